This design comes from an exercise in tuning for small area on the open sky130 flow, not from production work.
Function was checked by simulation only, so behaviour that the tests miss may differ from the original.
The runs stand in the order in which they began. Some may have run side by side, so a run need not build on the results above it, and the first need not be the original design.
The series may have gaps, and a smaller design here may also do less where the tests do not look.
Power is estimated from default activity; no workload was simulated.

`run.sh`:
```
#!/bin/bash
# synth_recipe.tcl (not shown) runs the flow's synth.tcl, then flattens the netlist and writes it again
# the make line also repeats each setting of config.mk as NAME=value (left out here)
make -C /OpenROAD-flow-scripts/flow DESIGN_CONFIG=/design/flow/config.mk WORK_HOME=/design/flow/orfs CLKGATE_MAP_FILE= SYNTH_SCRIPT=/design/flow/synth_recipe.tcl finish
```
`config.mk`:
```
export PLATFORM = sky130hd
export DESIGN_NAME = c7552_top
export DESIGN_NICKNAME = c7552_top
export VERILOG_FILES = /design/flow/design.v
export SDC_FILE = /design/flow/constraint.sdc
export NUM_CORES = 4
export LEC_CHECK = 0
export CAP_MARGIN = 20
export CORE_MARGIN = 2
export CORE_UTILIZATION = 40
export SLEW_MARGIN = 20
```
`constraint.sdc`:
```
create_clock -name core_clock -period 5.0 [get_ports {clk}]
set_input_delay 1.0000 -clock core_clock [delete_from_list [all_inputs] [get_ports {clk}]]
set_output_delay 1.0000 -clock core_clock [all_outputs]
set_load 0.01 [all_outputs]
```
`design.v`:
```
module c7552_top (clk,
    in213, in214, in215, in216, in209, in153, in154, in155, in156, in157, in158, in159, in160, in151, in219, in220, in221, in222, in223, in224, in225, in226, in217, in231, in232, in233, in234, in235, in236, in237, in238, in135, in144, in138, in147, in66, in50, in32, in35, in47, in121, in94, in97, in118, in100, in124, in127, in130, in103, in23, in26, in29, in41, in1486, in1480, in106, in1469, in1462, in2256, in2253, in2247, in2239, in2236, in2230, in2224, in2218, in2211, in4437, in4432, in4427, in4420, in4415, in4410, in4405, in4400, in4394, in3749, in3743, in3737, in3729, in3723, in3717, in3711, in3705, in88, in112, in87, in111, in113, in110, in109, in86, in63, in64, in85, in84, in83, in65, in62, in61, in60, in79, in80, in81, in59, in78, in77, in56, in55, in54, in53, in73, in75, in76, in74, in166, in167, in168, in169, in173, in174, in175, in176, in177, in178, in179, in180, in171, in189, in190, in191, in192, in193, in194, in195, in196, in187, in200, in201, in202, in203, in204, in205, in206, in207, in18, in12, in9, in4526, in89, in38, in4528, in211, in212, in161, in227, in239, in229, in141, in115, in44, in1459, in1496, in1492, in2208, in4393, in3701, in3698, in114, in2204, in1455, in82, in58, in70, in69, in170, in164, in165, in181, in197, in208, in198, in199, in188, in172, in162, in186, in185, in182, in183, in230, in218, in152, in210, in240, in228, in184, in150, in1, in163, in15, in1197, in134, in133, in5, in57, in339,
    out469, out471, out327, out330, out333, out336, out324, out298, out301, out304, out307, out310, out313, out316, out319, out295, out347, out350, out353, out356, out359, out362, out365, out368, out344, out376, out379, out382, out385, out388, out391, out394, out397, out373, out419, out422, out270, out246, out273, out276, out258, out264, out249, out252, out338, out321, out370, out399, out416, out414, out412, out418, out410, out408, out406, out404, out440, out438, out442, out444, out446, out448, out436, out480, out482, out484, out486, out488, out490, out492, out494, out478, out524, out526, out528, out530, out532, out534, out536, out538, out522, out544, out546, out548, out550, out552, out554, out556, out558, out542, out450, out496, out540, out560, out402, out289, out292, out279, out278, out2, out3, out432, out453, out286, out341, out281, out284, out339);
  input clk;
  input in213, in214, in215, in216, in209, in153, in154, in155, in156, in157, in158, in159, in160, in151, in219, in220, in221, in222, in223, in224, in225, in226, in217, in231, in232, in233, in234, in235, in236, in237, in238, in135, in144, in138, in147, in66, in50, in32, in35, in47, in121, in94, in97, in118, in100, in124, in127, in130, in103, in23, in26, in29, in41, in1486, in1480, in106, in1469, in1462, in2256, in2253, in2247, in2239, in2236, in2230, in2224, in2218, in2211, in4437, in4432, in4427, in4420, in4415, in4410, in4405, in4400, in4394, in3749, in3743, in3737, in3729, in3723, in3717, in3711, in3705, in88, in112, in87, in111, in113, in110, in109, in86, in63, in64, in85, in84, in83, in65, in62, in61, in60, in79, in80, in81, in59, in78, in77, in56, in55, in54, in53, in73, in75, in76, in74, in166, in167, in168, in169, in173, in174, in175, in176, in177, in178, in179, in180, in171, in189, in190, in191, in192, in193, in194, in195, in196, in187, in200, in201, in202, in203, in204, in205, in206, in207, in18, in12, in9, in4526, in89, in38, in4528, in211, in212, in161, in227, in239, in229, in141, in115, in44, in1459, in1496, in1492, in2208, in4393, in3701, in3698, in114, in2204, in1455, in82, in58, in70, in69, in170, in164, in165, in181, in197, in208, in198, in199, in188, in172, in162, in186, in185, in182, in183, in230, in218, in152, in210, in240, in228, in184, in150, in1, in163, in15, in1197, in134, in133, in5, in57, in339;
  output reg out469, out471, out327, out330, out333, out336, out324, out298, out301, out304, out307, out310, out313, out316, out319, out295, out347, out350, out353, out356, out359, out362, out365, out368, out344, out376, out379, out382, out385, out388, out391, out394, out397, out373, out419, out422, out270, out246, out273, out276, out258, out264, out249, out252, out338, out321, out370, out399, out416, out414, out412, out418, out410, out408, out406, out404, out440, out438, out442, out444, out446, out448, out436, out480, out482, out484, out486, out488, out490, out492, out494, out478, out524, out526, out528, out530, out532, out534, out536, out538, out522, out544, out546, out548, out550, out552, out554, out556, out558, out542, out450, out496, out540, out560, out402, out289, out292, out279, out278, out2, out3, out432, out453, out286, out341, out281, out284, out339;
  wire c_out469;
  wire c_out471;
  wire c_out327;
  wire c_out330;
  wire c_out333;
  wire c_out336;
  wire c_out324;
  wire c_out298;
  wire c_out301;
  wire c_out304;
  wire c_out307;
  wire c_out310;
  wire c_out313;
  wire c_out316;
  wire c_out319;
  wire c_out295;
  wire c_out347;
  wire c_out350;
  wire c_out353;
  wire c_out356;
  wire c_out359;
  wire c_out362;
  wire c_out365;
  wire c_out368;
  wire c_out344;
  wire c_out376;
  wire c_out379;
  wire c_out382;
  wire c_out385;
  wire c_out388;
  wire c_out391;
  wire c_out394;
  wire c_out397;
  wire c_out373;
  wire c_out419;
  wire c_out422;
  wire c_out270;
  wire c_out246;
  wire c_out273;
  wire c_out276;
  wire c_out258;
  wire c_out264;
  wire c_out249;
  wire c_out252;
  wire c_out338;
  wire c_out321;
  wire c_out370;
  wire c_out399;
  wire c_out416;
  wire c_out414;
  wire c_out412;
  wire c_out418;
  wire c_out410;
  wire c_out408;
  wire c_out406;
  wire c_out404;
  wire c_out440;
  wire c_out438;
  wire c_out442;
  wire c_out444;
  wire c_out446;
  wire c_out448;
  wire c_out436;
  wire c_out480;
  wire c_out482;
  wire c_out484;
  wire c_out486;
  wire c_out488;
  wire c_out490;
  wire c_out492;
  wire c_out494;
  wire c_out478;
  wire c_out524;
  wire c_out526;
  wire c_out528;
  wire c_out530;
  wire c_out532;
  wire c_out534;
  wire c_out536;
  wire c_out538;
  wire c_out522;
  wire c_out544;
  wire c_out546;
  wire c_out548;
  wire c_out550;
  wire c_out552;
  wire c_out554;
  wire c_out556;
  wire c_out558;
  wire c_out542;
  wire c_out450;
  wire c_out496;
  wire c_out540;
  wire c_out560;
  wire c_out402;
  wire c_out289;
  wire c_out292;
  wire c_out279;
  wire c_out278;
  wire c_out2;
  wire c_out3;
  wire c_out432;
  wire c_out453;
  wire c_out286;
  wire c_out341;
  wire c_out281;
  wire c_out284;
  wire c_out339;
  Circuit7552 core (
    .in213(in213),
    .in214(in214),
    .in215(in215),
    .in216(in216),
    .in209(in209),
    .in153(in153),
    .in154(in154),
    .in155(in155),
    .in156(in156),
    .in157(in157),
    .in158(in158),
    .in159(in159),
    .in160(in160),
    .in151(in151),
    .in219(in219),
    .in220(in220),
    .in221(in221),
    .in222(in222),
    .in223(in223),
    .in224(in224),
    .in225(in225),
    .in226(in226),
    .in217(in217),
    .in231(in231),
    .in232(in232),
    .in233(in233),
    .in234(in234),
    .in235(in235),
    .in236(in236),
    .in237(in237),
    .in238(in238),
    .in135(in135),
    .in144(in144),
    .in138(in138),
    .in147(in147),
    .in66(in66),
    .in50(in50),
    .in32(in32),
    .in35(in35),
    .in47(in47),
    .in121(in121),
    .in94(in94),
    .in97(in97),
    .in118(in118),
    .in100(in100),
    .in124(in124),
    .in127(in127),
    .in130(in130),
    .in103(in103),
    .in23(in23),
    .in26(in26),
    .in29(in29),
    .in41(in41),
    .in1486(in1486),
    .in1480(in1480),
    .in106(in106),
    .in1469(in1469),
    .in1462(in1462),
    .in2256(in2256),
    .in2253(in2253),
    .in2247(in2247),
    .in2239(in2239),
    .in2236(in2236),
    .in2230(in2230),
    .in2224(in2224),
    .in2218(in2218),
    .in2211(in2211),
    .in4437(in4437),
    .in4432(in4432),
    .in4427(in4427),
    .in4420(in4420),
    .in4415(in4415),
    .in4410(in4410),
    .in4405(in4405),
    .in4400(in4400),
    .in4394(in4394),
    .in3749(in3749),
    .in3743(in3743),
    .in3737(in3737),
    .in3729(in3729),
    .in3723(in3723),
    .in3717(in3717),
    .in3711(in3711),
    .in3705(in3705),
    .in88(in88),
    .in112(in112),
    .in87(in87),
    .in111(in111),
    .in113(in113),
    .in110(in110),
    .in109(in109),
    .in86(in86),
    .in63(in63),
    .in64(in64),
    .in85(in85),
    .in84(in84),
    .in83(in83),
    .in65(in65),
    .in62(in62),
    .in61(in61),
    .in60(in60),
    .in79(in79),
    .in80(in80),
    .in81(in81),
    .in59(in59),
    .in78(in78),
    .in77(in77),
    .in56(in56),
    .in55(in55),
    .in54(in54),
    .in53(in53),
    .in73(in73),
    .in75(in75),
    .in76(in76),
    .in74(in74),
    .in166(in166),
    .in167(in167),
    .in168(in168),
    .in169(in169),
    .in173(in173),
    .in174(in174),
    .in175(in175),
    .in176(in176),
    .in177(in177),
    .in178(in178),
    .in179(in179),
    .in180(in180),
    .in171(in171),
    .in189(in189),
    .in190(in190),
    .in191(in191),
    .in192(in192),
    .in193(in193),
    .in194(in194),
    .in195(in195),
    .in196(in196),
    .in187(in187),
    .in200(in200),
    .in201(in201),
    .in202(in202),
    .in203(in203),
    .in204(in204),
    .in205(in205),
    .in206(in206),
    .in207(in207),
    .in18(in18),
    .in12(in12),
    .in9(in9),
    .in4526(in4526),
    .in89(in89),
    .in38(in38),
    .in4528(in4528),
    .in211(in211),
    .in212(in212),
    .in161(in161),
    .in227(in227),
    .in239(in239),
    .in229(in229),
    .in141(in141),
    .in115(in115),
    .in44(in44),
    .in1459(in1459),
    .in1496(in1496),
    .in1492(in1492),
    .in2208(in2208),
    .in4393(in4393),
    .in3701(in3701),
    .in3698(in3698),
    .in114(in114),
    .in2204(in2204),
    .in1455(in1455),
    .in82(in82),
    .in58(in58),
    .in70(in70),
    .in69(in69),
    .in170(in170),
    .in164(in164),
    .in165(in165),
    .in181(in181),
    .in197(in197),
    .in208(in208),
    .in198(in198),
    .in199(in199),
    .in188(in188),
    .in172(in172),
    .in162(in162),
    .in186(in186),
    .in185(in185),
    .in182(in182),
    .in183(in183),
    .in230(in230),
    .in218(in218),
    .in152(in152),
    .in210(in210),
    .in240(in240),
    .in228(in228),
    .in184(in184),
    .in150(in150),
    .in1(in1),
    .in163(in163),
    .in15(in15),
    .in1197(in1197),
    .in134(in134),
    .in133(in133),
    .in5(in5),
    .in57(in57),
    .in339(in339),
    .out469(c_out469),
    .out471(c_out471),
    .out327(c_out327),
    .out330(c_out330),
    .out333(c_out333),
    .out336(c_out336),
    .out324(c_out324),
    .out298(c_out298),
    .out301(c_out301),
    .out304(c_out304),
    .out307(c_out307),
    .out310(c_out310),
    .out313(c_out313),
    .out316(c_out316),
    .out319(c_out319),
    .out295(c_out295),
    .out347(c_out347),
    .out350(c_out350),
    .out353(c_out353),
    .out356(c_out356),
    .out359(c_out359),
    .out362(c_out362),
    .out365(c_out365),
    .out368(c_out368),
    .out344(c_out344),
    .out376(c_out376),
    .out379(c_out379),
    .out382(c_out382),
    .out385(c_out385),
    .out388(c_out388),
    .out391(c_out391),
    .out394(c_out394),
    .out397(c_out397),
    .out373(c_out373),
    .out419(c_out419),
    .out422(c_out422),
    .out270(c_out270),
    .out246(c_out246),
    .out273(c_out273),
    .out276(c_out276),
    .out258(c_out258),
    .out264(c_out264),
    .out249(c_out249),
    .out252(c_out252),
    .out338(c_out338),
    .out321(c_out321),
    .out370(c_out370),
    .out399(c_out399),
    .out416(c_out416),
    .out414(c_out414),
    .out412(c_out412),
    .out418(c_out418),
    .out410(c_out410),
    .out408(c_out408),
    .out406(c_out406),
    .out404(c_out404),
    .out440(c_out440),
    .out438(c_out438),
    .out442(c_out442),
    .out444(c_out444),
    .out446(c_out446),
    .out448(c_out448),
    .out436(c_out436),
    .out480(c_out480),
    .out482(c_out482),
    .out484(c_out484),
    .out486(c_out486),
    .out488(c_out488),
    .out490(c_out490),
    .out492(c_out492),
    .out494(c_out494),
    .out478(c_out478),
    .out524(c_out524),
    .out526(c_out526),
    .out528(c_out528),
    .out530(c_out530),
    .out532(c_out532),
    .out534(c_out534),
    .out536(c_out536),
    .out538(c_out538),
    .out522(c_out522),
    .out544(c_out544),
    .out546(c_out546),
    .out548(c_out548),
    .out550(c_out550),
    .out552(c_out552),
    .out554(c_out554),
    .out556(c_out556),
    .out558(c_out558),
    .out542(c_out542),
    .out450(c_out450),
    .out496(c_out496),
    .out540(c_out540),
    .out560(c_out560),
    .out402(c_out402),
    .out289(c_out289),
    .out292(c_out292),
    .out279(c_out279),
    .out278(c_out278),
    .out2(c_out2),
    .out3(c_out3),
    .out432(c_out432),
    .out453(c_out453),
    .out286(c_out286),
    .out341(c_out341),
    .out281(c_out281),
    .out284(c_out284),
    .out339(c_out339)
  );
  always @(posedge clk) begin
    out469 <= c_out469;
    out471 <= c_out471;
    out327 <= c_out327;
    out330 <= c_out330;
    out333 <= c_out333;
    out336 <= c_out336;
    out324 <= c_out324;
    out298 <= c_out298;
    out301 <= c_out301;
    out304 <= c_out304;
    out307 <= c_out307;
    out310 <= c_out310;
    out313 <= c_out313;
    out316 <= c_out316;
    out319 <= c_out319;
    out295 <= c_out295;
    out347 <= c_out347;
    out350 <= c_out350;
    out353 <= c_out353;
    out356 <= c_out356;
    out359 <= c_out359;
    out362 <= c_out362;
    out365 <= c_out365;
    out368 <= c_out368;
    out344 <= c_out344;
    out376 <= c_out376;
    out379 <= c_out379;
    out382 <= c_out382;
    out385 <= c_out385;
    out388 <= c_out388;
    out391 <= c_out391;
    out394 <= c_out394;
    out397 <= c_out397;
    out373 <= c_out373;
    out419 <= c_out419;
    out422 <= c_out422;
    out270 <= c_out270;
    out246 <= c_out246;
    out273 <= c_out273;
    out276 <= c_out276;
    out258 <= c_out258;
    out264 <= c_out264;
    out249 <= c_out249;
    out252 <= c_out252;
    out338 <= c_out338;
    out321 <= c_out321;
    out370 <= c_out370;
    out399 <= c_out399;
    out416 <= c_out416;
    out414 <= c_out414;
    out412 <= c_out412;
    out418 <= c_out418;
    out410 <= c_out410;
    out408 <= c_out408;
    out406 <= c_out406;
    out404 <= c_out404;
    out440 <= c_out440;
    out438 <= c_out438;
    out442 <= c_out442;
    out444 <= c_out444;
    out446 <= c_out446;
    out448 <= c_out448;
    out436 <= c_out436;
    out480 <= c_out480;
    out482 <= c_out482;
    out484 <= c_out484;
    out486 <= c_out486;
    out488 <= c_out488;
    out490 <= c_out490;
    out492 <= c_out492;
    out494 <= c_out494;
    out478 <= c_out478;
    out524 <= c_out524;
    out526 <= c_out526;
    out528 <= c_out528;
    out530 <= c_out530;
    out532 <= c_out532;
    out534 <= c_out534;
    out536 <= c_out536;
    out538 <= c_out538;
    out522 <= c_out522;
    out544 <= c_out544;
    out546 <= c_out546;
    out548 <= c_out548;
    out550 <= c_out550;
    out552 <= c_out552;
    out554 <= c_out554;
    out556 <= c_out556;
    out558 <= c_out558;
    out542 <= c_out542;
    out450 <= c_out450;
    out496 <= c_out496;
    out540 <= c_out540;
    out560 <= c_out560;
    out402 <= c_out402;
    out289 <= c_out289;
    out292 <= c_out292;
    out279 <= c_out279;
    out278 <= c_out278;
    out2 <= c_out2;
    out3 <= c_out3;
    out432 <= c_out432;
    out453 <= c_out453;
    out286 <= c_out286;
    out341 <= c_out341;
    out281 <= c_out281;
    out284 <= c_out284;
    out339 <= c_out339;
  end
endmodule

module inv ( A, Y );
   input  A;
   output Y;
   assign Y = ~A;
endmodule
module buffer ( A, Y );
   input  A;
   output Y;
   assign Y = A;
endmodule
module and2 ( A, B, Y );
   input  A, B;
   output Y;
   assign Y = A & B;
endmodule
module and3 ( A, B, C, Y );
   input  A, B, C;
   output Y;
   assign Y = A & B & C;
endmodule
module and4 ( A, B, C, D, Y );
   input  A, B, C, D;
   output Y;
   assign Y = A & B & C & D;
endmodule
module and5 ( A, B, C, D, E, Y );
   input  A, B, C, D, E;
   output Y;
   assign Y = A & B & C & D & E;
endmodule
module and6 ( A, B, C, D, E, F, Y );
   input  A, B, C, D, E, F;
   output Y;
   assign Y = A & B & C & D & E & F;
endmodule
module nand2 ( A, B, Y );
   input  A, B;
   output Y;
   assign Y = ~(A & B);
endmodule
module nor2 ( A, B, Y );
   input  A, B;
   output Y;
   assign Y = ~(A | B);
endmodule
module or2 ( A, B, Y );
   input  A, B;
   output Y;
   assign Y = A | B;
endmodule
module or3 ( A, B, C, Y );
   input  A, B, C;
   output Y;
   assign Y = A | B | C;
endmodule
module or4 ( A, B, C, D, Y );
   input  A, B, C, D;
   output Y;
   assign Y = A | B | C | D;
endmodule
module or5 ( A, B, C, D, E, Y );
   input  A, B, C, D, E;
   output Y;
   assign Y = A | B | C | D | E;
endmodule
module or6 ( A, B, C, D, E, F, Y );
   input  A, B, C, D, E, F;
   output Y;
   assign Y = A | B | C | D | E | F;
endmodule
module Circuit7552(
        in213, in214, in215, in216, in209, in153, in154, 
        in155, in156, in157, in158, in159, in160, in151, in219, 
        in220, in221, in222, in223, in224, in225, in226, in217, 
        in231, in232, in233, in234, in235, in236, in237, in238, 
        in135, in144, in138, in147, in66, in50, in32, in35, 
        in47, in121, in94, in97, in118, in100, in124, in127, 
        in130, in103, in23, in26, in29, in41, in1486, in1480, 
        in106, in1469, in1462, in2256, in2253, in2247, in2239, in2236, 
        in2230, in2224, in2218, in2211, in4437, in4432, in4427, in4420, 
        in4415, in4410, in4405, in4400, in4394, in3749, in3743, in3737, 
        in3729, in3723, in3717, in3711, in3705, in88, in112, in87, 
        in111, in113, in110, in109, in86, in63, in64, in85, 
        in84, in83, in65, in62, in61, in60, in79, in80, 
        in81, in59, in78, in77, in56, in55, in54, in53, 
        in73, in75, in76, in74, in166, in167, in168, in169, 
        in173, in174, in175, in176, in177, in178, in179, in180, 
        in171, in189, in190, in191, in192, in193, in194, in195, 
        in196, in187, in200, in201, in202, in203, in204, in205, 
        in206, in207, in18, in12, in9, in4526, in89, in38, 
        in4528, in211, in212, in161, in227, in239, in229, in141, 
        in115, in44, in1459, in1496, in1492, in2208, in4393, in3701, 
        in3698, in114, in2204, in1455, in82, in58, in70, in69, 
        in170, in164, in165, in181, in197, in208, in198, in199, 
        in188, in172, in162, in186, in185, in182, in183, in230, 
        in218, in152, in210, in240, in228, in184, in150, in1, 
        in163, in15, in1197, in134, in133, in5, in57, in339,
        out469, out471, out327, out330, out333, out336, out324, 
        out298, out301, out304, out307, out310, out313, out316, out319, 
        out295, out347, out350, out353, out356, out359, out362, out365, 
        out368, out344, out376, out379, out382, out385, out388, out391, 
        out394, out397, out373, out419, out422, out270, out246, out273, 
        out276, out258, out264, out249, out252, out338, out321, out370, 
        out399, out416, out414, out412, out418, out410, out408, out406, 
        out404, out440, out438, out442, out444, out446, out448, out436, 
        out480, out482, out484, out486, out488, out490, out492, out494, 
        out478, out524, out526, out528, out530, out532, out534, out536, 
        out538, out522, out544, out546, out548, out550, out552, out554, 
        out556, out558, out542, out450, out496, out540, out560, out402, 
        out289, out292, out279, out278, out2, out3, out432, out453, 
        out286, out341, out281, out284, out339);
   input
        in213, in214, in215, in216, in209, in153, in154, 
        in155, in156, in157, in158, in159, in160, in151, in219, 
        in220, in221, in222, in223, in224, in225, in226, in217, 
        in231, in232, in233, in234, in235, in236, in237, in238, 
        in135, in144, in138, in147, in66, in50, in32, in35, 
        in47, in121, in94, in97, in118, in100, in124, in127, 
        in130, in103, in23, in26, in29, in41, in1486, in1480, 
        in106, in1469, in1462, in2256, in2253, in2247, in2239, in2236, 
        in2230, in2224, in2218, in2211, in4437, in4432, in4427, in4420, 
        in4415, in4410, in4405, in4400, in4394, in3749, in3743, in3737, 
        in3729, in3723, in3717, in3711, in3705, in88, in112, in87, 
        in111, in113, in110, in109, in86, in63, in64, in85, 
        in84, in83, in65, in62, in61, in60, in79, in80, 
        in81, in59, in78, in77, in56, in55, in54, in53, 
        in73, in75, in76, in74, in166, in167, in168, in169, 
        in173, in174, in175, in176, in177, in178, in179, in180, 
        in171, in189, in190, in191, in192, in193, in194, in195, 
        in196, in187, in200, in201, in202, in203, in204, in205, 
        in206, in207, in18, in12, in9, in4526, in89, in38, 
        in4528, in211, in212, in161, in227, in239, in229, in141, 
        in115, in44, in1459, in1496, in1492, in2208, in4393, in3701, 
        in3698, in114, in2204, in1455, in82, in58, in70, in69, 
        in170, in164, in165, in181, in197, in208, in198, in199, 
        in188, in172, in162, in186, in185, in182, in183, in230, 
        in218, in152, in210, in240, in228, in184, in150, in1, 
        in163, in15, in1197, in134, in133, in5, in57, in339;
   output
        out469, out471, out327, out330, out333, out336, out324, 
        out298, out301, out304, out307, out310, out313, out316, out319, 
        out295, out347, out350, out353, out356, out359, out362, out365, 
        out368, out344, out376, out379, out382, out385, out388, out391, 
        out394, out397, out373, out419, out422, out270, out246, out273, 
        out276, out258, out264, out249, out252, out338, out321, out370, 
        out399, out416, out414, out412, out418, out410, out408, out406, 
        out404, out440, out438, out442, out444, out446, out448, out436, 
        out480, out482, out484, out486, out488, out490, out492, out494, 
        out478, out524, out526, out528, out530, out532, out534, out536, 
        out538, out522, out544, out546, out548, out550, out552, out554, 
        out556, out558, out542, out450, out496, out540, out560, out402, 
        out289, out292, out279, out278, out2, out3, out432, out453, 
        out286, out341, out281, out284, out339;
   wire VDD, GND;
   assign
     VDD = 1'b1,
     GND = 1'b0;
   wire [31:0] XA0bus, XA1bus;
   wire [31:0] YA1bus;
   wire [33:0] XBbus, YB0bus;
   wire	       CinX, CinY;
   wire	       NotMuxSel, ContBusMask0, ContBusMask1;
   wire	       XYAext, XYBext;
   wire [33:0] SumXbus;
   wire [3:0]  NotSumParbus;
   wire	       CoutX1, CoutX2;
   wire	       CoutY1, CoutY2, CoutY_17;
   wire [6:0]  PCXA0bus, PCXA1bus, PCYA0bus, PCYA1bus, PCYB0bus;
   wire [3:0]  ParCheck;
   wire [33:0] XBbufbus;
   wire [3:0]  PCYA0bufbus;
   wire [15:0] StrobeInbus;
   wire [3:0]  Not_StrobeOutbus;
   wire [7:0]  MiscInbus;
   wire [5:0]  MiscOutbus;
   assign
      XA0bus[31:0] = { in213, in214, in215, in216, in209, in153, in154,
		       in155, in156, in157, in158, in159, in160, in151,
		       in219, in220, in221, in222, in223, in224, in225,
		       in226, in217, in231, in232, in233, in234, in235,
		       in236, in237, in238, GND };
   assign
      XA1bus[31:0] = { VDD, VDD, VDD, VDD, VDD, VDD, VDD, VDD, VDD, VDD,
		       in135, in144, in138, in147, in66, in50,
		       in32, in35, in47, in121, in94, in97, in118, in100,
		       in124, in127, in130, in103, in23, in26, in29, in41};
   assign
      XBbus[33:0] = { in1496, in1492,
		      in1486, in1480, in106,  in1469, in1462, in2256, in2253,
		      in2247, in2239, in2236, in2230, in2224, in2218, in2211,
		      in4437, in4432, in4427, in4420, in4415, in4410, in4405,
		      in4400, in4394, in3749, in3743, in3737, in3729, in3723,
		      in3717, in3711, in3705, in3701 };
   assign
      YA1bus[31:0] = { in88, in112, in87, in111, in113, in110, in109, in86,
		       in63, in64, in85, in84, in83, in65, in62, in61, in60,
		       in79, in80, in81, in59, in78, in77, in56, in55, in54,
		       in53, in73, in75, in76, in74, in70};
   assign
      YB0bus[33:0] = { in2204, in1455,
		       in166, in167, in168, in169, VDD,  in173, in174, in175,
		       in176, in177, in178, in179, in180, in171, in189, in190,
		       in191, in192, in193, in194, in195, in196, in187, in200,
		       in201, in202, in203, in204, in205, in206, in207, GND};
   assign NotMuxSel = in18;
   assign
      ContBusMask0 = in12, ContBusMask1 = in9;
   assign
      CinX = in4526, CinY = in89;
   assign
      XYAext = in38, XYBext = in4528;
   assign
      PCXA0bus[6:0] = { VDD, in211, in212, in161, in227, in239, in229 },
      PCXA1bus[6:0] = { VDD, VDD, VDD, in141, in115, in44, in41 },
      PCYA0bus[6:0] = { in1459, in1496, in1492, in2208, in4393, in3701, in3698 },
      PCYA1bus[6:0] = { in114, in2204, in1455, in82, in58, in70, in69 },
      PCYB0bus[6:0] = { in170, in164, in165, in181, in197, in208, in198 };
   assign
      StrobeInbus[15:0] = { in199, in188, in172, in162, in186, in185,
			    in182, in183, in230, in218, in152, in210,
			    in240, in228, in184, in150 };
   assign
      MiscInbus[7:0] = { in57 , in5, in133, in134, in1197, in15, in163, in1 };
   assign
      { out469, out471, out327, out330, out333, out336,
	out324, out298, out301, out304, out307, out310,
	out313, out316, out319, out295, out347, out350,
	out353, out356, out359, out362, out365, out368,
	out344, out376, out379, out382, out385, out388,
	out391, out394, out397, out373} = SumXbus[33:0];
   assign out419 = SumXbus[32];     
   assign out422 = SumXbus[33];     
   assign out270 = CoutX1;
   assign out246 = CoutX1;          
   assign out273 = CoutX2;
   assign out276 = CoutX2;
   assign out258 = CoutY1;
   assign out264 = CoutY1;           
   assign out249 = CoutY2;
   assign out252 = CoutY_17;
   assign
      { out338, out321, out370, out399 } = NotSumParbus[3:0];
   assign
      { out416, out414, out412, out418 } = ParCheck[3:0];
   assign
      { out410, out408, out406, out404 } = Not_StrobeOutbus[3:0];
   assign
      { out438, out440, out442, out444, out446, out448,
	out436, out480, out482, out484, out486, out488,
	out490, out492, out494, out478, out524, out526,
	out528, out530, out532, out534, out536, out538,
	out522, out544, out546, out548, out550, out552,
	out554, out556, out558, out542 } = XBbufbus[33:0];
   assign
      { out450, out496, out540, out560 } = PCYA0bufbus[3:0];
   assign
      { out402, out289, out292, out279, out278, out2 } = MiscOutbus[5:0];
   assign
      out3 = MiscOutbus[0],
      out432 = MiscOutbus[0],
      out453 = MiscOutbus[0],
      out286 = MiscOutbus[2],
      out341 = MiscOutbus[2],
      out281 = MiscOutbus[3],
      out284 = MiscOutbus[4];
   assign out339 = in339;     
   TopLevel7552 Ckt7552( XA0bus, XA1bus, XBbus, YA1bus, YB0bus,
			 NotMuxSel, ContBusMask0, ContBusMask1,
			 XYAext, XYBext, CinX, CinY, StrobeInbus,
			 PCXA0bus, PCXA1bus, PCYA0bus, PCYA1bus, PCYB0bus,
			 SumXbus, NotSumParbus, CoutX1, CoutX2,
			 CoutY1, CoutY2, CoutY_17, ParCheck, Not_StrobeOutbus,
			 XBbufbus, PCYA0bufbus, MiscInbus, MiscOutbus );
endmodule  
module TopLevel7552( XA0bus, XA1bus, XBbus, YA1bus, YB0bus,
		     NotMuxSel, ContBusMask0, ContBusMask1,
		     XYAext, XYBext, CinX, CinY, StrobeInbus,
		     PCXA0bus, PCXA1bus, PCYA0bus, PCYA1bus, PCYB0bus,
		     SumXbus, NotSumParbus, CoutX1, CoutX2,
		     CoutY1, CoutY2, CoutY_17, ParCheck, Not_StrobeOutbus,
		     XBbufbus, PCYA0bufbus, MiscInbus, MiscOutbus );
   input [31:0]	 XA0bus, XA1bus, YA1bus;
   input [33:0]	 XBbus, YB0bus;
   input	 NotMuxSel, ContBusMask0, ContBusMask1;
   input	 XYAext, XYBext;
   input	 CinX, CinY;
   input [6:0]	 PCXA0bus, PCXA1bus, PCYA0bus, PCYA1bus, PCYB0bus;
   input [15:0]	 StrobeInbus;
   input [7:0]	 MiscInbus;
   output [33:0] SumXbus;
   output [3:0]	 NotSumParbus;
   output	 CoutX1, CoutX2, CoutY1, CoutY2, CoutY_17;
   output [3:0]	 ParCheck;
   output [3:0]	 Not_StrobeOutbus;
   output [33:0] XBbufbus;
   output [3:0]	 PCYA0bufbus;
   output [5:0]	 MiscOutbus;
   wire		 MuxSel;
   wire [33:0]	 XAbus, YAbus, YBbus, Not_XBbus;
   wire [31:0]	 YA0bus, YB1bus;
   wire [33:0]	 PropXbus, CarryXbus;
   wire [33:0]	 LocalCarryXCin0, LocalCarryXCin1;
   wire [3:0]	 PCYA0select;
   assign YB1bus[31:0] = XA1bus[31:0];
   nand2 M0( .A(ContBusMask0), .B(ContBusMask1), .Y(ContBusMask) );
   inv   M00( .A(NotMuxSel), .Y(MuxSel) );
   MuxBusXA M1( XA0bus, XA1bus, MuxSel, ContBusMask, XYAext, XAbus);
   InvertXB M2( XBbus, MuxSel, XYBext, Not_XBbus);
   assign
      YA0bus[0]    = 1'b1,
      YA0bus[31:1] = Not_XBbus[31:1];
   MuxBusYA M3( YA0bus, YA1bus, MuxSel, XYAext, YAbus);
   MuxBusYB M4( YB0bus, YB1bus, MuxSel, ContBusMask, XYBext, YBbus);
   AdderX34bit M5( XAbus, Not_XBbus, CinX, PropXbus,
		   LocalCarryXCin0, LocalCarryXCin1, CarryXbus, CoutX1, CoutX2);
   GenerateSumX M6( PropXbus, CinX, LocalCarryXCin0, LocalCarryXCin1, CarryXbus,
		    SumXbus );
   GenerateSumParity M7( PropXbus, CinX, LocalCarryXCin0, LocalCarryXCin1, CarryXbus,
			 NotSumParbus);
   AdderY34bit M8( YAbus, YBbus, CinY, CoutY1, CoutY2, CoutY_17 );
   ParityModule M9( XAbus, YAbus, YBbus, MuxSel, ContBusMask, StrobeInbus,
		    PCXA0bus, PCXA1bus, PCYA0bus, PCYA1bus, PCYB0bus,
		    ParCheck, Not_StrobeOutbus );   
   Buffer34 M10( XBbus, XBbufbus );
   assign PCYA0select = { PCYA0bus[6],PCYA0bus[3],PCYA0bus[2],PCYA0bus[0] };
   Buffer4  M11( PCYA0select, PCYA0bufbus );
   MiscLogic M12( MiscInbus, MiscOutbus	);
endmodule  
module MuxBusXA( XA0bus, XA1bus, MuxSel, ContBusMask, XYAext, XAbus);
   input [31:0]	 XA0bus, XA1bus;
   input	 MuxSel, ContBusMask, XYAext;
   output [33:0] XAbus;
   Mux_and_Mask32 UM1_0( XA0bus, XA1bus, MuxSel, ContBusMask, XAbus[31:0]);
   assign
      XAbus[32] = XYAext,
   XAbus[33] = XYAext;
endmodule  
module Mux_and_Mask32( In1bus, In2bus, MuxSel, ContBusMask, Outbus);
   input [31:0]	 In1bus, In2bus;
   input	 MuxSel, ContBusMask;
   output [31:0] Outbus;
   wire [31:0]	 MuxOutbus;
   Mux32 MM0( In1bus, In2bus, MuxSel, MuxOutbus);
   assign Outbus[21:0] = MuxOutbus[21:0];
   and2 MM1( .A(MuxOutbus[22]), .B(ContBusMask), .Y(Outbus[22]) ),
        MM2( .A(MuxOutbus[23]), .B(ContBusMask), .Y(Outbus[23]) ),
        MM3( .A(MuxOutbus[24]), .B(ContBusMask), .Y(Outbus[24]) ),
        MM4( .A(MuxOutbus[25]), .B(ContBusMask), .Y(Outbus[25]) ),
        MM5( .A(MuxOutbus[26]), .B(ContBusMask), .Y(Outbus[26]) ),
        MM6( .A(MuxOutbus[27]), .B(ContBusMask), .Y(Outbus[27]) ),
        MM7( .A(MuxOutbus[28]), .B(ContBusMask), .Y(Outbus[28]) ),
        MM8( .A(MuxOutbus[29]), .B(ContBusMask), .Y(Outbus[29]) ),
        MM9( .A(MuxOutbus[30]), .B(ContBusMask), .Y(Outbus[30]) ),
        MM10( .A(MuxOutbus[31]), .B(ContBusMask), .Y(Outbus[31]) );
endmodule  
module Mux32( In1bus, In2bus, MuxSel, Outbus);
   input [31:0]	 In1bus, In2bus;
   input	 MuxSel;
   output [31:0] Outbus;
   Mux8 Mux32_0( In1bus[7:0],   In2bus[7:0],   MuxSel, Outbus[7:0]   ),
        Mux32_1( In1bus[15:8],  In2bus[15:8],  MuxSel, Outbus[15:8]  ),
        Mux32_2( In1bus[23:16], In2bus[23:16], MuxSel, Outbus[23:16] ),
        Mux32_3( In1bus[31:24], In2bus[31:24], MuxSel, Outbus[31:24] );
endmodule  
module Mux8( In1bus, In2bus, MuxSel, Outbus);
   input [7:0]	In1bus, In2bus;
   input	MuxSel;
   output [7:0]	Outbus;
   Mux2_1 Mux8_0 ( In1bus[0], In2bus[0], MuxSel, Outbus[0]),
          Mux8_1 ( In1bus[1], In2bus[1], MuxSel, Outbus[1]),
          Mux8_2 ( In1bus[2], In2bus[2], MuxSel, Outbus[2]),
          Mux8_3 ( In1bus[3], In2bus[3], MuxSel, Outbus[3]),
          Mux8_4 ( In1bus[4], In2bus[4], MuxSel, Outbus[4]),
          Mux8_5 ( In1bus[5], In2bus[5], MuxSel, Outbus[5]),
          Mux8_6 ( In1bus[6], In2bus[6], MuxSel, Outbus[6]),
          Mux8_7 ( In1bus[7], In2bus[7], MuxSel, Outbus[7]);
endmodule  
module InvertXB( XBbus, MuxSel, XYBext, Not_XBbus);
   input [33:0]	 XBbus;
   input	 MuxSel, XYBext;
   output [33:0] Not_XBbus;
   wire [33:0]	 AuxXBbus;
   Mux2_1 UM2_0( 1'b0, XBbus[0], MuxSel, AuxXBbus[0] );
   assign AuxXBbus[31:1] = XBbus[31:1];
   and2 UM2_1( .A(XBbus[32]), .B(XYBext), .Y(AuxXBbus[32]) );
   and2 UM2_2( .A(XBbus[33]), .B(XYBext), .Y(AuxXBbus[33]) );
   Invert34 UM2_3( AuxXBbus, Not_XBbus);
endmodule  
module Invert34( Inbus, Outbus );
   input [33:0]	 Inbus;
   output [33:0] Outbus;
   Invert8 Inv34_0( Inbus[7:0],   Outbus[7:0] ),
           Inv34_1( Inbus[15:8],  Outbus[15:8] ),
           Inv34_2( Inbus[23:16], Outbus[23:16] ),
           Inv34_3( Inbus[31:24], Outbus[31:24] );
   inv     Inv34_4( .A(Inbus[32]), .Y(Outbus[32]) ),
           Inv34_5( .A(Inbus[33]), .Y(Outbus[33]) );
endmodule  
module Invert8( Inbus, Outbus );
   input [7:0]	Inbus;
   output [7:0]	Outbus;
   inv Inv8_0( .A(Inbus[0]), .Y(Outbus[0]) ),
   Inv8_1( .A(Inbus[1]), .Y(Outbus[1]) ),
   Inv8_2( .A(Inbus[2]), .Y(Outbus[2]) ),
   Inv8_3( .A(Inbus[3]), .Y(Outbus[3]) ),
   Inv8_4( .A(Inbus[4]), .Y(Outbus[4]) ),
   Inv8_5( .A(Inbus[5]), .Y(Outbus[5]) ),
   Inv8_6( .A(Inbus[6]), .Y(Outbus[6]) ),
   Inv8_7( .A(Inbus[7]), .Y(Outbus[7]) );
endmodule  
module MuxBusYA( YA0bus, YA1bus, MuxSel, XYAext, YAbus);
   input [31:0]	 YA0bus, YA1bus;
   input	 MuxSel, XYAext;
   output [33:0] YAbus;
   Mux32 UM3_0( YA0bus, YA1bus, MuxSel, YAbus[31:0]);
   assign
      YAbus[32] = XYAext,
      YAbus[33] = XYAext;
endmodule  
module MuxBusYB( YB0bus, YB1bus, MuxSel, ContBusMask, XYBext, YBbus);
   input [33:0]	 YB0bus;
   input [31:0]	 YB1bus;
   input	 MuxSel, ContBusMask, XYBext;
   output [33:0] YBbus;
   Mux_and_Mask32 UM4_0( YB0bus[31:0], YB1bus, MuxSel, ContBusMask, YBbus[31:0]);
   inv     UM4_1( .A(XYBext), .Y(NotXYBext) );
   or2     UM4_2( .A(NotXYBext), .B(YB0bus[32]), .Y(YBbus[32]) ),
           UM4_3( .A(NotXYBext), .B(YB0bus[33]), .Y(YBbus[33]) );
endmodule  
module AdderX34bit( XAbus, XBbus, CinX, PropXbus, LocalCarryXCin0, LocalCarryXCin1,
		    CarryOutXbus, CoutX1, CoutX2);
   input [33:0]	 XAbus, XBbus;
   input	 CinX;
   output [33:0] PropXbus;
   output [33:0] LocalCarryXCin0, LocalCarryXCin1;
   output [33:0] CarryOutXbus;
   output	 CoutX1, CoutX2;
   wire [33:0]	 GenXbus;
   GenProp34 UM5_0( XAbus, XBbus, GenXbus, PropXbus);
   CLA_CSA34 UM5_1( GenXbus, PropXbus, CinX,
		    LocalCarryXCin0, LocalCarryXCin1, CarryOutXbus, CoutX1, CoutX2);
endmodule  
module GenProp34( InAbus, InBbus, Gbus, Pbus);
   input [33:0]	 InAbus, InBbus;
   output [33:0] Gbus, Pbus;
   GenProp8 GP34_0( InAbus[7:0],   InBbus[7:0],   Gbus[7:0],   Pbus[7:0]),
   GP34_1( InAbus[15:8],  InBbus[15:8],  Gbus[15:8],  Pbus[15:8]),
   GP34_2( InAbus[23:16], InBbus[23:16], Gbus[23:16], Pbus[23:16]),
   GP34_3( InAbus[31:24], InBbus[31:24], Gbus[31:24], Pbus[31:24]);
   and2    GP34_4( .A(InAbus[32]), .B(InBbus[32]), .Y(Gbus[32]) ),
   GP34_5( .A(InAbus[33]), .B(InBbus[33]), .Y(Gbus[33]) );
   XOR2a  GP34_6( .A(InAbus[32]), .B(InBbus[32]), .Y(Pbus[32]) ),
   GP34_7( .A(InAbus[33]), .B(InBbus[33]), .Y(Pbus[33]) );
endmodule  
module GenProp8( InAbus, InBbus, Gbus, Pbus);
   input [7:0]	InAbus, InBbus;
   output [7:0]	Gbus, Pbus;
   and2 GenProp8_0( .A(InAbus[0]), .B(InBbus[0]), .Y(Gbus[0]) ),
   GenProp8_1( .A(InAbus[1]), .B(InBbus[1]), .Y(Gbus[1]) ),
   GenProp8_2( .A(InAbus[2]), .B(InBbus[2]), .Y(Gbus[2]) ),
   GenProp8_3( .A(InAbus[3]), .B(InBbus[3]), .Y(Gbus[3]) ),
   GenProp8_4( .A(InAbus[4]), .B(InBbus[4]), .Y(Gbus[4]) ),
   GenProp8_5( .A(InAbus[5]), .B(InBbus[5]), .Y(Gbus[5]) ),
   GenProp8_6( .A(InAbus[6]), .B(InBbus[6]), .Y(Gbus[6]) ),
   GenProp8_7( .A(InAbus[7]), .B(InBbus[7]), .Y(Gbus[7]) );
   XOR2a GenProp8_8( .A(InAbus[0]), .B(InBbus[0]), .Y(Pbus[0]) ),
   GenProp8_9( .A(InAbus[1]), .B(InBbus[1]), .Y(Pbus[1]) ),
   GenProp8_10( .A(InAbus[2]), .B(InBbus[2]), .Y(Pbus[2]) ),
   GenProp8_11( .A(InAbus[3]), .B(InBbus[3]), .Y(Pbus[3]) ),
   GenProp8_12( .A(InAbus[4]), .B(InBbus[4]), .Y(Pbus[4]) ),
   GenProp8_13( .A(InAbus[5]), .B(InBbus[5]), .Y(Pbus[5]) ),
   GenProp8_14( .A(InAbus[6]), .B(InBbus[6]), .Y(Pbus[6]) ),
   GenProp8_15( .A(InAbus[7]), .B(InBbus[7]), .Y(Pbus[7]) );
endmodule  
module CLA_CSA34( Genbus, Propbus, Cin,
		  LocalCarryCin0, LocalCarryCin1, CarryOutbus, Cout1, Cout2);
   input [33:0]	 Genbus, Propbus;
   input	 Cin;
   output [33:0] LocalCarryCin0, LocalCarryCin1;
   output [33:0] CarryOutbus;
   output	 Cout1, Cout2;
   GenLocalCarry34 CC_0( Genbus, Propbus, LocalCarryCin0, LocalCarryCin1 );
   GenerateGlobalCarry34 CC_1( Genbus, Propbus, Cin, LocalCarryCin0, LocalCarryCin1,
			       CarryOutbus );
   assign Cout1 = CarryOutbus[33];
   Mux2_1 CC_2( LocalCarryCin0[33], LocalCarryCin1[33], CarryOutbus[31],
		Cout2 );
endmodule  
module GenLocalCarry34( Gbus, Pbus, LocalC0, LocalC1 );
   input [33:0]	 Gbus, Pbus;
   output [33:0] LocalC0, LocalC1;
   GenLocalCarry9 GLC34_0( Gbus[8:0], Pbus[8:0],
			   LocalC0[8:0], LocalC1[8:0] ),
   GLC34_1( Gbus[17:9], Pbus[17:9],
	    LocalC0[17:9], LocalC1[17:9] ),
   GLC34_2( Gbus[26:18], Pbus[26:18],
	    LocalC0[26:18], LocalC1[26:18] );
   GenLocalCarry5 GLC34_3( Gbus[31:27], Pbus[31:27],
			   LocalC0[31:27], LocalC1[31:27] );
   GenLocalCarry2 GLC34_4( Gbus[33:32], Pbus[33:32],
			   LocalC0[33:32], LocalC1[33:32] );
endmodule  
module GenLocalCarry9( Gbus, Pbus, LocalC0, LocalC1 );
   input [8:0]	Gbus, Pbus;
   output [8:0]	LocalC0, LocalC1;
   GenLocalCarry5 GLC9_0( Gbus[4:0], Pbus[4:0],
			  LocalC0[4:0], LocalC1[4:0] );
   GenLocalCarry4 GLC9_4( Gbus[8:5], Pbus[8:5],
			  LocalC0[8:5], LocalC1[8:5] );
endmodule  
module GenLocalCarry5( Gbus, Pbus, LocalC0, LocalC1 );
   input [4:0]	Gbus, Pbus;
   output [4:0]	LocalC0, LocalC1;
   GenLocalCarry4 GLC5_0( Gbus[3:0], Pbus[3:0],
			  LocalC0[3:0], LocalC1[3:0] );
   AND_OR5a GLC5_1( Gbus[4], Pbus[4], Gbus[3], Pbus[3], Gbus[2],
		    Pbus[2], Gbus[1], Pbus[1], Gbus[0],
		    LocalC0[4] );
   AND_OR6b GLC5_2( Gbus[4], Pbus[4], Gbus[3], Pbus[3], Gbus[2],
		    Pbus[2], Gbus[1], Pbus[1], Gbus[0], Pbus[0],
		    LocalC1[4] );
endmodule  
module GenLocalCarry4( Gbus, Pbus, LocalC0, LocalC1 );
   input [3:0]	Gbus, Pbus;
   output [3:0]	LocalC0, LocalC1;
   assign LocalC0[0] = Gbus[0];
   or2 GLC4_0( .A(Gbus[0]), .B(Pbus[0]), .Y(LocalC1[0]) );
   AND_OR2  GLC4_1( Gbus[1], Pbus[1], Gbus[0], LocalC0[1] );
   AND_OR3b GLC4_2( Gbus[1], Pbus[1], Gbus[0], Pbus[0], LocalC1[1] );
   AND_OR3a GLC4_3( Gbus[2], Pbus[2], Gbus[1], Pbus[1], Gbus[0],
		    LocalC0[2] );
   AND_OR4b GLC4_4( Gbus[2], Pbus[2], Gbus[1], Pbus[1], Gbus[0],
		    Pbus[0], LocalC1[2] );
   AND_OR4a GLC4_5( Gbus[3], Pbus[3], Gbus[2], Pbus[2], Gbus[1],
		    Pbus[1], Gbus[0], LocalC0[3] );
   AND_OR5b GLC4_6( Gbus[3], Pbus[3], Gbus[2], Pbus[2], Gbus[1],
		    Pbus[1], Gbus[0], Pbus[0], LocalC1[3] );
endmodule  
module GenLocalCarry2( Gbus, Pbus, LocalC0, LocalC1 );
   input [1:0]	Gbus, Pbus;
   output [1:0]	LocalC0, LocalC1;
   assign LocalC0[0] = Gbus[0];
   or2 GLC2_0( .A(Gbus[0]), .B(Pbus[0]), .Y(LocalC1[0]) );
   AND_OR2  GLC2_1( Gbus[1], Pbus[1], Gbus[0], LocalC0[1] );
   AND_OR3b GLC2_2( Gbus[1], Pbus[1], Gbus[0], Pbus[0], LocalC1[1] );
endmodule  
module GenerateGlobalCarry34( Gbus, Pbus, Cin, LocalC0, LocalC1,
			      CarryOutbus );
   input [33:0]	 Gbus, Pbus;
   input	 Cin;
   input [33:0]	 LocalC0, LocalC1;
   output [33:0] CarryOutbus;
   CalcPivotCarry CGC34_0( Pbus, Cin, LocalC0, LocalC1, CarryOutbus );
   CalcBlockCLA5 CGC34_1( Pbus[3:0], Gbus[3:0], Cin,
			  CarryOutbus[3:0] );
   CalcBlockCLA5 CGC34_2( Pbus[12:9], Gbus[12:9], CarryOutbus[8],
			  CarryOutbus[12:9] );
   CalcBlockCLA5 CGC34_3( Pbus[21:18], Gbus[21:18], CarryOutbus[17],
			  CarryOutbus[21:18] );
   CalcBlockCLA5 CGC34_4( Pbus[30:27], Gbus[30:27], CarryOutbus[26],
			  CarryOutbus[30:27] );
endmodule  
module CalcPivotCarry( Pbus, Cin, LocalC0, LocalC1, CarryOutbus );
   input [33:0]	 Pbus;
   input	 Cin;
   input [33:0]	 LocalC0, LocalC1;
   output [33:0] CarryOutbus;
   and5 CBC0( .A(Pbus[0]), .B(Pbus[1]), .C(Pbus[2]), .D(Pbus[3]),
	     .E(Pbus[4]), .Y(Prop4_0) );
   and4 CBC1( .A(Pbus[5]), .B(Pbus[6]), .C(Pbus[7]), .D(Pbus[8]),
	     .Y(Prop8_5) );
   and5 CBC2( .A(Pbus[9]), .B(Pbus[10]), .C(Pbus[11]), .D(Pbus[12]),
	     .E(Pbus[13]), .Y(Prop13_9) );
   and4 CBC3( .A(Pbus[14]), .B(Pbus[15]), .C(Pbus[16]), .D(Pbus[17]),
	     .Y(Prop17_14) );
   and5 CBC4( .A(Pbus[18]), .B(Pbus[19]), .C(Pbus[20]), .D(Pbus[21]),
	     .E(Pbus[22]), .Y(Prop22_18) );
   and4 CBC5( .A(Pbus[23]), .B(Pbus[24]), .C(Pbus[25]), .D(Pbus[26]),
	     .Y(Prop26_23) );
   and5 CBC6( .A(Pbus[27]), .B(Pbus[28]), .C(Pbus[29]), .D(Pbus[30]),
	     .E(Pbus[31]), .Y(Prop31_27) );
   and2 CBC7( .A(Pbus[32]), .B(Pbus[33]), .Y(Prop33_32) );
   and2 CBC8( .A(Prop4_0), .B(Prop8_5), .Y(Prop8_0) );
   and2 CBC9( .A(Prop13_9), .B(Prop17_14), .Y(Prop17_9) );
   and2 CBC10( .A(Prop22_18), .B(Prop26_23), .Y(Prop26_18) );
   and2 CBC11( .A(Prop31_27), .B(Prop33_32), .Y(Prop33_27) );
   AND_OR2 CBC12( LocalC0[4], Cin, Prop4_0, CarryOutbus[4]);
   Mux2_1 CGC13( LocalC0[8],  LocalC1[8], CarryOutbus[4],
		 CarryOutbus[8] );
   AND_OR2 GGC14( LocalC0[13], CarryOutbus[8], Prop13_9,
		  CarryOutbus[13] );
   AND_OR2 CGC15( LocalC0[17], LocalC0[13], Prop17_14,
		  LocalCarry17_9 );
   AND_OR2 CGC16( LocalC0[8], LocalC0[4], Prop8_5, LocalCarry8_0 );
   AND_OR3a CGC17( LocalCarry17_9, Prop17_9, LocalCarry8_0,
		   Prop8_0, Cin, CarryOutbus[17] );
   AND_OR2 CGC18( LocalC0[22], CarryOutbus[17], Prop22_18,
		  CarryOutbus[22]);
   AND_OR2 CGC19( LocalC0[26], LocalC0[22], Prop26_23,
		  LocalCarry26_18 );
   AND_OR4a CGC20( LocalCarry26_18, Prop26_18, LocalCarry17_9,
		   Prop17_9, LocalCarry8_0, Prop8_0, Cin, CarryOutbus[26] );
   AND_OR2 CGC21( LocalC0[31], CarryOutbus[26], Prop31_27,
		  CarryOutbus[31]);
   AND_OR2 CGC22( LocalC0[33], LocalC0[31], Prop33_32,
		  LocalCarry33_27 );
   AND_OR5a CGC23( LocalCarry33_27, Prop33_27, LocalCarry26_18, Prop26_18,
		   LocalCarry17_9,	Prop17_9, LocalCarry8_0, Prop8_0, Cin,
		   CarryOutbus[33] );
endmodule  
module CalcBlockCLA5( Pbus, Gbus, Cin, Carrybus );
   input [3:0]	Pbus, Gbus;
   input	Cin;
   output [3:0]	Carrybus;
   AND_OR2  CB5_0( Gbus[0], Pbus[0], Cin, Carrybus[0] );
   AND_OR3a CB5_1( Gbus[1], Pbus[1], Gbus[0], Pbus[0], Cin, Carrybus[1] );
   AND_OR4a CB5_2( Gbus[2], Pbus[2], Gbus[1], Pbus[1],
		   Gbus[0], Pbus[0], Cin, Carrybus[2] );
   AND_OR5a CB5_3( Gbus[3], Pbus[3], Gbus[2], Pbus[2], Gbus[1], Pbus[1],
		   Gbus[0], Pbus[0], Cin, Carrybus[3] );
endmodule
module GenerateSumX( PropXbus, CinX, LocalCarryCin0, LocalCarryCin1, CarryXbus,
		     SumXbus );
   input [33:0]	 PropXbus;
   input	 CinX;
   input [33:0]	 LocalCarryCin0, LocalCarryCin1, CarryXbus;
   output [33:0] SumXbus;
   wire [5:0]	 Cry5_0;
   assign Cry5_0[0] = CinX,
   Cry5_0[5:1] = CarryXbus[4:0]; 
   CalcSumXor6 UM6_0( PropXbus[5:0], Cry5_0, SumXbus[5:0] );
   CalcSumMux3 UM6_1( PropXbus[8:6], CarryXbus[4], LocalCarryCin0[7:5],
		      LocalCarryCin1[7:5], SumXbus[8:6] );
   CalcSumXor6 UM6_2( PropXbus[14:9], CarryXbus[13:8], SumXbus[14:9] );
   CalcSumMux3 UM6_3( PropXbus[17:15], CarryXbus[13], LocalCarryCin0[16:14],
		      LocalCarryCin1[16:14], SumXbus[17:15] );
   CalcSumXor6 UM6_4( PropXbus[23:18], CarryXbus[22:17], SumXbus[23:18] );
   CalcSumMux3 UM6_5( PropXbus[26:24], CarryXbus[22], LocalCarryCin0[25:23],
		      LocalCarryCin1[25:23], SumXbus[26:24] );
   CalcSumXor6 UM6_6( PropXbus[32:27], CarryXbus[31:26], SumXbus[32:27] );
   XOR2a  UM6_7( .A(PropXbus[33]), .B(LocalCarryCin0[32]), .Y(Sum33_0) ),
   UM6_8( .A(PropXbus[33]), .B(LocalCarryCin1[32]), .Y(Sum33_1) );
   Mux2_1 UM6_9( Sum33_0, Sum33_1, CarryXbus[31], SumXbus[33] );
endmodule  
module CalcSumXor6( Pbus, Carrybus, Sumbus );
   input [5:0]	Pbus;
   input [5:0]	Carrybus;
   output [5:0]	Sumbus;
   XOR2a CSX6_0( .A(Pbus[0]), .B(Carrybus[0]), .Y(Sumbus[0]) ),
   CSX6_1( .A(Pbus[1]), .B(Carrybus[1]), .Y(Sumbus[1]) ),
   CSX6_2( .A(Pbus[2]), .B(Carrybus[2]), .Y(Sumbus[2]) ),
   CSX6_3( .A(Pbus[3]), .B(Carrybus[3]), .Y(Sumbus[3]) ),
   CSX6_4( .A(Pbus[4]), .B(Carrybus[4]), .Y(Sumbus[4]) ),
   CSX6_5( .A(Pbus[5]), .B(Carrybus[5]), .Y(Sumbus[5]) );
endmodule  
module CalcSumMux3( Pbus, Cin, LocalCarryCin0, LocalCarryCin1, Sumbus );
   input [2:0]	Pbus;
   input	Cin;
   input [2:0]	LocalCarryCin0, LocalCarryCin1;
   output [2:0]	Sumbus;
   wire [2:0]	Sum0, Sum1;
   XOR2a CSM4_0( .A(Pbus[0]), .B(LocalCarryCin0[0]), .Y(Sum0[0]) ),
   CSM4_1( .A(Pbus[1]), .B(LocalCarryCin0[1]), .Y(Sum0[1]) ),
   CSM4_2( .A(Pbus[2]), .B(LocalCarryCin0[2]), .Y(Sum0[2]) ),
   CSM4_3( .A(Pbus[0]), .B(LocalCarryCin1[0]), .Y(Sum1[0]) ),
   CSM4_4( .A(Pbus[1]), .B(LocalCarryCin1[1]), .Y(Sum1[1]) ),
   CSM4_5( .A(Pbus[2]), .B(LocalCarryCin1[2]), .Y(Sum1[2]) );
   Mux2_1 CSM4_6( Sum0[0], Sum1[0], Cin, Sumbus[0] ),
   CSM4_7( Sum0[1], Sum1[1], Cin, Sumbus[1] ),
   CSM4_8( Sum0[2], Sum1[2], Cin, Sumbus[2] );
endmodule  
module GenerateSumParity( Pbus, CinX, LocalC0, LocalC1, CarryXbus,
			  NotSumParbus);
   input [33:0]	Pbus;
   input	CinX;
   input [33:0]	LocalC0, LocalC1, CarryXbus;
   output [3:0]	NotSumParbus;
   wire		ParCin0b33_32, ParCin1b33_32armut; 
   SerialPar9nc GSP0( {Pbus[4:0], LocalC0[3:0]}, ParCin0b4_0);
   SerialPar9c  GSP1( {Pbus[4:0], LocalC1[3:0]}, ParCin1b4_0);   
   SerialPar7nc GSP2( {Pbus[8:5], LocalC0[7:5]}, ParCin0b8_5);
   SerialPar7c  GSP3( {Pbus[8:5], LocalC1[7:5]}, ParCin1b8_5);
   SerialPar9nc GSP4( {Pbus[13:9], LocalC0[12:9]}, ParCin0b13_9);
   SerialPar9c  GSP5( {Pbus[13:9], LocalC1[12:9]}, ParCin1b13_9);
   SerialPar7nc GSP6( {Pbus[17:14], LocalC0[16:14]}, ParCin0b17_14);
   SerialPar7c  GSP7( {Pbus[17:14], LocalC1[16:14]}, ParCin1b17_14);
   SerialPar9nc GSP8( {Pbus[22:18], LocalC0[21:18]}, ParCin0b22_18);
   SerialPar9c  GSP9( {Pbus[22:18], LocalC1[21:18]}, ParCin1b22_18);
   SerialPar7nc GSP10( {Pbus[26:23], LocalC0[25:23]}, ParCin0b26_23);
   SerialPar7c  GSP11( {Pbus[26:23], LocalC1[25:23]}, ParCin1b26_23);
   SerialPar9nc GSP12( {Pbus[31:27], LocalC0[30:27]}, ParCin0b31_27);
   SerialPar9c  GSP13( {Pbus[31:27], LocalC1[30:27]}, ParCin1b31_27);
   SerialPar3nc GSP14( {Pbus[33:32], LocalC0[32]}, ParCin0b33_32);
   SerialPar3c  GSP15( {Pbus[33:32], LocalC1[32]}, ParCin1b33_32armut);
   SelectPar9 GSP16( ParCin0b4_0, ParCin1b4_0, ParCin0b8_5, ParCin1b8_5,
		     CinX, LocalC0[4], LocalC1[4],
		     NotSumParbus[0] );
   SelectPar9 GSP17( ParCin0b13_9, ParCin1b13_9, ParCin0b17_14, ParCin1b17_14,
		     CarryXbus[8], LocalC0[13], LocalC1[13],
		     NotSumParbus[1] );
   SelectPar9 GSP18( ParCin0b22_18, ParCin1b22_18, ParCin0b26_23, ParCin1b26_23,
		     CarryXbus[17], LocalC0[22], LocalC1[22],
		     NotSumParbus[2] );
   SelectPar9 GSP19( ParCin0b31_27, ParCin1b31_27, ParCin0b33_32, ParCin1b33_32armut,
		     CarryXbus[26], LocalC0[31], LocalC1[31],
		     NotSumParbus[3] );
endmodule  
module SerialPar9nc( Inbus, Out);
   input [8:0] Inbus;
   output      Out;
   SerialPar7nc SP9nc0( Inbus[6:0], line0 );
   XOR2a        SP9nc1( .A(Inbus[7]), .B(line0), .Y(line1) ),
   SP9nc2( .A(Inbus[8]), .B(line1), .Y(Out) );
endmodule  
module SerialPar9c( Inbus, Out);
   input [8:0] Inbus;
   output      Out;
   SerialPar7c SP9nc0( Inbus[6:0], line0 );
   XOR2a       SP9nc1( .A(Inbus[7]), .B(line0), .Y(line1) ),
   SP9nc2( .A(Inbus[8]), .B(line1), .Y(Out) );
endmodule  
module SerialPar7nc( Inbus, Out);
   input [6:0] Inbus;
   output      Out;
   XOR2a SP7nc0( .A(Inbus[0]), .B(Inbus[1]), .Y(line0) ),
   SP7nc1( .A(Inbus[2]), .B(line0), .Y(line1) ),
   SP7nc2( .A(Inbus[3]), .B(line1), .Y(line2) ),
   SP7nc3( .A(Inbus[4]), .B(line2), .Y(line3) ),
   SP7nc4( .A(Inbus[5]), .B(line3), .Y(line4) ),
   SP7nc5( .A(Inbus[6]), .B(line4), .Y(Out) );
endmodule  
module SerialPar7c( Inbus, Out);
   input [6:0] Inbus;
   output      Out;
   wire [6:0]  NewInbus;
   inv  SP7c0( .A(Inbus[6]), .Y(NewInbus[6]) );
   assign NewInbus[5:0] = Inbus[5:0];
   SerialPar7nc SP7c2( NewInbus, Out );
endmodule  
module SerialPar3nc( Inbus, Out );
   input [2:0] Inbus;
   output      Out;
   XOR2a  SP3nc0( .A(Inbus[0]), .B(Inbus[1]), .Y(line0) ),
   SP3nc1( .A(Inbus[2]), .B(line0), .Y(Out) );
endmodule  
module SerialPar3c( Inbus, Out );
   input [2:0] Inbus;
   output      Out;
   inv     SP3c0( .A(Inbus[2]), .Y(NotIn2) );
   XOR2a  SP3c1( .A(Inbus[0]), .B(Inbus[1]), .Y(line1) ),
   SP3c2( .A(NotIn2), .B(line1), .Y(Out) );
endmodule  
module SelectPar9( ParCin0Lo, ParCin1Lo, ParCin0Hi, ParCin1Hi,
		   Cin, LocalC0, LocalC1,
		   NotSumPar );
   input  ParCin0Lo, ParCin1Lo, ParCin0Hi, ParCin1Hi;
   input  Cin, LocalC0, LocalC1;
   output NotSumPar;
   Mux2_1 SPar0( ParCin0Lo, ParCin1Lo, Cin, line0),
   SPar1( ParCin0Hi, ParCin1Hi, LocalC0, line1),
   SPar2( ParCin0Hi, ParCin1Hi, LocalC1, line2),
   SPar3( line1, line2, Cin, line3);
   XOR2a  SPar4( .A(line0), .B(line3), .Y(line4) );
   inv     SPar5( .A(line4), .Y(NotSumPar) );
endmodule  
module AdderY34bit( YAbus, YBbus, CinY, CoutY1, CoutY2, CoutY_17 );
   input [33:0]	YAbus, YBbus;
   input	CinY;
   output	CoutY1, CoutY2, CoutY_17;
   wire [33:0]	GenYbus, PropYbus;
   wire [33:0]	CarryOutYbus;
   wire [33:0]	dummy0, dummy1;
   GenProp34 UM8_0( YAbus, YBbus, GenYbus, PropYbus);
   CLA_CSA34 UM8_1( .Genbus(GenYbus), .Propbus(PropYbus), .Cin(CinY),
		    .LocalCarryCin0(dummy0), .LocalCarryCin1(dummy1),
		    .CarryOutbus(CarryOutYbus), .Cout1(CoutY1), .Cout2(CoutY2) );
   assign CoutY_17 = CarryOutYbus[17];
endmodule  
module ParityModule( XAbus, YAbus, YBbus, MuxSel, ContBusMask, StrobeInbus,
		     PCXA0bus, PCXA1bus, PCYA0bus, PCYA1bus, PCYB0bus,
		     ParCheck, Not_StrobeOutbus );
   input [33:0]	XAbus, YAbus, YBbus;
   input	MuxSel, ContBusMask;
   input [15:0]	StrobeInbus;
   input [6:0]	PCXA0bus, PCXA1bus, PCYA0bus, PCYA1bus, PCYB0bus;
   output [3:0]	ParCheck;
   output [3:0]	Not_StrobeOutbus;
   wire [6:0]	PCXAbus, PCYAbus, PCYBbus, PCYB1bus;
   wire		StrobeK0_1, StrobeK2_3;
   assign PCYB1bus[6:0] = PCXA1bus[6:0];
   ParityStrobe UM9_0( StrobeInbus, StrobeK0_1, StrobeK2_3, Not_StrobeOutbus );
   ParChkBuses UM9_1( PCXA0bus, PCXA1bus, PCYA0bus, PCYA1bus, PCYB0bus, PCYB1bus,
		      MuxSel, ContBusMask,
		      PCXAbus, PCYAbus, PCYBbus );
   ParityChecker UM9_2( XAbus, YAbus, YBbus, PCXAbus, PCYAbus, PCYBbus,
			StrobeK0_1, StrobeK2_3, ParCheck );
endmodule
module ParityStrobe( StrInbus, StrobeK0_1, StrobeK2_3,
		     Not_StrOutbus );
   input [15:0]	StrInbus;
   output	StrobeK0_1, StrobeK2_3;
   output [3:0]	Not_StrOutbus;
   wire		K0, K1, K2, K3;
   and4  GS0( .A(StrInbus[0]), .B(StrInbus[1]), .C(StrInbus[2]),
	     .D(StrInbus[3]), .Y(K0) ),
   GS1( .A(StrInbus[4]), .B(StrInbus[5]), .C(StrInbus[6]),
	.D(StrInbus[7]), .Y(K1) ),
   GS2( .A(StrInbus[8]), .B(StrInbus[9]), .C(StrInbus[10]),
	.D(StrInbus[11]), .Y(K2) ),
   GS3( .A(StrInbus[12]), .B(StrInbus[13]), .C(StrInbus[14]),
	.D(StrInbus[15]), .Y(K3) );
   and2 GS4( .A(K0), .B(K1), .Y(StrobeK0_1) ),
   GS5( .A(K2), .B(K3), .Y(StrobeK2_3) );
   inv  GS6( .A(K0), .Y(Not_StrOutbus[0]) ),
   GS7( .A(K1), .Y(Not_StrOutbus[1]) ),
   GS8( .A(K2), .Y(Not_StrOutbus[2]) ),
   GS9( .A(K3), .Y(Not_StrOutbus[3]) );
endmodule  
module ParChkBuses( PCXA0bus, PCXA1bus, PCYA0bus, PCYA1bus, PCYB0bus, PCYB1bus,
		    MuxSel, ContBusMask,
		    PCXAbus, PCYAbus, PCYBbus );
   input [6:0]	PCXA0bus, PCXA1bus, PCYA0bus, PCYA1bus, PCYB0bus, PCYB1bus;
   input	MuxSel, ContBusMask;
   output [6:0]	PCXAbus, PCYAbus, PCYBbus;
   wire [6:0]	Not_PCYA0bus;
   wire [6:0]	PCXAtempbus, PCYBtempbus;
   Invert7 PCB0( PCYA0bus, Not_PCYA0bus );
   Mux7    PCB1( PCXA0bus, PCXA1bus, MuxSel, PCXAtempbus ),
   PCB2( Not_PCYA0bus, PCYA1bus, MuxSel, PCYAbus ),
   PCB3( PCYB0bus, PCYB1bus, MuxSel, PCYBtempbus );
   Mask3_Not1 PCB4( PCXAtempbus, ContBusMask, PCXAbus ),
   PCB5( PCYBtempbus, ContBusMask, PCYBbus );
endmodule  
module Mux7( In1bus, In2bus, MuxSel, Outbus);
   input [6:0]	In1bus, In2bus;
   input	MuxSel;
   output [6:0]	Outbus;
   Mux2_1 Mux7_0 ( In1bus[0], In2bus[0], MuxSel, Outbus[0]),
   Mux7_1 ( In1bus[1], In2bus[1], MuxSel, Outbus[1]),
   Mux7_2 ( In1bus[2], In2bus[2], MuxSel, Outbus[2]),
   Mux7_3 ( In1bus[3], In2bus[3], MuxSel, Outbus[3]),
   Mux7_4 ( In1bus[4], In2bus[4], MuxSel, Outbus[4]),
   Mux7_5 ( In1bus[5], In2bus[5], MuxSel, Outbus[5]),
   Mux7_6 ( In1bus[6], In2bus[6], MuxSel, Outbus[6]);
endmodule  
module Invert7( Inbus, Outbus );
   input [6:0]	Inbus;
   output [6:0]	Outbus;
   inv Inv7_0( .A(Inbus[0]), .Y(Outbus[0]) ),
   Inv7_1( .A(Inbus[1]), .Y(Outbus[1]) ),
   Inv7_2( .A(Inbus[2]), .Y(Outbus[2]) ),
   Inv7_3( .A(Inbus[3]), .Y(Outbus[3]) ),
   Inv7_4( .A(Inbus[4]), .Y(Outbus[4]) ),
   Inv7_5( .A(Inbus[5]), .Y(Outbus[5]) ),
   Inv7_6( .A(Inbus[6]), .Y(Outbus[6]) );
endmodule  
module Mask3_Not1( Inbus, ContBusMask, Outbus );
   input [6:0]	Inbus;
   input	ContBusMask;
   output [6:0]	Outbus;
   assign Outbus[3:0] = Inbus[3:0];
   and2 MN0( .A(Inbus[4]), .B(ContBusMask), .Y(Outbus[4]) ),
        MN1( .A(Inbus[5]), .B(ContBusMask), .Y(Outbus[5]) );
   and2 MN2( .A(Inbus[6]), .B(ContBusMask), .Y(line2) );
   inv  MN3( .A(line2), .Y(Outbus[6]) );
endmodule  
module ParityChecker( XAbus, YAbus, YBbus, PCXAbus, PCYAbus, PCYBbus,
		      StrobeK0_1, StrobeK2_3, ParCheck);
   input [33:0]	XAbus, YAbus, YBbus;
   input [6:0]	PCXAbus, PCYAbus, PCYBbus;
   input	StrobeK0_1, StrobeK2_3;
   output [3:0]	ParCheck;
   ParityTree10bit ParC0( { XAbus[8:1],PCXAbus[1:0] },   XaP0),
   ParC1( { XAbus[17:9],PCXAbus[2] },    XaP1),
   ParC2( { XAbus[26:18],PCXAbus[3] },   XaP2);
   ParityTree8bit  ParC3( { XAbus[31:27],PCXAbus[6:4] }, XaP3);
   ParityTree10bit ParC4( { YAbus[8:1],PCYAbus[1:0] },   YaP0),
   ParC5( { YAbus[17:9],PCYAbus[2] },    YaP1),
   ParC6( { YAbus[26:18],PCYAbus[3] },   YaP2);
   ParityTree8bit  ParC7( { YAbus[31:27],PCYAbus[6:4] }, YaP3);
   ParityTree10bit ParC8( { YBbus[8:1],PCYBbus[1:0] },   YbP0),
   ParC9( { YBbus[17:9],PCYBbus[2] },    YbP1),
   ParC10({ YBbus[26:18],PCYBbus[3] },   YbP2);
   ParityTree8bit  ParC11({ YBbus[31:27],PCYBbus[6:4] }, YbP3);
   and4 ParC12( .A(XaP0), .B(XaP1), .C(XaP2), .D(XaP3), .Y(XaP) ),
   ParC13( .A(YaP0), .B(YaP1), .C(YaP2), .D(YaP3), .Y(YaP) ),
   ParC14( .A(YbP0), .B(YbP1), .C(YbP2), .D(YbP3), .Y(YbP) );
   and3 ParC15( .A(XaP), .B(YaP), .C(YbP), .Y(XYabP) ),
   ParC16( .A(StrobeK0_1), .B(StrobeK2_3), .C(XYabP), .Y(NotPar0) );
   inv  ParC17( .A(NotPar0), .Y(ParCheck[0]) ),
   ParC18( .A(XaP), .Y(ParCheck[1]) ),
   ParC19( .A(YaP), .Y(ParCheck[2]) ),
   ParC20( .A(YbP), .Y(ParCheck[3]) );
endmodule  
module ParityTree10bit( Inbus, ParOut );
   input [9:0] Inbus;
   output      ParOut;
   XOR2a PT0( .A(Inbus[6]), .B(Inbus[7]), .Y(line0) ),
         PT1( .A(Inbus[8]), .B(Inbus[9]), .Y(line1) ),
         PT2( .A(Inbus[2]), .B(Inbus[3]), .Y(line2) ),
         PT3( .A(Inbus[0]), .B(Inbus[1]), .Y(line3) ),
         PT4( .A(Inbus[4]), .B(Inbus[5]), .Y(line4) );
   XOR2a PT5( .A(line0), .B(line1), .Y(line5) );
   XOR3a PT6( .A(line2), .B(line3), .C(line4), .Y(line6) );
   XOR2a PT7( .A(line5), .B(line6), .Y(ParOut) );
endmodule  
module ParityTree8bit( Inbus, ParOut );
   input [7:0] Inbus;
   output      ParOut;
   XOR2a PT0( .A(Inbus[0]), .B(Inbus[1]), .Y(line0) ),
         PT1( .A(Inbus[2]), .B(Inbus[3]), .Y(line1) ),
         PT2( .A(Inbus[4]), .B(Inbus[5]), .Y(line2) ),
         PT3( .A(Inbus[6]), .B(Inbus[7]), .Y(line3) );
   XOR3a PT4( .A(line1), .B(line2), .C(line3), .Y(line4) );
   XOR2a PT5( .A(line0), .B(line4), .Y(ParOut) );
endmodule  
module Buffer34( Inbus, Outbus );
   input [33:0]	 Inbus;
   output [33:0] Outbus;
   Buffer8 Buf34_0( Inbus[7:0],   Outbus[7:0] ),
           Buf34_1( Inbus[15:8],  Outbus[15:8] ),
           Buf34_2( Inbus[23:16], Outbus[23:16] ),
           Buf34_3( Inbus[31:24], Outbus[31:24] );
   buffer   Buf34_4( .A(Inbus[32]), .Y(Outbus[32]) ),
   Buf34_5( .A(Inbus[33]), .Y(Outbus[33]) );
endmodule  
module Buffer8( Inbus, Outbus );
   input [7:0]	Inbus;
   output [7:0]	Outbus;
   Buffer4  Buf8_0( Inbus[3:0], Outbus[3:0] ),
            Buf8_1( Inbus[7:4], Outbus[7:4] );
endmodule  
module Buffer4( Inbus, Outbus );
   input [3:0]	Inbus;
   output [3:0]	Outbus;
   buffer Buf4_0( .A(Inbus[0]), .Y(Outbus[0]) ),
          Buf4_1( .A(Inbus[1]), .Y(Outbus[1]) ),
          Buf4_2( .A(Inbus[2]), .Y(Outbus[2]) ),
          Buf4_3( .A(Inbus[3]), .Y(Outbus[3]) );
endmodule  
module MiscLogic( MiscInbus, MiscOutbus	);
   input [7:0]	MiscInbus;
   output [5:0]	MiscOutbus;
   buffer UM12_0( .A(MiscInbus[0]), .Y(MiscOutbus[0]) );
   and2   UM12_1( .A(MiscInbus[0]), .B(MiscInbus[1]), .Y(MiscOutbus[1]) );
   inv    UM12_2( .A(MiscInbus[2]), .Y(MiscOutbus[2]) );
   and2   UM12_3( .A(MiscInbus[4]), .B(MiscInbus[5]), .Y(line3) );
   inv    UM12_4( .A(MiscInbus[6]), .Y(line4) );
   nand2   UM12_5( .A(line3), .B(line4), .Y(MiscOutbus[3]) );
   nand2   UM12_6( .A(MiscInbus[3]), .B(line4), .Y(MiscOutbus[4]) );
   inv    UM12_7( .A(MiscInbus[7]), .Y(line7) );
   nand2   UM12_8( .A(line7), .B(line4), .Y(MiscOutbus[5]) );
endmodule  
module Mux2_1( In1, In2, ContIn, Out );
   input  In1, In2, ContIn;
   output Out;
   inv  Mux0( .A(ContIn), .Y(Not_ContIn) );
   and2 Mux1( .A(In1), .B(Not_ContIn), .Y(line1) ),
   Mux2( .A(In2), .B(ContIn), .Y(line2) );
   or2 Mux3( .A(line1), .B(line2), .Y(Out) );
endmodule  
module AND_OR2( O, P, Q, YY);
   input  O, P, Q;
   output YY;
   and2 Ao2_0( .A(P), .B(Q), .Y(line0) );
   or2 Ao2_1( .A(O), .B(line0), .Y(YY) );
endmodule  
module AND_OR3a( O, P, Q, R, S, YY);
   input  O, P, Q, R, S;
   output YY;
   and2 Ao3a_0( .A(P), .B(Q), .Y(line0) );
   and3 Ao3a_1( .A(P), .B(R), .C(S), .Y(line1) );
   or3 Ao3a_2( .A(O), .B(line0), .C(line1), .Y(YY) );
endmodule  
module AND_OR3b( O, P, Q, R, YY);
   input  O, P, Q, R;
   output YY;
   and2 Ao3a_0( .A(P), .B(Q), .Y(line0) );
   and2 Ao3a_1( .A(P), .B(R), .Y(line1) );
   or3 Ao3a_2( .A(O), .B(line0), .C(line1), .Y(YY) );
endmodule  
module AND_OR4a( O, P, Q, R, S, T, U, YY);
   input  O, P, Q, R, S, T, U;
   output YY;
   and2 Ao4a_0( .A(P), .B(Q), .Y(line0) );
   and3 Ao4a_1( .A(P), .B(R), .C(S), .Y(line1) );
   and4 Ao4a_2( .A(P), .B(R), .C(T), .D(U), .Y(line2) );
   or4 Ao4a_3( .A(O), .B(line0), .C(line1), .D(line2), .Y(YY) );
endmodule  
module AND_OR4b( O, P, Q, R, S, T, YY);
   input  O, P, Q, R, S, T;
   output YY;
   and2 Ao4a_0( .A(P), .B(Q), .Y(line0) );
   and3 Ao4a_1( .A(P), .B(R), .C(S), .Y(line1) );
   and3 Ao4a_2( .A(P), .B(R), .C(T), .Y(line2) );
   or4 Ao4a_3( .A(O), .B(line0), .C(line1), .D(line2), .Y(YY) );
endmodule  
module AND_OR5a( O, P, Q, R, S, T, U, V, W, YY);
   input  O, P, Q, R, S, T, U, V, W;
   output YY;
   and2 Ao5a_0( .A(P), .B(Q), .Y(line0) );
   and3 Ao5a_1( .A(P), .B(R), .C(S), .Y(line1) );
   and4 Ao5a_2( .A(P), .B(R), .C(T), .D(U), .Y(line2) );
   and5 Ao5a_3( .A(P), .B(R), .C(T), .D(V), .E(W), .Y(line3) );
   or5 Ao5a_4( .A(O), .B(line0), .C(line1), .D(line2), .E(line3), .Y(YY) );
endmodule  
module AND_OR5b( O, P, Q, R, S, T, U, V, YY);
   input  O, P, Q, R, S, T, U, V;
   output YY;
   and2 Ao5a_0( .A(P), .B(Q), .Y(line0) );
   and3 Ao5a_1( .A(P), .B(R), .C(S), .Y(line1) );
   and4 Ao5a_2( .A(P), .B(R), .C(T), .D(U), .Y(line2) );
   and4 Ao5a_3( .A(P), .B(R), .C(T), .D(V), .Y(line3) );
   or5 Ao5a_4( .A(O), .B(line0), .C(line1), .D(line2), .E(line3), .Y(YY) );
endmodule  
module AND_OR6a( O, P, Q, R, S, T, U, V, W, X, Y, YY);
   input  O, P, Q, R, S, T, U, V, W, X, Y;
   output YY;
   and2 Ao6a_0( .A(P), .B(Q), .Y(line0) );
   and3 Ao6a_1( .A(P), .B(R), .C(S), .Y(line1) );
   and4 Ao6a_2( .A(P), .B(R), .C(T), .D(U), .Y(line2) );
   and5 Ao6a_3( .A(P), .B(R), .C(T), .D(V), .E(W), .Y(line3) );
   and6 Ao6a_4( .A(P), .B(R), .C(T), .D(V), .E(X), .F(Y), .Y(line4) );
   or6 Ao6a_5( .A(O), .B(line0), .C(line1), .D(line2), .E(line3),
	       .F(line4), .Y(YY) );
endmodule  
module AND_OR6b( O, P, Q, R, S, T, U, V, W, X, YY);
   input  O, P, Q, R, S, T, U, V, W, X;
   output YY;
   and2 Ao6a_0( .A(P), .B(Q), .Y(line0) );
   and3 Ao6a_1( .A(P), .B(R), .C(S), .Y(line1) );
   and4 Ao6a_2( .A(P), .B(R), .C(T), .D(U), .Y(line2) );
   and5 Ao6a_3( .A(P), .B(R), .C(T), .D(V), .E(W), .Y(line3) );
   and5 Ao6a_4( .A(P), .B(R), .C(T), .D(V), .E(X), .Y(line4) );
   or6 Ao6a_5( .A(O), .B(line0), .C(line1), .D(line2), .E(line3),
	       .F(line4), .Y(YY) );
endmodule  
module XOR2a ( A, B, Y );
   input  A, B;
   output Y;
   inv  Xo0( .A(A), .Y(NotA) ),
   Xo1( .A(B), .Y(NotB) );
   nand2 Xo2( .A(NotA), .B(B), .Y(line2) ),
   Xo3( .A(NotB), .B(A), .Y(line3) ),
   Xo4( .A(line2), .B(line3), .Y(Y) );
endmodule  
module XOR3a( A, B, C, Y);
   input  A, B, C;
   output Y;
   inv  Xo3_0( .A(A), .Y(NotA) ),
   Xo3_1( .A(B), .Y(NotB) ),
   Xo3_2( .A(C), .Y(NotC) );
   and3 Xo3_3( .A(NotA), .B(NotB), .C(C), .Y(line3) ),
   Xo3_4( .A(NotA), .B(B), .C(NotC), .Y(line4) ),
   Xo3_5( .A(A), .B(NotB), .C(NotC), .Y(line5) ),
   Xo3_6( .A(A), .B(B), .C(C), .Y(line6) );
   nor2 Xo3_7( .A(line3), .B(line4), .Y(line7) ),
   Xo3_8( .A(line5), .B(line6), .Y(line8) );
   nand2 Xo3_9( .A(line7), .B(line8), .Y(Y) );
endmodule  
```
==> results of run 1 <==
## per-layer routing
layer / GRT usage [%] / vias to the layer above / share of wire (%)
met5: 0 / - / 0
met4: 6.12 / 0 / 1.4
met3: 4.72 / 20 / 6.1
met2: 40.5 / 230 / 47
met1: 31.0 / 3349 / 45
li1: - / 3748 / -
## final cells by class
type / instances / share of cell area (%)
diodes: 2 / 0.0428
flip-flops and latches: 96 / 16.4
well taps: 270 / 2.89
clock inverters: 5 / 0.535
multi-input cells: 736 / 47.9
repair buffers: 333 / 28.2
clock buffers: 11 / 2.07
inverters: 60 / 1.92
## cells by family (layout without fill, tap and decap cells)
| kind of cell | Yosys count | in the layout | share of synthesized area, % |
|---|---|---|---|
| adders and majority gates | 88 | 88 | 14.2 |
| DFF | 96 | 96 | 23.7 |
| muxes | 30 | 30 | 4.11 |
| AOI/OAI and AO/OA | 192 | 192 | 14.9 |
| and+or+nand+nor | 240 | 240 | 13.5 |
| other | 0 | 2 | 0 |
| buffers and inverters | 118 | 409 | 7.01 |
| xor gates and xnor gates | 186 | 186 | 22.6 |
## worst min-delay path by stage
stage	from	end	slack, ns
after detailed placement	in339	out339	1.46
after global placement	in339	out339	1.46
after CTS	in339	out339	1.08
after global routing	in339	out339	1.08
final	in339	out339	1.09
after floorplan	in339	out339	1.03
## layout by cell type, fill, tap and decap left out, types with 7 or more instances in the layout
cell type and n:
o21ai_0 29, mux2_2 13, nor2b_1 12, clkdlybuf4s50_1 314
dfxtp_1 96, a31oi_1 11, buf_4 18, nand4_1 10
ha_1 77, inv_1 59, fa_1 8, o21a_1 20
nand3_1 8, nor3_1 7, xor2_1 47, xnor3_1 10
mux2i_1 13, clkbuf_16 9, nor2_1 52, a21oi_1 73
nand2b_1 14, xnor2_1 124, nand2_1 114, a21o_1 20
## power groups by stage
stage	Combinational, mW	Clock (mW)	Sequential [mW]
finish	1.74	0.743	0.935
global route	1.89	0.794	0.947
CTS	1.76	0.765	0.936
detailed placement	1.74	0	0.953
global placement	1.74	0	0.952
floorplan	0.995	0	1.02
## stage by stage
step           hold WS, ns  power [mW]  util [%]  worst slack [ns]
2_1_floorplan         1.03        2.01         -            0.0771
3_3_place_gp          1.46        2.69      56.9             0.408
3_5_place_dp          1.46        2.70      56.9             0.281
4_1_cts               1.08        3.46      58.4             0.654
5_1_grt               1.08        3.64      58.4             0.285
6_report              1.09        3.42      58.4             0.629
## worst max-delay path: cells and delay by family
family / cells / cell delay [ns]
simple gates: 1 / 0.12
xor+xnor: 1 / 0.16
buf+inv: 2 / 0.67
fa+ha+maj: 2 / 0.71
compound gates: 6 / 1.91
==> flow_metrics.env, run 1 <==
export IMPL_tns_ns=0
export IMPL_grt_max_degree=55
export IMPL_yosys_area_top_type="dfxtp_1"
export IMPL_syn_avg_cell_area_um2=8.53
export IMPL_numPlacedInstances=1495
export IMPL_yosys_top_cells_count="xnor2_1 (124), nand2_1 (114), dfxtp_1 (96)"
export IMPL_fmax_mhz=229
export IMPL_p_leak_nw=5.10
export IMPL_dr_pass1_iters=4
export IMPL_dieArea_um2=21400
export IMPL_fin_crit_sh_pct=87.4
export IMPL_netlist_area_um2=8100
export IMPL_fillers=1879
export IMPL_grt_pass1_wl_mm=40.1
export IMPL_root_buffer="clkbuf_16"
export IMPL_synth_area_leaders="dfxtp_1 (24%), xnor2_1 (13%), ha_1 (12%)"
export IMPL_synth_flop_cell="dfxtp_1"
export IMPL_synthesis_nets=1243
export IMPL_path_cells="clkdlybuf4s50_1 > nand2_1 > ha_1 > a211oi_2 > o211ai_1 > a21oi_2 > o21ai_2 > a31o_1 > a311oi_2 > inv_1 > fa_1 > xor2_1"
export IMPL_clockPowerShare_pct=21.7
export IMPL_htreeDepth=3
export IMPL_initial_core_util_pct=40.4
export IMPL_cts_tree="yes"
export IMPL_ys_ff_latch=96
export IMPL_ff_latch_area_um2=1920
export IMPL_path_clk_slew_ns=0.07
export IMPL_multi_input_area_um2=5610
export IMPL_io_buffers=315
export IMPL_rsz0062_at_grt="no"
export IMPL_final_area_um2=11700
export IMPL_dp_hpwl_mm=21.5
export IMPL_slowest_delay_ns=0.59
export IMPL_switchingPower_mw=1.17
export IMPL_p_comb_share_pct=50.9
export IMPL_slew_violations=0
export IMPL_clk_path_buf_depth=2
export IMPL_endpoint="out336"
export IMPL_synth_top_area_share_pct=23.7
export IMPL_ys_seq_area_share_pct=23.7
export IMPL_seqPwrFrac_pct=27.3
export IMPL_synth_most_common_cell="xnor2_1"
export IMPL_ant_nets=0
export IMPL_fin_cells=1513
export IMPL_min_path_cells=1
export IMPL_io_pin_count=316
export IMPL_synth_edf_count=0
export IMPL_period_needed_ns=4.37
export IMPL_wl_per_cell_um=16.9
export IMPL_drive_gt1_share_pct=5.40
export IMPL_vias=7347
export IMPL_routed_wl_mm=25.6
export IMPL_end_kind="flop"
export IMPL_yosysWarnings=125
export IMPL_avgViaCountPerCell=4.86
export IMPL_final_setup_viol_count=0
export IMPL_cts_setup_buffers=0
export IMPL_path_class="in -> reg"
export IMPL_gp_congestion=0.872
export IMPL_area_growth_pct=44.5
export IMPL_start_kind="input port"
export IMPL_grt_use_total_pct=23.8
export IMPL_status="finished clean"
export IMPL_dpl_cell_area_um2=11400
export IMPL_synthCells=950
export IMPL_path_max_fanout=7
export IMPL_hold_viol_final=0
export IMPL_yosysUniqueCellTypes=68
export IMPL_drc_errors=0
export IMPL_grt_pass1_vias=7422
export IMPL_maxCapViolations=0
export IMPL_p_int_mw=2.25
export IMPL_arrival_ns=4.59
export IMPL_rows=52
export IMPL_antenna_found_initial=1
export IMPL_cts_buffers=9
export IMPL_crit_start="in3701"
export IMPL_grt_ovfl_total=0
export IMPL_cts_num_sinks=96
export IMPL_slowest_stage="a311oi_2"
export IMPL_fin_nets=1529
export IMPL_async_flop_share_pct=0
export IMPL_max_slew_margin_pct=51.4
export IMPL_cts_resized_gates=0
export IMPL_swShare_pct=34.3
export IMPL_cts_hold_buf=0
export IMPL_hold_class="in -> reg"
export IMPL_powerDensity_nw_per_um2=292
export IMPL_worstMarginPinSlew_ns=0.721
export IMPL_drtIter0Drc=315
export IMPL_ir_drop_v=0.000193
export IMPL_worstPathRequired_ns=5.22
export IMPL_coreArea_um2=20000
export IMPL_die_w_um=146
export IMPL_die_h_um=146
==> run 2: changes to the inputs <==
==> design.v (replaced) <==
module c7552_top (clk,
    in213, in214, in215, in216, in209, in153, in154, in155, in156, in157, in158, in159, in160, in151, in219, in220, in221, in222, in223, in224, in225, in226, in217, in231, in232, in233, in234, in235, in236, in237, in238, in135, in144, in138, in147, in66, in50, in32, in35, in47, in121, in94, in97, in118, in100, in124, in127, in130, in103, in23, in26, in29, in41, in1486, in1480, in106, in1469, in1462, in2256, in2253, in2247, in2239, in2236, in2230, in2224, in2218, in2211, in4437, in4432, in4427, in4420, in4415, in4410, in4405, in4400, in4394, in3749, in3743, in3737, in3729, in3723, in3717, in3711, in3705, in88, in112, in87, in111, in113, in110, in109, in86, in63, in64, in85, in84, in83, in65, in62, in61, in60, in79, in80, in81, in59, in78, in77, in56, in55, in54, in53, in73, in75, in76, in74, in166, in167, in168, in169, in173, in174, in175, in176, in177, in178, in179, in180, in171, in189, in190, in191, in192, in193, in194, in195, in196, in187, in200, in201, in202, in203, in204, in205, in206, in207, in18, in12, in9, in4526, in89, in38, in4528, in211, in212, in161, in227, in239, in229, in141, in115, in44, in1459, in1496, in1492, in2208, in4393, in3701, in3698, in114, in2204, in1455, in82, in58, in70, in69, in170, in164, in165, in181, in197, in208, in198, in199, in188, in172, in162, in186, in185, in182, in183, in230, in218, in152, in210, in240, in228, in184, in150, in1, in163, in15, in1197, in134, in133, in5, in57, in339,
    out469, out471, out327, out330, out333, out336, out324, out298, out301, out304, out307, out310, out313, out316, out319, out295, out347, out350, out353, out356, out359, out362, out365, out368, out344, out376, out379, out382, out385, out388, out391, out394, out397, out373, out419, out422, out270, out246, out273, out276, out258, out264, out249, out252, out338, out321, out370, out399, out416, out414, out412, out418, out410, out408, out406, out404, out440, out438, out442, out444, out446, out448, out436, out480, out482, out484, out486, out488, out490, out492, out494, out478, out524, out526, out528, out530, out532, out534, out536, out538, out522, out544, out546, out548, out550, out552, out554, out556, out558, out542, out450, out496, out540, out560, out402, out289, out292, out279, out278, out2, out3, out432, out453, out286, out341, out281, out284, out339);
  input clk;
  input in213, in214, in215, in216, in209, in153, in154, in155, in156, in157, in158, in159, in160, in151, in219, in220, in221, in222, in223, in224, in225, in226, in217, in231, in232, in233, in234, in235, in236, in237, in238, in135, in144, in138, in147, in66, in50, in32, in35, in47, in121, in94, in97, in118, in100, in124, in127, in130, in103, in23, in26, in29, in41, in1486, in1480, in106, in1469, in1462, in2256, in2253, in2247, in2239, in2236, in2230, in2224, in2218, in2211, in4437, in4432, in4427, in4420, in4415, in4410, in4405, in4400, in4394, in3749, in3743, in3737, in3729, in3723, in3717, in3711, in3705, in88, in112, in87, in111, in113, in110, in109, in86, in63, in64, in85, in84, in83, in65, in62, in61, in60, in79, in80, in81, in59, in78, in77, in56, in55, in54, in53, in73, in75, in76, in74, in166, in167, in168, in169, in173, in174, in175, in176, in177, in178, in179, in180, in171, in189, in190, in191, in192, in193, in194, in195, in196, in187, in200, in201, in202, in203, in204, in205, in206, in207, in18, in12, in9, in4526, in89, in38, in4528, in211, in212, in161, in227, in239, in229, in141, in115, in44, in1459, in1496, in1492, in2208, in4393, in3701, in3698, in114, in2204, in1455, in82, in58, in70, in69, in170, in164, in165, in181, in197, in208, in198, in199, in188, in172, in162, in186, in185, in182, in183, in230, in218, in152, in210, in240, in228, in184, in150, in1, in163, in15, in1197, in134, in133, in5, in57, in339;
  output reg out469, out471, out327, out330, out333, out336, out324, out298, out301, out304, out307, out310, out313, out316, out319, out295, out347, out350, out353, out356, out359, out362, out365, out368, out344, out376, out379, out382, out385, out388, out391, out394, out397, out373, out419, out422, out270, out246, out273, out276, out258, out264, out249, out252, out338, out321, out370, out399, out416, out414, out412, out418, out410, out408, out406, out404, out440, out438, out442, out444, out446, out448, out436, out480, out482, out484, out486, out488, out490, out492, out494, out478, out524, out526, out528, out530, out532, out534, out536, out538, out522, out544, out546, out548, out550, out552, out554, out556, out558, out542, out450, out496, out540, out560, out402, out289, out292, out279, out278, out2, out3, out432, out453, out286, out341, out281, out284, out339;
  wire c_out469;
  wire c_out471;
  wire c_out327;
  wire c_out330;
  wire c_out333;
  wire c_out336;
  wire c_out324;
  wire c_out298;
  wire c_out301;
  wire c_out304;
  wire c_out307;
  wire c_out310;
  wire c_out313;
  wire c_out316;
  wire c_out319;
  wire c_out295;
  wire c_out347;
  wire c_out350;
  wire c_out353;
  wire c_out356;
  wire c_out359;
  wire c_out362;
  wire c_out365;
  wire c_out368;
  wire c_out344;
  wire c_out376;
  wire c_out379;
  wire c_out382;
  wire c_out385;
  wire c_out388;
  wire c_out391;
  wire c_out394;
  wire c_out397;
  wire c_out373;
  wire c_out419;
  wire c_out422;
  wire c_out270;
  wire c_out246;
  wire c_out273;
  wire c_out276;
  wire c_out258;
  wire c_out264;
  wire c_out249;
  wire c_out252;
  wire c_out338;
  wire c_out321;
  wire c_out370;
  wire c_out399;
  wire c_out416;
  wire c_out414;
  wire c_out412;
  wire c_out418;
  wire c_out410;
  wire c_out408;
  wire c_out406;
  wire c_out404;
  wire c_out440;
  wire c_out438;
  wire c_out442;
  wire c_out444;
  wire c_out446;
  wire c_out448;
  wire c_out436;
  wire c_out480;
  wire c_out482;
  wire c_out484;
  wire c_out486;
  wire c_out488;
  wire c_out490;
  wire c_out492;
  wire c_out494;
  wire c_out478;
  wire c_out524;
  wire c_out526;
  wire c_out528;
  wire c_out530;
  wire c_out532;
  wire c_out534;
  wire c_out536;
  wire c_out538;
  wire c_out522;
  wire c_out544;
  wire c_out546;
  wire c_out548;
  wire c_out550;
  wire c_out552;
  wire c_out554;
  wire c_out556;
  wire c_out558;
  wire c_out542;
  wire c_out450;
  wire c_out496;
  wire c_out540;
  wire c_out560;
  wire c_out402;
  wire c_out289;
  wire c_out292;
  wire c_out279;
  wire c_out278;
  wire c_out2;
  wire c_out3;
  wire c_out432;
  wire c_out453;
  wire c_out286;
  wire c_out341;
  wire c_out281;
  wire c_out284;
  wire c_out339;
  Circuit7552 core (
    .in213(in213),
    .in214(in214),
    .in215(in215),
    .in216(in216),
    .in209(in209),
    .in153(in153),
    .in154(in154),
    .in155(in155),
    .in156(in156),
    .in157(in157),
    .in158(in158),
    .in159(in159),
    .in160(in160),
    .in151(in151),
    .in219(in219),
    .in220(in220),
    .in221(in221),
    .in222(in222),
    .in223(in223),
    .in224(in224),
    .in225(in225),
    .in226(in226),
    .in217(in217),
    .in231(in231),
    .in232(in232),
    .in233(in233),
    .in234(in234),
    .in235(in235),
    .in236(in236),
    .in237(in237),
    .in238(in238),
    .in135(in135),
    .in144(in144),
    .in138(in138),
    .in147(in147),
    .in66(in66),
    .in50(in50),
    .in32(in32),
    .in35(in35),
    .in47(in47),
    .in121(in121),
    .in94(in94),
    .in97(in97),
    .in118(in118),
    .in100(in100),
    .in124(in124),
    .in127(in127),
    .in130(in130),
    .in103(in103),
    .in23(in23),
    .in26(in26),
    .in29(in29),
    .in41(in41),
    .in1486(in1486),
    .in1480(in1480),
    .in106(in106),
    .in1469(in1469),
    .in1462(in1462),
    .in2256(in2256),
    .in2253(in2253),
    .in2247(in2247),
    .in2239(in2239),
    .in2236(in2236),
    .in2230(in2230),
    .in2224(in2224),
    .in2218(in2218),
    .in2211(in2211),
    .in4437(in4437),
    .in4432(in4432),
    .in4427(in4427),
    .in4420(in4420),
    .in4415(in4415),
    .in4410(in4410),
    .in4405(in4405),
    .in4400(in4400),
    .in4394(in4394),
    .in3749(in3749),
    .in3743(in3743),
    .in3737(in3737),
    .in3729(in3729),
    .in3723(in3723),
    .in3717(in3717),
    .in3711(in3711),
    .in3705(in3705),
    .in88(in88),
    .in112(in112),
    .in87(in87),
    .in111(in111),
    .in113(in113),
    .in110(in110),
    .in109(in109),
    .in86(in86),
    .in63(in63),
    .in64(in64),
    .in85(in85),
    .in84(in84),
    .in83(in83),
    .in65(in65),
    .in62(in62),
    .in61(in61),
    .in60(in60),
    .in79(in79),
    .in80(in80),
    .in81(in81),
    .in59(in59),
    .in78(in78),
    .in77(in77),
    .in56(in56),
    .in55(in55),
    .in54(in54),
    .in53(in53),
    .in73(in73),
    .in75(in75),
    .in76(in76),
    .in74(in74),
    .in166(in166),
    .in167(in167),
    .in168(in168),
    .in169(in169),
    .in173(in173),
    .in174(in174),
    .in175(in175),
    .in176(in176),
    .in177(in177),
    .in178(in178),
    .in179(in179),
    .in180(in180),
    .in171(in171),
    .in189(in189),
    .in190(in190),
    .in191(in191),
    .in192(in192),
    .in193(in193),
    .in194(in194),
    .in195(in195),
    .in196(in196),
    .in187(in187),
    .in200(in200),
    .in201(in201),
    .in202(in202),
    .in203(in203),
    .in204(in204),
    .in205(in205),
    .in206(in206),
    .in207(in207),
    .in18(in18),
    .in12(in12),
    .in9(in9),
    .in4526(in4526),
    .in89(in89),
    .in38(in38),
    .in4528(in4528),
    .in211(in211),
    .in212(in212),
    .in161(in161),
    .in227(in227),
    .in239(in239),
    .in229(in229),
    .in141(in141),
    .in115(in115),
    .in44(in44),
    .in1459(in1459),
    .in1496(in1496),
    .in1492(in1492),
    .in2208(in2208),
    .in4393(in4393),
    .in3701(in3701),
    .in3698(in3698),
    .in114(in114),
    .in2204(in2204),
    .in1455(in1455),
    .in82(in82),
    .in58(in58),
    .in70(in70),
    .in69(in69),
    .in170(in170),
    .in164(in164),
    .in165(in165),
    .in181(in181),
    .in197(in197),
    .in208(in208),
    .in198(in198),
    .in199(in199),
    .in188(in188),
    .in172(in172),
    .in162(in162),
    .in186(in186),
    .in185(in185),
    .in182(in182),
    .in183(in183),
    .in230(in230),
    .in218(in218),
    .in152(in152),
    .in210(in210),
    .in240(in240),
    .in228(in228),
    .in184(in184),
    .in150(in150),
    .in1(in1),
    .in163(in163),
    .in15(in15),
    .in1197(in1197),
    .in134(in134),
    .in133(in133),
    .in5(in5),
    .in57(in57),
    .in339(in339),
    .out469(c_out469),
    .out471(c_out471),
    .out327(c_out327),
    .out330(c_out330),
    .out333(c_out333),
    .out336(c_out336),
    .out324(c_out324),
    .out298(c_out298),
    .out301(c_out301),
    .out304(c_out304),
    .out307(c_out307),
    .out310(c_out310),
    .out313(c_out313),
    .out316(c_out316),
    .out319(c_out319),
    .out295(c_out295),
    .out347(c_out347),
    .out350(c_out350),
    .out353(c_out353),
    .out356(c_out356),
    .out359(c_out359),
    .out362(c_out362),
    .out365(c_out365),
    .out368(c_out368),
    .out344(c_out344),
    .out376(c_out376),
    .out379(c_out379),
    .out382(c_out382),
    .out385(c_out385),
    .out388(c_out388),
    .out391(c_out391),
    .out394(c_out394),
    .out397(c_out397),
    .out373(c_out373),
    .out419(c_out419),
    .out422(c_out422),
    .out270(c_out270),
    .out246(c_out246),
    .out273(c_out273),
    .out276(c_out276),
    .out258(c_out258),
    .out264(c_out264),
    .out249(c_out249),
    .out252(c_out252),
    .out338(c_out338),
    .out321(c_out321),
    .out370(c_out370),
    .out399(c_out399),
    .out416(c_out416),
    .out414(c_out414),
    .out412(c_out412),
    .out418(c_out418),
    .out410(c_out410),
    .out408(c_out408),
    .out406(c_out406),
    .out404(c_out404),
    .out440(c_out440),
    .out438(c_out438),
    .out442(c_out442),
    .out444(c_out444),
    .out446(c_out446),
    .out448(c_out448),
    .out436(c_out436),
    .out480(c_out480),
    .out482(c_out482),
    .out484(c_out484),
    .out486(c_out486),
    .out488(c_out488),
    .out490(c_out490),
    .out492(c_out492),
    .out494(c_out494),
    .out478(c_out478),
    .out524(c_out524),
    .out526(c_out526),
    .out528(c_out528),
    .out530(c_out530),
    .out532(c_out532),
    .out534(c_out534),
    .out536(c_out536),
    .out538(c_out538),
    .out522(c_out522),
    .out544(c_out544),
    .out546(c_out546),
    .out548(c_out548),
    .out550(c_out550),
    .out552(c_out552),
    .out554(c_out554),
    .out556(c_out556),
    .out558(c_out558),
    .out542(c_out542),
    .out450(c_out450),
    .out496(c_out496),
    .out540(c_out540),
    .out560(c_out560),
    .out402(c_out402),
    .out289(c_out289),
    .out292(c_out292),
    .out279(c_out279),
    .out278(c_out278),
    .out2(c_out2),
    .out3(c_out3),
    .out432(c_out432),
    .out453(c_out453),
    .out286(c_out286),
    .out341(c_out341),
    .out281(c_out281),
    .out284(c_out284),
    .out339(c_out339)
  );
  always @(posedge clk) begin
    out469 <= c_out469;
    out471 <= c_out471;
    out327 <= c_out327;
    out330 <= c_out330;
    out333 <= c_out333;
    out336 <= c_out336;
    out324 <= c_out324;
    out298 <= c_out298;
    out301 <= c_out301;
    out304 <= c_out304;
    out307 <= c_out307;
    out310 <= c_out310;
    out313 <= c_out313;
    out316 <= c_out316;
    out319 <= c_out319;
    out295 <= c_out295;
    out347 <= c_out347;
    out350 <= c_out350;
    out353 <= c_out353;
    out356 <= c_out356;
    out359 <= c_out359;
    out362 <= c_out362;
    out365 <= c_out365;
    out368 <= c_out368;
    out344 <= c_out344;
    out376 <= c_out376;
    out379 <= c_out379;
    out382 <= c_out382;
    out385 <= c_out385;
    out388 <= c_out388;
    out391 <= c_out391;
    out394 <= c_out394;
    out397 <= c_out397;
    out373 <= c_out373;
    out419 <= c_out419;
    out422 <= c_out422;
    out270 <= c_out270;
    out246 <= c_out246;
    out273 <= c_out273;
    out276 <= c_out276;
    out258 <= c_out258;
    out264 <= c_out264;
    out249 <= c_out249;
    out252 <= c_out252;
    out338 <= c_out338;
    out321 <= c_out321;
    out370 <= c_out370;
    out399 <= c_out399;
    out416 <= c_out416;
    out414 <= c_out414;
    out412 <= c_out412;
    out418 <= c_out418;
    out410 <= c_out410;
    out408 <= c_out408;
    out406 <= c_out406;
    out404 <= c_out404;
    out440 <= c_out440;
    out438 <= c_out438;
    out442 <= c_out442;
    out444 <= c_out444;
    out446 <= c_out446;
    out448 <= c_out448;
    out436 <= c_out436;
    out480 <= c_out480;
    out482 <= c_out482;
    out484 <= c_out484;
    out486 <= c_out486;
    out488 <= c_out488;
    out490 <= c_out490;
    out492 <= c_out492;
    out494 <= c_out494;
    out478 <= c_out478;
    out524 <= c_out524;
    out526 <= c_out526;
    out528 <= c_out528;
    out530 <= c_out530;
    out532 <= c_out532;
    out534 <= c_out534;
    out536 <= c_out536;
    out538 <= c_out538;
    out522 <= c_out522;
    out544 <= c_out544;
    out546 <= c_out546;
    out548 <= c_out548;
    out550 <= c_out550;
    out552 <= c_out552;
    out554 <= c_out554;
    out556 <= c_out556;
    out558 <= c_out558;
    out542 <= c_out542;
    out450 <= c_out450;
    out496 <= c_out496;
    out540 <= c_out540;
    out560 <= c_out560;
    out402 <= c_out402;
    out289 <= c_out289;
    out292 <= c_out292;
    out279 <= c_out279;
    out278 <= c_out278;
    out2 <= c_out2;
    out3 <= c_out3;
    out432 <= c_out432;
    out453 <= c_out453;
    out286 <= c_out286;
    out341 <= c_out341;
    out281 <= c_out281;
    out284 <= c_out284;
    out339 <= c_out339;
  end
endmodule

module Circuit7552(
        in213, in214, in215, in216, in209, in153, in154, 
        in155, in156, in157, in158, in159, in160, in151, in219, 
        in220, in221, in222, in223, in224, in225, in226, in217, 
        in231, in232, in233, in234, in235, in236, in237, in238, 
        in135, in144, in138, in147, in66, in50, in32, in35, 
        in47, in121, in94, in97, in118, in100, in124, in127, 
        in130, in103, in23, in26, in29, in41, in1486, in1480, 
        in106, in1469, in1462, in2256, in2253, in2247, in2239, in2236, 
        in2230, in2224, in2218, in2211, in4437, in4432, in4427, in4420, 
        in4415, in4410, in4405, in4400, in4394, in3749, in3743, in3737, 
        in3729, in3723, in3717, in3711, in3705, in88, in112, in87, 
        in111, in113, in110, in109, in86, in63, in64, in85, 
        in84, in83, in65, in62, in61, in60, in79, in80, 
        in81, in59, in78, in77, in56, in55, in54, in53, 
        in73, in75, in76, in74, in166, in167, in168, in169, 
        in173, in174, in175, in176, in177, in178, in179, in180, 
        in171, in189, in190, in191, in192, in193, in194, in195, 
        in196, in187, in200, in201, in202, in203, in204, in205, 
        in206, in207, in18, in12, in9, in4526, in89, in38, 
        in4528, in211, in212, in161, in227, in239, in229, in141, 
        in115, in44, in1459, in1496, in1492, in2208, in4393, in3701, 
        in3698, in114, in2204, in1455, in82, in58, in70, in69, 
        in170, in164, in165, in181, in197, in208, in198, in199, 
        in188, in172, in162, in186, in185, in182, in183, in230, 
        in218, in152, in210, in240, in228, in184, in150, in1, 
        in163, in15, in1197, in134, in133, in5, in57, in339,
        out469, out471, out327, out330, out333, out336, out324, 
        out298, out301, out304, out307, out310, out313, out316, out319, 
        out295, out347, out350, out353, out356, out359, out362, out365, 
        out368, out344, out376, out379, out382, out385, out388, out391, 
        out394, out397, out373, out419, out422, out270, out246, out273, 
        out276, out258, out264, out249, out252, out338, out321, out370, 
        out399, out416, out414, out412, out418, out410, out408, out406, 
        out404, out440, out438, out442, out444, out446, out448, out436, 
        out480, out482, out484, out486, out488, out490, out492, out494, 
        out478, out524, out526, out528, out530, out532, out534, out536, 
        out538, out522, out544, out546, out548, out550, out552, out554, 
        out556, out558, out542, out450, out496, out540, out560, out402, 
        out289, out292, out279, out278, out2, out3, out432, out453, 
        out286, out341, out281, out284, out339);
   input
        in213, in214, in215, in216, in209, in153, in154, 
        in155, in156, in157, in158, in159, in160, in151, in219, 
        in220, in221, in222, in223, in224, in225, in226, in217, 
        in231, in232, in233, in234, in235, in236, in237, in238, 
        in135, in144, in138, in147, in66, in50, in32, in35, 
        in47, in121, in94, in97, in118, in100, in124, in127, 
        in130, in103, in23, in26, in29, in41, in1486, in1480, 
        in106, in1469, in1462, in2256, in2253, in2247, in2239, in2236, 
        in2230, in2224, in2218, in2211, in4437, in4432, in4427, in4420, 
        in4415, in4410, in4405, in4400, in4394, in3749, in3743, in3737, 
        in3729, in3723, in3717, in3711, in3705, in88, in112, in87, 
        in111, in113, in110, in109, in86, in63, in64, in85, 
        in84, in83, in65, in62, in61, in60, in79, in80, 
        in81, in59, in78, in77, in56, in55, in54, in53, 
        in73, in75, in76, in74, in166, in167, in168, in169, 
        in173, in174, in175, in176, in177, in178, in179, in180, 
        in171, in189, in190, in191, in192, in193, in194, in195, 
        in196, in187, in200, in201, in202, in203, in204, in205, 
        in206, in207, in18, in12, in9, in4526, in89, in38, 
        in4528, in211, in212, in161, in227, in239, in229, in141, 
        in115, in44, in1459, in1496, in1492, in2208, in4393, in3701, 
        in3698, in114, in2204, in1455, in82, in58, in70, in69, 
        in170, in164, in165, in181, in197, in208, in198, in199, 
        in188, in172, in162, in186, in185, in182, in183, in230, 
        in218, in152, in210, in240, in228, in184, in150, in1, 
        in163, in15, in1197, in134, in133, in5, in57, in339;
   output
        out469, out471, out327, out330, out333, out336, out324, 
        out298, out301, out304, out307, out310, out313, out316, out319, 
        out295, out347, out350, out353, out356, out359, out362, out365, 
        out368, out344, out376, out379, out382, out385, out388, out391, 
        out394, out397, out373, out419, out422, out270, out246, out273, 
        out276, out258, out264, out249, out252, out338, out321, out370, 
        out399, out416, out414, out412, out418, out410, out408, out406, 
        out404, out440, out438, out442, out444, out446, out448, out436, 
        out480, out482, out484, out486, out488, out490, out492, out494, 
        out478, out524, out526, out528, out530, out532, out534, out536, 
        out538, out522, out544, out546, out548, out550, out552, out554, 
        out556, out558, out542, out450, out496, out540, out560, out402, 
        out289, out292, out279, out278, out2, out3, out432, out453, 
        out286, out341, out281, out284, out339;
   wire        M   = ~in18;                  
   wire        CBM = ~(in12 & in9);          
   wire        XYA = in38, XYB = in4528;
   wire [31:0] XA0 = { in213, in214, in215, in216, in209, in153, in154,
                       in155, in156, in157, in158, in159, in160, in151,
                       in219, in220, in221, in222, in223, in224, in225,
                       in226, in217, in231, in232, in233, in234, in235,
                       in236, in237, in238, 1'b0 };
   wire [31:0] XA1 = { 10'h3ff,
                       in135, in144, in138, in147, in66, in50,
                       in32, in35, in47, in121, in94, in97, in118, in100,
                       in124, in127, in130, in103, in23, in26, in29, in41 };
   wire [33:0] XB  = { in1496, in1492,
                       in1486, in1480, in106,  in1469, in1462, in2256, in2253,
                       in2247, in2239, in2236, in2230, in2224, in2218, in2211,
                       in4437, in4432, in4427, in4420, in4415, in4410, in4405,
                       in4400, in4394, in3749, in3743, in3737, in3729, in3723,
                       in3717, in3711, in3705, in3701 };
   wire [31:0] YA1 = { in88, in112, in87, in111, in113, in110, in109, in86,
                       in63, in64, in85, in84, in83, in65, in62, in61, in60,
                       in79, in80, in81, in59, in78, in77, in56, in55, in54,
                       in53, in73, in75, in76, in74, in70 };
   wire [33:0] YB0 = { in2204, in1455,
                       in166, in167, in168, in169, 1'b1, in173, in174, in175,
                       in176, in177, in178, in179, in180, in171, in189, in190,
                       in191, in192, in193, in194, in195, in196, in187, in200,
                       in201, in202, in203, in204, in205, in206, in207, 1'b0 };
   wire [6:0]  PCXA0 = { 1'b1, in211, in212, in161, in227, in239, in229 };
   wire [6:0]  PCXA1 = { 3'b111, in141, in115, in44, in41 };
   wire [6:0]  PCYA0 = { in1459, in1496, in1492, in2208, in4393, in3701, in3698 };
   wire [6:0]  PCYA1 = { in114, in2204, in1455, in82, in58, in70, in69 };
   wire [6:0]  PCYB0 = { in170, in164, in165, in181, in197, in208, in198 };
   wire [15:0] STR = { in199, in188, in172, in162, in186, in185,
                       in182, in183, in230, in218, in152, in210,
                       in240, in228, in184, in150 };
   wire [31:0] mask = { {10{CBM}}, 22'h3fffff };
   wire [33:0] XA  = { XYA, XYA, (M ? XA1 : XA0) & mask };
   wire [33:0] NXB = ~{ XB[33:32] & {2{XYB}}, XB[31:1], XB[0] & M };
   wire [33:0] YA  = { XYA, XYA, M ? YA1 : {~XB[31:1], 1'b1} };
   wire [33:0] YB  = { YB0[33:32] | {2{~XYB}}, (M ? XA1 : YB0[31:0]) & mask };
   wire [34:0] SX  = {1'b0, XA} + {1'b0, NXB} + {34'b0, in4526};
   wire [33:0] SumX = SX[33:0];
   wire        CoutX = SX[34];
   wire [18:0] SYL = {1'b0, YA[17:0]} + {1'b0, YB[17:0]} + {18'b0, in89};
   wire [16:0] SYH = {1'b0, YA[33:18]} + {1'b0, YB[33:18]} + {16'b0, SYL[18]};
   wire        CoutY = SYH[16], CoutY17 = SYL[18];
   wire [6:0]  PCXt = M ? PCXA1 : PCXA0;
   wire [6:0]  PCYBt = M ? PCXA1 : PCYB0;
   wire [6:0]  PCXA = { ~(PCXt[6] & CBM), PCXt[5:4] & {2{CBM}}, PCXt[3:0] };
   wire [6:0]  PCYB = { ~(PCYBt[6] & CBM), PCYBt[5:4] & {2{CBM}}, PCYBt[3:0] };
   wire [6:0]  PCYA = M ? PCYA1 : ~PCYA0;
   wire XaP = (^{XA[8:1], PCXA[1:0]}) & (^{XA[17:9], PCXA[2]}) &
              (^{XA[26:18], PCXA[3]}) & (^{XA[31:27], PCXA[6:4]});
   wire YaP = (^{YA[8:1], PCYA[1:0]}) & (^{YA[17:9], PCYA[2]}) &
              (^{YA[26:18], PCYA[3]}) & (^{YA[31:27], PCYA[6:4]});
   wire YbP = (^{YB[8:1], PCYB[1:0]}) & (^{YB[17:9], PCYB[2]}) &
              (^{YB[26:18], PCYB[3]}) & (^{YB[31:27], PCYB[6:4]});
   wire K0 = &STR[3:0], K1 = &STR[7:4], K2 = &STR[11:8], K3 = &STR[15:12];
   assign
      { out469, out471, out327, out330, out333, out336,
        out324, out298, out301, out304, out307, out310,
        out313, out316, out319, out295, out347, out350,
        out353, out356, out359, out362, out365, out368,
        out344, out376, out379, out382, out385, out388,
        out391, out394, out397, out373 } = SumX;
   assign out419 = SumX[32], out422 = SumX[33];
   assign out270 = CoutX, out246 = CoutX, out273 = CoutX, out276 = CoutX;
   assign out258 = CoutY, out264 = CoutY, out249 = CoutY, out252 = CoutY17;
   assign out338 = ~^SumX[33:27], out321 = ~^SumX[26:18],
          out370 = ~^SumX[17:9],  out399 = ~^SumX[8:0];
   assign out418 = ~(K0 & K1 & K2 & K3 & XaP & YaP & YbP),
          out412 = ~XaP, out414 = ~YaP, out416 = ~YbP;
   assign out410 = ~K3, out408 = ~K2, out406 = ~K1, out404 = ~K0;
   assign
      { out438, out440, out442, out444, out446, out448,
        out436, out480, out482, out484, out486, out488,
        out490, out492, out494, out478, out524, out526,
        out528, out530, out532, out534, out536, out538,
        out522, out544, out546, out548, out550, out552,
        out554, out556, out558, out542 } = XB;
   assign { out450, out496, out540, out560 } = { in1459, in2208, in4393, in3698 };
   assign out2 = in1, out3 = in1, out432 = in1, out453 = in1;
   assign out278 = in1 & in163;
   assign out279 = ~in15, out286 = ~in15, out341 = ~in15;
   assign out292 = ~(in134 & in133 & ~in5), out281 = ~(in134 & in133 & ~in5);
   assign out289 = ~(in1197 & ~in5), out284 = ~(in1197 & ~in5);
   assign out402 = in57 | in5;
   assign out339 = in339;
endmodule  
==> run 2 against run 1 <==
Effect of this change:
- maximum frequency shrank 2.5%
- sequential power shrank 2%
- routed wire length shrank 4.0%
- hold slack lost 0.0086 ns
- critical path depth grew 2
- global-route usage grew 1.5 points
- still clean
- non-clock buffer count grew 8
- sequential share of layout area grew 0.75 points
==> flow_metrics.env, run 2 <==
export IMPL_status="finished clean"
export IMPL_arrival_ns=4.73
export IMPL_slowest_delay_ns=0.50
export IMPL_cts_buffers=9
export IMPL_die_w_um=140
export IMPL_async_flop_share_pct=0
export IMPL_path_cells="clkdlybuf4s50_1 > nand2b_1 > fa_1 > fa_1 > nor2b_1 > o31a_1 > a41oi_1 > a211oi_2 > a31oi_2 > nor2b_1 > a21oi_1 > xnor2_1 > xnor3_1 > xnor3_1"
export IMPL_ys_seq_area_share_pct=25.6
export IMPL_path_max_fanout=3
export IMPL_drc_errors=0
export IMPL_vias=6930
export IMPL_final_setup_viol_count=0
export IMPL_ant_nets=0
export IMPL_period_needed_ns=4.48
export IMPL_yosys_top_cells_count="dfxtp_1 (94), nand2_1 (93), a21oi_1 (87)"
export IMPL_fin_crit_sh_pct=89.7
export IMPL_drive_gt1_share_pct=6.98
export IMPL_fin_nets=1446
export IMPL_io_buffers=315
export IMPL_synthCells=858
export IMPL_diodes=0
export IMPL_area_growth_pct=49.0
export IMPL_cts_setup_buffers=0
export IMPL_maxCapViolations=0
export IMPL_path_class="in -> reg"
export IMPL_layout_common_cells="clkdlybuf4s50_1 (314), dfxtp_1 (94), nand2_1 (93)"
export IMPL_dp_hpwl_mm=21.3
export IMPL_grt_use_total_pct=25.3
export IMPL_min_to="out339"
export IMPL_fillers=1661
export IMPL_end_kind="flop"
export IMPL_yosysUniqueCellTypes=65
export IMPL_syn_avg_cell_area_um2=8.57
export IMPL_synth_most_common_cell="dfxtp_1"
export IMPL_synth_flop_cell="dfxtp_1"
export IMPL_antenna_found_initial=0
export IMPL_p_leak_nw=4.93
export IMPL_yosys_area_top_type="dfxtp_1"
export IMPL_wl_per_cell_um=17.5
export IMPL_worstMarginPinSlew_ns=0.440
export IMPL_io_pin_count=316
export IMPL_grt_pass1_wl_mm=38.0
export IMPL_fmax_mhz=223
export IMPL_yosysWarnings=1
export IMPL_cts_hold_buf=0
export IMPL_synth_edf_count=0
export IMPL_ys_ff_latch=94
export IMPL_final_common_cell="clkdlybuf4s50_1"
export IMPL_path_clk_slew_ns=0.07
export IMPL_tns_ns=0
export IMPL_dr_pass1_iters=5
export IMPL_min_path_cells=1
export IMPL_crit_start="in41"
export IMPL_avgViaCountPerCell=4.94
export IMPL_synthesis_nets=1135
export IMPL_ff_latch_area_um2=1880
export IMPL_hold_start="in339"
export IMPL_cts_resized_gates=0
export IMPL_hold_class="in -> reg"
export IMPL_drtIter0Drc=356
export IMPL_rsz0062_at_grt="no"
export IMPL_initial_core_util_pct=40.8
export IMPL_dieArea_um2=19500
export IMPL_whs_ns=1.08
export IMPL_start_kind="input port"
export IMPL_grt_pass1_vias=6970
export IMPL_synth_top_area_share_pct=25.6
export IMPL_grt_max_degree=43
export IMPL_worstPathRequired_ns=5.24
export IMPL_p_total_mw=3.26
export IMPL_gp_congestion=0.912
export IMPL_cts_num_sinks=94
export IMPL_powerDensity_nw_per_um2=297
export IMPL_slew_violations=0
export IMPL_hold_viol_final=0
export IMPL_slowest_stage="fa_1"
export IMPL_routed_wl_mm=24.6
export IMPL_multi_input_area_um2=4920
export IMPL_max_slew_margin_pct=70.3
export IMPL_netlist_area_um2=7350
export IMPL_cts_tree="yes"
export IMPL_rows=49
export IMPL_coreArea_um2=18000
export IMPL_die_h_um=140
export IMPL_root_buffer="clkbuf_16"
export IMPL_grt_ovfl_total=0
export IMPL_ir_drop_v=0.000336
export IMPL_clk_path_buf_depth=2
export IMPL_htreeDepth=3
export IMPL_synth_area_leaders="dfxtp_1 (26%), ha_1 (11%), xnor2_1 (9.3%)"
-- run 2: cell types whose count changed after synthesis, moves of 9 or more --
cell      previous run  this run
mux2i_1             13         1
nand2_2              2        13
nand2_1            114        93
o21a_1              20         6
a21oi_1             73        87
ha_1                77        67
clkbuf_1            27         6
xnor2_1            124        78
xor2_1              47        38
mux2_2              13         4
nand2b_1            14        26
-- run 2: cell type report --
type                            instances  area share [%]
Multi-Input combinational cell        660            44.9
Clock inverter                          6           0.480
Tap cell                              229            2.62
Sequential cell                        94            17.2
Timing Repair Buffer                  341            30.5
Clock buffer                           10            2.09
Inverter                               63            2.16
-- run 2: worst max path at each step --
| stage | endpoint | slack, ns | cells past startpoint |
|---|---|---|---|
| after floorplan | out338 | 0.12 | 19 |
| after global placement | out338 | 0.17 | 14 |
| after detailed placement | out338 | 0.15 | 15 |
| after CTS | out338 | 0.52 | 14 |
| after global routing | out338 | 0.22 | 15 |
| final | out338 | 0.52 | 14 |
-- run 2: routing by layer --
metal / up-vias / global-route usage [%] / wire length, um
met1: 3120 / 35.2 / 11600
met3: 29 / 5.26 / 1530
met5: - / 0 / 0
li1: 3525 / - / -
met4: 0 / 7.05 / 505
met2: 256 / 39.8 / 10900
-- run 2: critical path, delay by kind of cell --
kind	cells	cell delay, ns
fa+ha+maj	2	0.96
compound gates	5	0.98
xor+xnor	3	0.79
buf+inv	1	0.49
simple gates	3	0.50
-- run 2: report_power, final --
part / internal (mW) / switching [mW]
Sequential: 0.883 / 0.0355
Combinational: 0.949 / 0.707
Clock: 0.347 / 0.334
-- run 2: cell families after synthesis --
group                    after synthesis  synth area share (%)
AND/OR/NAND/NOR                      254                  17.2
buffers and inverters                104                  7.44
adder cells (fa/ha/maj)               69                  11.9
multiplexers                           5                 0.749
XOR/XNOR                             140                  21.0
flip-flops                            94                  25.6
AO/OA/AOI/OAI                        192                  16.1
-- run 2: per-stage QoR --
stage,cells,instance area [um^2],utilization (%),setup slack [ns]
after CTS,1403,11000,60.8,0.517
after global routing,1403,11000,60.8,0.220
final,1403,11000,60.8,0.515
after floorplan,858,7360,-,0.121
after global placement,1387,10700,59.2,0.169
after detailed placement,1387,10700,59.2,0.151
==> run 3: changes to the inputs <==
--- a/config.mk
+++ b/config.mk
@@ -5,6 +5,7 @@
 export SDC_FILE = /design/flow/constraint.sdc
 export NUM_CORES = 4
 export LEC_CHECK = 0
+export ABC_AREA = 1
 export CAP_MARGIN = 20
 export CORE_MARGIN = 2
 export CORE_UTILIZATION = 40
==> run 3 against run 2 <==
Effect of this change:
- sequential cell count stayed put
- critical endpoint is now out321
- final area is 10% higher
- maximum frequency is 17% higher
==> flow_metrics.env, run 3 <==
export IMPL_status="finished clean"
export IMPL_worstPathRequired_ns=5.26
export IMPL_yosysWarnings=1
export IMPL_routed_wl_mm=29.4
export IMPL_synth_edf_count=0
export IMPL_synth_area_leaders="nand2_1 (26%), dfxtp_1 (22%), ha_1 (9.8%)"
export IMPL_path_class="in -> reg"
export IMPL_rsz0062_at_grt="no"
export IMPL_start_kind="input port"
export IMPL_maxCapViolations=0
export IMPL_dr_pass1_iters=6
export IMPL_worstMarginPinSlew_ns=0.545
export IMPL_grt_max_degree=90
export IMPL_io_pin_count=316
export IMPL_async_flop_share_pct=0
export IMPL_coreArea_um2=21000
export IMPL_cts_hold_buf=0
export IMPL_dieArea_um2=22500
export IMPL_crit_start="in12"
export IMPL_final_common_cell="nand2_1"
export IMPL_syn_avg_cell_area_um2=6.14
export IMPL_clk_path_buf_depth=2
export IMPL_max_slew_margin_pct=63.6
export IMPL_diodes=0
export IMPL_drtIter0Drc=443
export IMPL_period_needed_ns=3.85
export IMPL_root_buffer="clkbuf_16"
export IMPL_arrival_ns=4.11
export IMPL_grt_use_total_pct=26.5
export IMPL_slew_violations=0
export IMPL_io_buffers=315
export IMPL_synth_most_common_cell="nand2_1"
export IMPL_wl_per_cell_um=14.9
export IMPL_ys_seq_area_share_pct=22.0
export IMPL_hold_viol_final=0
export IMPL_synthesis_nets=1668
export IMPL_synth_top_area_share_pct=25.5
export IMPL_synth_flop_cell="dfxtp_1"
export IMPL_die_w_um=150
export IMPL_htreeDepth=3
export IMPL_final_setup_viol_count=0
export IMPL_drive_gt1_share_pct=2.96
export IMPL_cts_tree="yes"
export IMPL_fin_nets=1962
export IMPL_cts_buffers=9
export IMPL_fillers=2175
export IMPL_vias=9114
export IMPL_rows=53
export IMPL_area_growth_pct=41.8
export IMPL_layout_common_cells="nand2_1 (581), clkdlybuf4s50_1 (314), inv_1 (210)"
export IMPL_drc_errors=0
export IMPL_path_max_fanout=18
export IMPL_die_h_um=150
export IMPL_ant_nets=0
export IMPL_initial_core_util_pct=40.8
export IMPL_grt_pass1_wl_mm=45.6
export IMPL_powerDensity_nw_per_um2=270
export IMPL_avgViaCountPerCell=4.64
export IMPL_dpl_cell_area_um2=11800
export IMPL_dp_hpwl_mm=25.2
export IMPL_path_clk_slew_ns=0.07
export IMPL_fin_cells=1965
export IMPL_ir_drop_v=0.000173
export IMPL_fmax_mhz=260
export IMPL_yosys_area_top_type="nand2_1"
export IMPL_p_leak_nw=6.26
export IMPL_hold_class="in -> reg"
export IMPL_yosysUniqueCellTypes=40
export IMPL_grt_pass1_vias=8805
export IMPL_endpoint="out321"
export IMPL_cts_num_sinks=94
export IMPL_antenna_found_initial=1
export IMPL_gp_congestion=0.930
export IMPL_tns_ns=0
export IMPL_cts_setup_buffers=0
export IMPL_final_area_um2=12100
export IMPL_fin_crit_sh_pct=77.0
export IMPL_ys_ff_latch=94
export IMPL_end_kind="flop"
export IMPL_cts_resized_gates=0
export IMPL_netlist_area_um2=8540
export IMPL_synthCells=1391
export IMPL_grt_ovfl_total=0
export IMPL_numPlacedInstances=1949
export IMPL_yosys_top_cells_count="nand2_1 (581), inv_1 (210), dfxtp_1 (94)"
[run 3: worst max-delay path, stage by stage]
cell and delay (ns):
clkdlybuf4s50_1 0.40, nand2_1 0.42, inv_1 0.21, nor2_1 0.30
ha_1 0.36, a21oi_1 0.22, nor2_1 0.08, nor2_1 0.16
nand2_1 0.08, a21oi_1 0.23, nand2_1 0.11, nand2_1 0.07
nand2_1 0.09, nand2_1 0.10, nand2_1 0.05, nand2_1 0.05
nand2_1 0.06, nand3_1 0.08, nand2_1 0.05
[run 3: how the worst min path moves through the flow]
stage | start | to | slack, ns | cells after the start
floorplan | in339 | out339 | 1.03 | 0
global placement | in339 | out339 | 1.45 | 1
detailed placement | in339 | out339 | 1.45 | 1
CTS | in339 | out339 | 1.06 | 1
global route | in339 | out339 | 1.05 | 1
finish | in339 | out339 | 1.07 | 1
[run 3: report_power, final]
part / internal (mW) / switching (mW) / total (mW)
Clock: 0.355 / 0.359 / 0.714
Sequential: 0.868 / 0.0332 / 0.901
Combinational: 0.772 / 0.883 / 1.66
[run 3: cells by family after synthesis]
| group | after synthesis | synth area share (%) |
|---|---|---|
| AOI/OAI and AO/OA | 103 | 6.90 |
| xor gates and xnor gates | 117 | 12.5 |
| adders and majority gates | 69 | 10.3 |
| buffers and inverters | 248 | 12.5 |
| DFF | 94 | 22.0 |
| and+or+nand+nor | 760 | 35.8 |
[run 3: metrics by stage]
step	worst slack [ns]	util, %	power, mW	hold slack (ns)
3_5_place_dp	0.851	56.3	2.58	1.45
2_1_floorplan	1.39	-	1.92	1.03
4_1_cts	1.22	57.8	3.30	1.06
5_1_grt	0.789	57.8	3.54	1.05
3_3_place_gp	0.911	56.3	2.56	1.45
6_report	1.15	57.8	3.27	1.07
[run 3: cell type report]
class	count	area (um^2)	area share, %
multi-input cells	1049	5590	46.2
repair buffers	318	3180	26.3
flip-flops and latches	94	1880	15.5
inverters	213	802	6.62
well taps	275	344	2.84
clock buffers	9	225	1.86
clock inverters	7	80.1	0.661
[run 3: layer usage]
layer / track usage (%) / wire [um] / up-vias
met5: 0 / 0 / -
met2: 48.9 / 14500 / 311
li1: - / - / 4824
met4: 8.02 / 707 / 0
met1: 30.2 / 11900 / 3939
met3: 5.94 / 2290 / 40
==> run 4: changes to the inputs <==
==> flow/run.sh (new file) <==
#!/bin/bash
set -euo pipefail
export BUFFER_PORTS_ARGS="-buffer_cell sky130_fd_sc_hd__buf_1"
bash standard.sh > make_flow.log 2>&1
==> standard.sh (new file) <==
#!/bin/bash
# synth_recipe.tcl (not shown) runs the flow's synth.tcl, then flattens the netlist and writes it again
# the make line also repeats each setting of config.mk as NAME=value (left out here)
make -C /OpenROAD-flow-scripts/flow DESIGN_CONFIG=/design/flow/config.mk WORK_HOME=/design/flow/orfs CLKGATE_MAP_FILE= SYNTH_SCRIPT=/design/flow/synth_recipe.tcl "${@:-finish}"
--- a/config.mk
+++ b/config.mk
@@ -5,7 +5,6 @@
 export SDC_FILE = /design/flow/constraint.sdc
 export NUM_CORES = 4
 export LEC_CHECK = 0
-export ABC_AREA = 1
 export CAP_MARGIN = 20
 export CORE_MARGIN = 2
 export CORE_UTILIZATION = 40
removed: run.sh
==> run 4 against run 3 <==
Effect of this change:
- sequential power increased by 2%
- first-iteration DRC count shrank 12%
- die area is 14% lower
- critical path depth shrank 3
- area after synthesis down 14%
- sequential cell count is the same
==> flow_metrics.env, run 4 <==
export IMPL_synthCells=858
export IMPL_wl_per_cell_um=16.4
export IMPL_powerDensity_nw_per_um2=332
export IMPL_worstPathRequired_ns=5.24
export IMPL_grt_pass1_vias=6602
export IMPL_synth_area_leaders="dfxtp_1 (26%), ha_1 (11%), xnor2_1 (9.3%)"
export IMPL_maxCapViolations=0
export IMPL_yosys_top_cells_count="dfxtp_1 (94), nand2_1 (93), a21oi_1 (87)"
export IMPL_cts_buffers=9
export IMPL_grt_max_degree=39
export IMPL_fillers=1854
export IMPL_io_pin_count=316
export IMPL_arrival_ns=4.71
export IMPL_layout_common_cells="buf_1 (314), dfxtp_1 (94), nand2_1 (93)"
export IMPL_clk_path_buf_depth=2
export IMPL_p_leak_nw=4.02
export IMPL_routed_wl_mm=22.9
export IMPL_hold_class="in -> reg"
export IMPL_tns_ns=0
export IMPL_fin_crit_sh_pct=89.5
export IMPL_synthesis_nets=1135
export IMPL_path_max_fanout=38
export IMPL_fin_nets=1434
export IMPL_synth_most_common_cell="dfxtp_1"
export IMPL_ant_nets=0
export IMPL_drtIter0Drc=391
export IMPL_cts_tree="yes"
export IMPL_met1_usage_pct=31.2
export IMPL_die_h_um=140
export IMPL_grt_use_total_pct=22.7
export IMPL_cts_setup_buffers=0
export IMPL_yosys_area_top_type="dfxtp_1"
export IMPL_grt_ovfl_total=0
export IMPL_dpl_cell_area_um2=8630
export IMPL_worstMarginPinSlew_ns=0.457
export IMPL_dr_pass1_iters=5
export IMPL_path_class="in -> reg"
export IMPL_async_flop_share_pct=0
export IMPL_dp_slack_ns=0.164
export IMPL_ys_seq_area_share_pct=25.6
export IMPL_netlist_area_um2=7350
export IMPL_cts_resized_gates=0
export IMPL_root_buffer="clkbuf_16"
export IMPL_status="finished clean"
export IMPL_grt_pass1_wl_mm=34.9
export IMPL_area_growth_pct=21.2
export IMPL_met3_usage_pct=4.23
export IMPL_hold_viol_final=0
export IMPL_slew_violations=0
export IMPL_gp_congestion=0.987
export IMPL_final_area_um2=8910
export IMPL_yosysWarnings=1
export IMPL_path_clk_slew_ns=0.07
export IMPL_diodes=0
export IMPL_cts_hold_buf=0
export IMPL_coreArea_um2=18000
export IMPL_htreeDepth=3
export IMPL_antenna_found_initial=0
export IMPL_fmax_mhz=224
export IMPL_synth_edf_count=0
export IMPL_top_usage_layer="met2"
export IMPL_final_util_pct=49.5
export IMPL_period_needed_ns=4.47
export IMPL_synth_flop_cell="dfxtp_1"
export IMPL_cts_num_sinks=94
export IMPL_final_setup_viol_count=0
export IMPL_die_w_um=140
export IMPL_end_kind="flop"
export IMPL_rsz0062_at_grt="no"
export IMPL_worst_slack_ns=0.527
export IMPL_io_buffers=315
export IMPL_drc_errors=0
export IMPL_ys_ff_latch=94
export IMPL_final_common_cell="buf_1"
export IMPL_yosysUniqueCellTypes=65
export IMPL_ir_drop_v=0.000267
export IMPL_rows=49
export IMPL_drive_gt1_share_pct=6.02
export IMPL_dieArea_um2=19500
export IMPL_max_slew_margin_pct=69.2
export IMPL_use_met2_pct=37.3
export IMPL_dp_hpwl_mm=19.6
export IMPL_start_kind="input port"
export IMPL_vias=6904
export IMPL_min_path_cells=1
export IMPL_avgViaCountPerCell=4.96
export IMPL_syn_avg_cell_area_um2=8.57
export IMPL_initial_core_util_pct=40.8
export IMPL_synth_top_area_share_pct=25.6
-- run 4: cell count changes after synthesis, moves of 9 or more --
| cell | before | now |
|---|---|---|
| xor2_1 | 47 | 38 |
| nand2_1 | 581 | 93 |
| nor2b_1 | 0 | 11 |
| nor2_1 | 78 | 50 |
| nand2b_1 | 0 | 26 |
| nand3_1 | 56 | 8 |
| a21o_1 | 2 | 24 |
| inv_1 | 210 | 63 |
| xnor3_1 | 0 | 15 |
| xnor2_1 | 64 | 78 |
| nand3b_1 | 12 | 2 |
| a21oi_1 | 37 | 87 |
| o21ai_2 | 11 | 0 |
-- run 4: worst paths after layout --
path | from | endpoint | slack (ns)
setup / recovery | in18 | out338 | 0.53
hold / removal | in339 | out339 | 0.74
-- run 4: where the power goes --
part | switching, mW | leakage (nW) | internal, mW | total (mW)
Clock | 0.322 | 0.140 | 0.347 | 0.669
Combinational | 0.705 | 3.09 | 0.666 | 1.37
Sequential | 0.0322 | 0.791 | 0.883 | 0.915
Total | 1.06 | 4.02 | 1.90 | 2.96
-- run 4: per-layer routing --
layer  share of wire [%]  vias up
met4                 1.3        0
met1                  46     3141
li1                    -     3484
met2                  46      252
met3                 6.4       27
met5                   0        -
-- run 4: critical path, cell delays in order --
cell and delay [ns]:
clkbuf_4 0.22, buf_12 0.22, buf_4 0.26, nand2b_1 0.20, nand2_2 0.08, ha_1 0.39, nand2_1 0.15, or4_1 0.44
a211oi_2 0.24, nor4_2 0.09, nor2_2 0.18, a221oi_2 0.09, xnor2_2 0.17, xor2_1 0.20, xnor3_1 0.44, xnor3_1 0.33
-- run 4: logic make-up (layout without fill, tap and decap cells) --
kind of cell | after synthesis | after routing | share of synthesized area [%]
adder cells (fa/ha/maj) | 69 | 69 | 11.9
multiplexers | 5 | 5 | 0.749
AO/OA/AOI/OAI | 192 | 192 | 16.1
XOR/XNOR | 140 | 140 | 21.0
buffers and inverters | 104 | 408 | 7.44
AND/OR/NAND/NOR | 254 | 254 | 17.2
flip-flops | 94 | 94 | 25.6
-- run 4: area by class of cell --
| class | count | area [um^2] | share of cell area (%) |
|---|---|---|---|
| tap | 229 | 287 | 3.21 |
| clock buffer | 10 | 229 | 2.57 |
| timing repair buffer | 329 | 1300 | 14.6 |
| sequential | 94 | 1880 | 21.1 |
| multi-input combinational | 660 | 4920 | 55.2 |
| clock inverter | 6 | 51.3 | 0.576 |
| inverter | 63 | 236 | 2.65 |
-- run 4: stage by stage --
stage                     total power [mW]  hold WS, ns  cells
after floorplan                       1.96         1.03    858
after global placement                2.30         1.09   1375
after detailed placement              2.31         1.11   1375
after CTS                             2.98        0.733   1391
after global routing                  3.14        0.732   1391
final                                 2.96        0.743   1391

## re-timing with driven ports
The results above use ideal ports. As a check the final layouts listed here were re-extracted and re-timed, cells and wires unchanged. Step 1 sets driving cells, clkbuf_16 on the clock port and buf_2 on the other inputs (assumed; they add their load-dependent delay and slew). Step 2 adds t to the input delays and takes it off the output delays; t is the mean of the earliest and latest rising clock arrival at the registers after step 1. Input paths then give back, and output paths get back, about the clock's delay inside the block. Slacks: no drivers / after step 1 / after step 2; pairs: no drivers / after step 1.
run | t, ns | setup WS [ns] | worst setup path at the end
run 1 | 0.395 | 0.629 / 0.652 / 0.258 | input to register
run 2 | 0.399 | 0.515 / 0.532 / 0.133 | input to register
run 3 | 0.410 | 1.152 / 1.176 / 0.766 | input to register
run 4 | 0.398 | 0.527 / 0.544 / 0.147 | input to register
After both steps setup and hold are still met in every run listed. The setup slack of run 3, which loses most, moves by +0.024 ns with the drivers and by -0.386 ns with both steps.
